From an optimization exercise on the open Yosys and OpenROAD flow, aimed at small area; shortcuts taken in it are not production practice.
Only simulation tests tie the RTL to the original design; equivalence was not proved.
Order is by start time. A run may have started before the one above it ended, and the first run may already hold edits.
The series may have gaps, and a smaller design here may also do less where the tests do not look.
Power and IR drop assume default switching activity.

===== design/flow/config.mk =====
export PLATFORM = sky130hd
export DESIGN_NAME = top
export DESIGN_NICKNAME = top
export VERILOG_FILES = /design/flow/design.v
export SDC_FILE = /design/flow/constraint.sdc
export NUM_CORES = 4
export LEC_CHECK = 0
export CAP_MARGIN = 20
export CORE_MARGIN = 2
export CORE_UTILIZATION = 40
export SLEW_MARGIN = 20

===== design/flow/constraint.sdc =====
create_clock -name core_clock -period 16.0 [get_ports {clk}]
set_input_delay 3.2000 -clock core_clock [delete_from_list [all_inputs] [get_ports {clk}]]
set_output_delay 3.2000 -clock core_clock [all_outputs]
set_load 0.01 [all_outputs]

===== design/flow/design.v =====
`timescale 1ns / 1ps
module debounce(
    input clk,
    input rst,
    input btn_in,
    output reg btn_out
    );
    reg [11:0] count;
    reg btn_prev;
    reg btn_stable;
    always @(posedge clk) begin
        if (rst) begin
            count <= 0;
            btn_prev <= 0;
            btn_stable <= 0;
            btn_out <= 0;
        end else begin
            if (btn_in != btn_stable) begin
                count <= count + 1;
                if (count == 12'd2400) begin
                    btn_stable <= btn_in;
                    count <= 0;
                end
            end else begin
                count <= 0;
            end
            btn_prev <= btn_stable;
            btn_out <= (btn_stable == 1'b1 && btn_prev == 1'b0) ? 1'b1 : 1'b0;
        end
    end
endmodule
`timescale 1ns / 1ps
module vga_display(
    input clk,               
    input rst,
    output hsync,
    output vsync,
    output video_on,
    output [9:0] x,          
    output [9:0] y,          
    output p_tick            
    );
    parameter HD = 640, HF = 16, HB = 48, HR = 96;
    parameter VD = 480, VF = 10, VB = 33, VR = 2;
    reg [1:0] clk_div;
    always @(posedge clk) begin
        if (rst)
            clk_div <= 0;
        else
            clk_div <= clk_div + 1;
    end
    assign p_tick = (clk_div == 0);  
    reg [9:0] h_count_reg, h_count_next;
    reg [9:0] v_count_reg, v_count_next;
    always @(posedge clk) begin
        if (rst) begin
            h_count_reg <= 0;
            v_count_reg <= 0;
        end else if (p_tick) begin
            h_count_reg <= h_count_next;
            v_count_reg <= v_count_next;
        end
    end
    always @(*) begin
        h_count_next = h_count_reg;
        v_count_next = v_count_reg;
        if (h_count_reg == (HD+HF+HB+HR-1)) begin
            h_count_next = 0;
            if (v_count_reg == (VD+VF+VB+VR-1))
                v_count_next = 0;
            else
                v_count_next = v_count_reg + 1;
        end else begin
            h_count_next = h_count_reg + 1;
        end
    end
    assign hsync = ~(h_count_reg >= (HD+HF) && h_count_reg < (HD+HF+HR));
    assign vsync = ~(v_count_reg >= (VD+VF) && v_count_reg < (VD+VF+VR));
    assign video_on = (h_count_reg < HD) && (v_count_reg < VD);
    assign x = h_count_reg;
    assign y = v_count_reg;
endmodule
`timescale 1ns / 1ps
module game_engine(
    input clk,
    input rst,
    input jump_btn,
    input start_btn,
    input video_on,
    input [9:0] pixel_x,
    input [9:0] pixel_y,
    output reg [11:0] rgb,
    output reg [13:0] score
    );
    reg [13:0] current_score_reg;
    reg [13:0] high_score;
    reg [9:0] bird_y;
    reg signed [9:0] velocity;
    parameter BIRD_X = 100;
    parameter BIRD_SIZE = 20;
    parameter PIPE_WIDTH = 50;
    parameter PIPE_GAP_SIZE = 120;
    reg [11:0] pipe1_x;
    reg [9:0] pipe1_gap_y;
    reg [11:0] pipe2_x;
    reg [9:0] pipe2_gap_y;
    wire [10:0] real_pipe1_x = pipe1_x[11:2];
    wire [10:0] real_pipe2_x = pipe2_x[11:2];
    reg [4:0] current_speed;
    reg [3:0] pipes_passed;
    reg [1:0] state;
    reg [3:0] gravity_counter;
    reg first_play;
    reg [5:0] timer_frame_tick;
    reg [2:0] countdown_val;
    reg [15:0] random_lfsr;
    always @(posedge clk) begin
        if (rst) random_lfsr <= 16'hACE1;
        else random_lfsr <= {random_lfsr[14:0], random_lfsr[15] ^ random_lfsr[13] ^ random_lfsr[12] ^ random_lfsr[10]};
    end
    reg [10:0] frame_counter;
    wire frame_tick = (frame_counter == 1999);
    reg jump_latched;
    always @(posedge clk) begin
        if (rst) jump_latched <= 0;
        else begin
            if (jump_btn) jump_latched <= 1;
            else if (frame_tick) jump_latched <= 0;
        end
    end
    reg start_latched;
    always @(posedge clk) begin
        if (rst) start_latched <= 0;
        else begin
            if (start_btn) start_latched <= 0;
            if (start_btn) start_latched <= 1;
            else if (frame_tick) start_latched <= 0;
        end
    end
    always @(*) score = current_score_reg;
    always @(posedge clk) begin
        if(rst) begin
            state <= 0;
            bird_y <= 240;
            velocity <= 0;
            current_score_reg <= 0;
            high_score <= 0;
            pipe1_x <= 320 * 4;
            pipe1_gap_y <= 200;
            pipe2_x <= (320 + 340) * 4;
            pipe2_gap_y <= 300;
            frame_counter <= 0;
            gravity_counter <= 0;
            current_speed <= 4;
            pipes_passed <= 0;
            first_play <= 1;
            timer_frame_tick <= 0;
            countdown_val <= 3;
        end else begin
            frame_counter <= (frame_counter >= 1999) ? 0 : frame_counter + 1;
            if (frame_tick) begin
                case (state)
                    0: begin
                        if (first_play) begin
                            if (pipe1_x < current_speed) begin
                                pipe1_x <= 640 * 4;
                                pipe1_gap_y <= (random_lfsr % 280) + 100;
                            end else begin
                                pipe1_x <= pipe1_x - current_speed;
                            end
                            if (pipe2_x < current_speed) begin
                                pipe2_x <= 640 * 4;
                                pipe2_gap_y <= (random_lfsr % 280) + 100;
                            end else begin
                                pipe2_x <= pipe2_x - current_speed;
                            end
                        end
                        if (start_latched) begin
                            state <= 1;  
                            current_score_reg <= 0;
                            first_play <= 0;
                            bird_y <= 240;
                            velocity <= 0;
                            gravity_counter <= 0;
                            current_speed <= 4;
                            pipes_passed <= 0;
                            pipe1_x <= 320 * 4;
                            pipe2_x <= (320 + 340) * 4;
                            pipe1_gap_y <= (random_lfsr[15:0] % 280) + 100;
                            pipe2_gap_y <= (random_lfsr[7:0] % 280) + 100;
                            countdown_val <= 3;
                            timer_frame_tick <= 0;
                        end
                    end
                    1: begin
                        if (timer_frame_tick >= 60) begin
                            timer_frame_tick <= 0;
                            if (countdown_val == 0) begin
                                state <= 2;  
                            end else begin
                                countdown_val <= countdown_val - 1;
                            end
                        end else begin
                            timer_frame_tick <= timer_frame_tick + 1;
                        end
                    end
                    2: begin
                        if (jump_latched) begin
                            velocity <= -3;
                            gravity_counter <= 0;
                        end
                        else begin
                            gravity_counter <= gravity_counter + 1;
                            if (gravity_counter == 8) begin
                                if (velocity < 10) velocity <= velocity + 1;
                                gravity_counter <= 0;
                            end
                        end
                        bird_y <= bird_y + velocity;
                        if (pipe1_x < current_speed) begin
                            pipe1_x <= 640 * 4;
                            pipe1_gap_y <= (random_lfsr % 280) + 100;
                            current_score_reg <= current_score_reg + 1;
                            pipes_passed <= pipes_passed + 1;
                            if (pipes_passed >= 1) begin
                                pipes_passed <= 0;
                                if (current_speed < 24) current_speed <= current_speed + 1;
                            end
                        end else begin
                            pipe1_x <= pipe1_x - current_speed;
                        end
                        if (pipe2_x < current_speed) begin
                            pipe2_x <= 640 * 4;
                            pipe2_gap_y <= (random_lfsr % 280) + 100;
                            current_score_reg <= current_score_reg + 1;
                            pipes_passed <= pipes_passed + 1;
                            if (pipes_passed >= 1) begin
                                pipes_passed <= 0;
                                if (current_speed < 24) current_speed <= current_speed + 1;
                            end
                        end else begin
                            pipe2_x <= pipe2_x - current_speed;
                        end
                        if (bird_y < 0 || bird_y > 480 ||
                           ((BIRD_X + BIRD_SIZE > real_pipe1_x) && (BIRD_X < real_pipe1_x + PIPE_WIDTH) && ((bird_y < pipe1_gap_y) || (bird_y + BIRD_SIZE > pipe1_gap_y + PIPE_GAP_SIZE))) ||
                           ((BIRD_X + BIRD_SIZE > real_pipe2_x) && (BIRD_X < real_pipe2_x + PIPE_WIDTH) && ((bird_y < pipe2_gap_y) || (bird_y + BIRD_SIZE > pipe2_gap_y + PIPE_GAP_SIZE))))
                        begin
                            state <= 3;  
                        end
                    end
                    3: begin
                         if (current_score_reg > high_score) begin
                             high_score <= current_score_reg;
                         end
                         state <= 0;  
                    end
                endcase
            end
        end
    end
    function [6:0] get_digit_seg(input [3:0] num);
        case(num)
            0: get_digit_seg = 7'b1111110; 1: get_digit_seg = 7'b0110000;
            2: get_digit_seg = 7'b1101101; 3: get_digit_seg = 7'b1111001;
            4: get_digit_seg = 7'b0110011; 5: get_digit_seg = 7'b1011011;
            6: get_digit_seg = 7'b1011111; 7: get_digit_seg = 7'b1110000;
            8: get_digit_seg = 7'b1111111; 9: get_digit_seg = 7'b1111011;
            default: get_digit_seg = 7'b0000000;
        endcase
    endfunction
    wire [3:0] cur_tens = (current_score_reg / 10) % 10;
    wire [3:0] cur_ones = current_score_reg % 10;
    wire in_cur_tens = (pixel_x >= 280 && pixel_x < 320 && pixel_y >= 280 && pixel_y < 340);
    wire in_cur_ones = (pixel_x >= 330 && pixel_x < 370 && pixel_y >= 280 && pixel_y < 340);
    wire in_high_text_y = (pixel_y >= 20 && pixel_y < 34);
    reg is_highest_text;
    always @(*) begin
        is_highest_text = 0;
        if (in_high_text_y) begin
            if (pixel_x>=20 && pixel_x<=28) begin
                if (pixel_x==20 || pixel_x==28 || pixel_y==27) is_highest_text = 1;
            end
            else if (pixel_x>=32 && pixel_x<=34) begin
                if (pixel_x==33 || pixel_y==20 || pixel_y==33) is_highest_text = 1;
            end
            else if (pixel_x>=38 && pixel_x<=46) begin
                if (pixel_y==20 || pixel_y==33 || pixel_x==38 || (pixel_x==46 && pixel_y>=27) || (pixel_y==27 && pixel_x>=42)) is_highest_text = 1;
            end
            else if (pixel_x>=50 && pixel_x<=58) begin
                if (pixel_x==50 || pixel_x==58 || pixel_y==27) is_highest_text = 1;
            end
            else if (pixel_x>=62 && pixel_x<=70) begin
                if (pixel_x==62 || pixel_y==20 || pixel_y==27 || pixel_y==33) is_highest_text = 1;
            end
            else if (pixel_x>=74 && pixel_x<=82) begin
                if (pixel_y==20 || pixel_y==27 || pixel_y==33 || (pixel_x==74 && pixel_y<27) || (pixel_x==82 && pixel_y>27)) is_highest_text = 1;
            end
            else if (pixel_x>=86 && pixel_x<=94) begin
                if (pixel_y==20 || pixel_x==90) is_highest_text = 1;
            end
            else if (pixel_x>=98 && pixel_x<=100) begin
                if (pixel_y==24 || pixel_y==30) is_highest_text = 1;
            end
        end
    end
    wire [3:0] hi_tens = (high_score / 10) % 10;
    wire [3:0] hi_ones = high_score % 10;
    wire in_hi_tens = (pixel_x >= 110 && pixel_x < 120 && pixel_y >= 15 && pixel_y < 35);
    wire in_hi_ones = (pixel_x >= 125 && pixel_x < 135 && pixel_y >= 15 && pixel_y < 35);
    wire in_countdown = (state == 1) && (pixel_x >= 300 && pixel_x < 340 && pixel_y >= 210 && pixel_y < 270);
    reg pixel_is_big_score;
    reg pixel_is_small_score;
    reg [9:0] dx, dy;
    reg [6:0] current_segs;
    reg is_seg_draw;
    always @(*) begin
        pixel_is_big_score = 0;
        pixel_is_small_score = 0;
        dx = 0; dy = 0; current_segs = 0;
        is_seg_draw = 0;
        if (state == 1 && in_countdown) begin
             dx = pixel_x - 300; dy = pixel_y - 210;
             current_segs = get_digit_seg({1'b0, countdown_val});
        end
        else if (state != 1) begin
            if (in_cur_tens) begin
                 dx = pixel_x - 280; dy = pixel_y - 280; current_segs = get_digit_seg(cur_tens);
            end
            else if (in_cur_ones) begin
                 dx = pixel_x - 330; dy = pixel_y - 280; current_segs = get_digit_seg(cur_ones);
            end
            if (state == 0 && !first_play) begin
                if (in_hi_tens) begin
                    dx = (pixel_x - 110) * 4;
                    dy = (pixel_y - 15) * 3;
                    current_segs = get_digit_seg(hi_tens);
                end
                else if (in_hi_ones) begin
                    dx = (pixel_x - 125) * 4;
                    dy = (pixel_y - 15) * 3;
                    current_segs = get_digit_seg(hi_ones);
                end
            end
        end
        if (current_segs != 0) begin
            if (current_segs[6] && dy >= 0 && dy < 6 && dx >= 6 && dx <= 33) is_seg_draw = 1;
            if (current_segs[5] && dx >= 34 && dx <= 39 && dy >= 6 && dy <= 26) is_seg_draw = 1;
            if (current_segs[4] && dx >= 34 && dx <= 39 && dy >= 33 && dy <= 53) is_seg_draw = 1;
            if (current_segs[3] && dy >= 54 && dy <= 59 && dx >= 6 && dx <= 33) is_seg_draw = 1;
            if (current_segs[2] && dx >= 0 && dx <= 5 && dy >= 33 && dy <= 53) is_seg_draw = 1;
            if (current_segs[1] && dx >= 0 && dx <= 5 && dy >= 6 && dy <= 26) is_seg_draw = 1;
            if (current_segs[0] && dy >= 27 && dy <= 32 && dx >= 6 && dx <= 33) is_seg_draw = 1;
            if (is_seg_draw) begin
                if (in_hi_tens || in_hi_ones) pixel_is_small_score = 1;
                else pixel_is_big_score = 1;
            end
        end
    end
    wire in_text_y = (pixel_y >= 200 && pixel_y <= 260);
    wire draw_M = in_text_y && ((pixel_x>=220 && pixel_x<=225) || (pixel_x>=255 && pixel_x<=260) || (pixel_x>=235 && pixel_x<=245 && pixel_y<=220));
    wire draw_E_menu = in_text_y && ((pixel_x>=270 && pixel_x<=275) || (pixel_x>=270 && pixel_x<=310 && (pixel_y<=205 || (pixel_y>=227 && pixel_y<=232) || pixel_y>=255)));
    wire draw_N = in_text_y && ((pixel_x>=320 && pixel_x<=325) || (pixel_x>=355 && pixel_x<=360) || (pixel_x>=320 && pixel_x<=360 && pixel_y<=205));
    wire draw_U = in_text_y && ((pixel_x>=370 && pixel_x<=375) || (pixel_x>=405 && pixel_x<=410) || (pixel_x>=370 && pixel_x<=410 && pixel_y>=255));
    wire text_MENU = (draw_M || draw_E_menu || draw_N || draw_U);
    wire draw_R1 = in_text_y && (pixel_x>=190 && pixel_x<=220) && ((pixel_x<=195) || (pixel_y<=205) || (pixel_y>=225 && pixel_y<=230) || (pixel_x>=215 && pixel_y<=230) || (pixel_x>=195 && pixel_y>=230 && (pixel_y - pixel_x >= 32) && (pixel_y - pixel_x <= 38)));
    wire draw_E_res = in_text_y && (pixel_x>=230 && pixel_x<=260) && ((pixel_x<=235) || (pixel_y<=205) || (pixel_y>=225 && pixel_y<=230) || (pixel_y>=255));
    wire draw_S  = in_text_y && (pixel_x>=270 && pixel_x<=300) && ((pixel_y<=205) || (pixel_y>=225 && pixel_y<=230) || (pixel_y>=255) || (pixel_x<=275 && pixel_y<=230) || (pixel_x>=295 && pixel_y>=230));
    wire draw_T1 = in_text_y && (pixel_x>=310 && pixel_x<=340) && ((pixel_y<=205) || (pixel_x>=322 && pixel_x<=327));
    wire draw_A  = in_text_y && (pixel_x>=350 && pixel_x<=380) && ((pixel_y<=205) || (pixel_x<=355) || (pixel_x>=375) || (pixel_y>=225 && pixel_y<=230));
    wire draw_R2 = in_text_y && (pixel_x>=390 && pixel_x<=420) && ((pixel_x<=395) || (pixel_y<=205) || (pixel_y>=225 && pixel_y<=230) || (pixel_x>=415 && pixel_y<=230) || (pixel_x>=395 && pixel_y>=230 && (pixel_y - pixel_x >= -168) && (pixel_y - pixel_x <= -162)));
    wire draw_T2 = in_text_y && (pixel_x>=430 && pixel_x<=460) && ((pixel_y<=205) || (pixel_x>=442 && pixel_x<=447));
    wire text_RESTART = (draw_R1 || draw_E_res || draw_S || draw_T1 || draw_A || draw_R2 || draw_T2);
    wire cloud1 = (pixel_x >= 60 && pixel_x <= 110 && pixel_y >= 60 && pixel_y <= 85) || (pixel_x >= 75 && pixel_x <= 100 && pixel_y >= 50 && pixel_y <= 60);
    wire cloud2 = (pixel_x >= 400 && pixel_x <= 460 && pixel_y >= 150 && pixel_y <= 175) || (pixel_x >= 415 && pixel_x <= 445 && pixel_y >= 140 && pixel_y <= 150);
    wire cloud3 = (pixel_x >= 250 && pixel_x <= 310 && pixel_y >= 350 && pixel_y <= 375) || (pixel_x >= 265 && pixel_x <= 295 && pixel_y >= 340 && pixel_y <= 350);
    wire is_cloud = (cloud1 || cloud2 || cloud3);
    always @(*) begin
        if (!video_on) rgb = 12'h000;
        else begin
            if (state == 0) begin  
                if (first_play) begin
                    if (text_MENU) rgb = 12'hFF0;
                    else draw_background_with_pipes();
                end else begin
                    if (text_RESTART) rgb = 12'hF00;
                    else if (pixel_is_big_score) rgb = 12'hF00;
                    else if (is_highest_text || pixel_is_small_score) rgb = 12'hF00;
                    else draw_frozen_crash_with_filter();
                end
            end
            else if (state == 1) begin
                 if (pixel_is_big_score) rgb = 12'hFF0;
                 else draw_background_with_bird_pipes();
            end
            else begin  
                draw_background_with_bird_pipes();
            end
        end
    end
    task draw_background_with_pipes;
    begin
         if (pixel_x >= real_pipe1_x && pixel_x < real_pipe1_x+PIPE_WIDTH && (pixel_y < pipe1_gap_y || pixel_y > pipe1_gap_y+PIPE_GAP_SIZE)) rgb = 12'h444;
         else if (pixel_x >= real_pipe2_x && pixel_x < real_pipe2_x+PIPE_WIDTH && (pixel_y < pipe2_gap_y || pixel_y > pipe2_gap_y+PIPE_GAP_SIZE)) rgb = 12'h444;
         else begin
             if (is_cloud) rgb = 12'hFFF;
             else rgb = 12'h8CE;
         end
    end
    endtask
    task draw_background_with_bird_pipes;
    begin
        if (pixel_x >= BIRD_X && pixel_x < BIRD_X+BIRD_SIZE && pixel_y >= bird_y && pixel_y < bird_y+BIRD_SIZE) rgb = 12'hFF0;
        else if (pixel_x >= real_pipe1_x && pixel_x < real_pipe1_x+PIPE_WIDTH && (pixel_y < pipe1_gap_y || pixel_y > pipe1_gap_y+PIPE_GAP_SIZE)) rgb = 12'h444;
        else if (pixel_x >= real_pipe2_x && pixel_x < real_pipe2_x+PIPE_WIDTH && (pixel_y < pipe2_gap_y || pixel_y > pipe2_gap_y+PIPE_GAP_SIZE)) rgb = 12'h444;
        else begin
            if (is_cloud) rgb = 12'hFFF;
            else rgb = 12'h8CE;
        end
    end
    endtask
    task draw_frozen_crash_with_filter;
    begin
        if (pixel_x >= BIRD_X && pixel_x < BIRD_X+BIRD_SIZE && pixel_y >= bird_y && pixel_y < bird_y+BIRD_SIZE) rgb = 12'hF40;
        else if (pixel_x >= real_pipe1_x && pixel_x < real_pipe1_x+PIPE_WIDTH && (pixel_y < pipe1_gap_y || pixel_y > pipe1_gap_y+PIPE_GAP_SIZE)) rgb = 12'h622;
        else if (pixel_x >= real_pipe2_x && pixel_x < real_pipe2_x+PIPE_WIDTH && (pixel_y < pipe2_gap_y || pixel_y > pipe2_gap_y+PIPE_GAP_SIZE)) rgb = 12'h622;
        else begin
            if (is_cloud) rgb = 12'hFBB;
            else rgb = 12'hD66;
        end
    end
    endtask
endmodule
`timescale 1ns / 1ps
module seg7_control(
    input clk,
    input rst,
    input [13:0] number,
    output reg [3:0] an,  
    output reg [6:0] seg  
    );
    reg [3:0] digit_val;
    reg [19:0] refresh_counter;
    wire [1:0] digit_sel = refresh_counter[19:18];
    always @(posedge clk) begin
        if (rst) refresh_counter <= 0;
        else refresh_counter <= refresh_counter + 1;
    end
    integer val;
    always @(*) begin
        case(digit_sel)
            2'b00: begin an = 4'b1110; val = number % 10; end
            2'b01: begin an = 4'b1101; val = (number / 10) % 10; end
            default: begin an = 4'b1111; val = 0; end
        endcase
    end
    always @(*) begin
        case(val)
            0: seg = 7'b1000000;  
            1: seg = 7'b1111001;  
            2: seg = 7'b0100100;  
            3: seg = 7'b0110000;  
            4: seg = 7'b0011001;  
            5: seg = 7'b0010010;  
            6: seg = 7'b0000010;  
            7: seg = 7'b1111000;  
            8: seg = 7'b0000000;  
            9: seg = 7'b0010000;  
            default: seg = 7'b1111111;
        endcase
    end
endmodule
`timescale 1ns / 1ps
module top(
    input clk,           
    input btnC,          
    input btnL,          
    input sw0,           
    output [3:0] vgaRed,
    output [3:0] vgaGreen,
    output [3:0] vgaBlue,
    output Hsync,
    output Vsync,
    output [6:0] seg,    
    output [3:0] an      
    );
    wire clean_jump;     
    wire clean_start;    
    wire video_on;
    wire [9:0] x, y;
    wire [11:0] rgb_out;
    wire [13:0] score;
    wire p_tick;
    debounce db_jump (
        .clk(clk),
        .rst(sw0),
        .btn_in(btnC),
        .btn_out(clean_jump)
    );
    debounce db_start (
        .clk(clk),
        .rst(sw0),
        .btn_in(btnL),
        .btn_out(clean_start)
    );
    vga_display vga_inst (
        .clk(clk),
        .rst(sw0),
        .hsync(Hsync),
        .vsync(Vsync),
        .video_on(video_on),
        .x(x),
        .y(y),
        .p_tick(p_tick)
    );
    game_engine game_inst (
        .clk(clk),
        .rst(sw0),
        .jump_btn(clean_jump),
        .start_btn(clean_start),  
        .video_on(video_on),
        .pixel_x(x),
        .pixel_y(y),
        .rgb(rgb_out),
        .score(score)
    );
    seg7_control seg_inst (
        .clk(clk),
        .rst(sw0),
        .number(score),
        .an(an),
        .seg(seg)
    );
    assign vgaRed   = rgb_out[11:8];
    assign vgaGreen = rgb_out[7:4];
    assign vgaBlue  = rgb_out[3:0];
endmodule

===== design/flow/run.sh =====
#!/bin/bash
# synth_recipe.tcl (not shown) runs the flow's synth.tcl, then flattens the netlist and writes it again
# the make line also repeats each setting of config.mk as NAME=value (left out here)
make -C /OpenROAD-flow-scripts/flow DESIGN_CONFIG=/design/flow/config.mk WORK_HOME=/design/flow/orfs CLKGATE_MAP_FILE= SYNTH_SCRIPT=/design/flow/synth_recipe.tcl finish

==> summary.md, run 1 <==
| Metric | Value |
|---|---|
| Via-to-Cell Ratio | `between 6 and 7` |
| Largest net degree at the start of global routing | `73` |
| Slowest Stage Delay on Critical Path | `slightly above 0.6 ns` |
| Clock Pin Slew Worst Setup and Hold Paths | `around 0.060 ns` |
| Number of clock sinks | `approximately 230` |
| Vias | `about 35000` |
| Die height | `290 um` |
| WL/cell | `around 19 um` |
| Worst Path Required | `12.80 ns` |
| CTS Buffer Depth | `3` |
| CTS tree | `done` |
| IO Pins | `29` |
| CP Capture Type | `output pin` |
| Area Overhead vs Synth | `8.73%` |
| Final setup fails | `0` |
| Headroom to the max-slew limit | `between 20% and 30%` |
| Mapped cell area | `between 30000 and 40000 um^2` |
| Commonest non-fill, non-tap cell in the layout | `nor2_1` |
| Worst skew pair latency | `roughly 0.63 ns` |
| Startpoint Class | `flop` |
| Least-Margin Pin Slew | `1.10 ns` |
| # port buffers | `26` |
| Final Net Count | `4907` |
| Worst R2R Setup Slack | `~4.3 ns` |
| Max-cap viol count | `0` |
| Dpl hpwl | `~80000 um` |
| Antenna-violating nets left | `0` |
| Critical path peak fanout | `8` |
| Synth area leaders | `dfxtp_1 (14%), ha_1 (11%), nor2_1 (5.8%), a21oi_1 (5.6%), xnor2_1 (5.6%)` |
| Root buffer cell | `clkbuf_16` |
| Register area share after synthesis | `between 10% and 20%` |
| Tightest Hold Check Type | `flop to flop` |
| Die area | `84300 um^2` |
| P_leak | `approximately 14 nW` |
| DRC | `0` |
| Final wirelength | `108000 um` |
| Tcrit/Tclk final | `96.9%` |
| Largest regs | `seg_inst.refresh_counter: 20 flops, game_inst.random_lfsr: 16 flops` |
| Vias in the first global route | `32427` |
| Final hold vios | `0` |
| Layout Skew | `about 0.070 ns` |
| Max stage delay cell, worst path | `clkdlybuf4s50_1` |
| Achievable frequency | `roughly 65 MHz` |
| Area fraction of the dominant cell type after synthesis | `roughly 14%` |
| Drt pass-1 iters | `6` |
| Placer congestion estimate | `~0.98` |
| Max H-tree Level | `1` |
| Status | `timing/DRC/antenna clean` |
| Initial core utilization | `about 40%` |
| Initial antenna violation count | `0` |
| VDD IR-drop max | `about 0.095 mV` |
| Post-synth EDFFs | `0` |
| Slew Viols, Final | `0` |
| Iteration-0 DRC Markers | `3095` |
| Min Clock Period, post-route | `15.50 ns` |
| Critical setup path kind | `flop to output pin` |
| Share of cells above drive strength 1 | `~8.7%` |
| Most frequent cells in the layout | `nor2_1 (499), nand2_1 (423), a21oi_1 (364)` |
| Die W | `290 um` |
| Gate Count Post-Synth | `between 4000 and 5000` |
| Setup TNS | `0 ns` |
| Power per cell area | `a little under 50 nW/um^2` |
| #FFs+latches synth | `225` |
| Most flops, register | `seg_inst.refresh_counter` |
| Grt ovf | `0` |
| Post-synth top area cell | `dfxtp_1` |
| GRT Overall Usage | `between 20% and 30%` |
| First-pass GRT wire length | `174000 um` |
| # hold bufs at CTS | `0` |
| Pwr Total | `1.72 mW` |
| Core Region | `just over 80000 um^2` |
| Worst Path Arrival | `12.30 ns` |
| Yosys warnings | `4` |
| Max FFs per register | `20` |
| Mean post-synth cell area | `between 7 and 8 um^2` |
| Hold_ws | `approximately 0.38 ns` |
| Synth Flop Type | `dfxtp_1` |
| Synth cell types | `137` |
| Inserted Clock Buffers | `30` |
| FFs w/ async S/R, synth | `0%` |
| Row cnt | `~110` |
## worst max-delay path, delay by kind of cell (launching register included)
family / cells / cell delay, ns
fa+ha+maj: 2 / 0.53
mux: 2 / 0.70
buf+inv: 5 / 1.21
xor+xnor: 1 / 0.18
compound gates: 23 / 6.27
simple gates: 10 / 2.51
flops: 1 / 0.33
## through the flow
step,setup slack [ns],utilization (%),instance area (um^2),cells
3_3_place_gp,0.570,41.8,34100,5632
5_1_grt,-0.141,43.7,35700,5701
3_5_place_dp,0.330,41.8,34100,5632
4_1_cts,0.00547,43.1,35200,5686
6_report,0.502,43.7,35700,5702
2_1_floorplan,2.20,-,32800,4683
## per-layer routing
layer  GRT usage (%)  vias to the layer above  part of all wire (%)
met4            6.61                        0                   2.7
li1                -                    17143                     -
met2            39.5                     1346                    45
met5               0                        -                     0
met3            3.42                      216                   6.8
met1            33.5                    16356                    46
## final timing paths
kind	from	end	cells past startpoint
hold / removal	db_start.btn_prev$_SDFF_PP0_	db_start.btn_out$_SDFF_PP0_	1
setup reg to reg	game_inst.random_lfsr[11]$_SDFF_PP1_	game_inst.pipe2_gap_y[8]$_SDFFE_PP1P_	38
setup / recovery	game_inst.current_score_reg[11]$_SDFFE_PP0P_	vgaBlue[1]	43
hold reg to reg	db_start.btn_prev$_SDFF_PP0_	db_start.btn_out$_SDFF_PP0_	1
## kinds of logic after synthesis
| kind of cell | share of synthesized area (%) |
|---|---|
| AO/OA/AOI/OAI | 30.0 |
| XOR/XNOR | 7.64 |
| adder cells (fa/ha/maj) | 11.7 |
| buffers and inverters | 5.67 |
| flip-flops | 13.7 |
| multiplexers | 2.50 |
| other | 0.0114 |
| AND/OR/NAND/NOR | 28.8 |
## power by group
group | switching (mW) | total, mW | internal [mW]
clock | 0.283 | 0.706 | 0.423
combinational | 0.273 | 0.431 | 0.157
sequential | 0.0144 | 0.581 | 0.567
## layout make-up
| class | instances | area (um^2) |
|---|---|---|
| Antenna cell | 1 | 2.50 |
| Clock buffer | 35 | 800 |
| Clock inverter | 18 | 236 |
| Fill cell | 8431 | 45900 |
| Inverter | 220 | 828 |
| Multi-Input combinational cell | 3992 | 26800 |
| Sequential cell | 225 | 4500 |
| Tap cell | 1070 | 1340 |
| Timing Repair Buffer | 141 | 1130 |
## synthesized netlist by cell type, types with 50 or more instances
master,n
nor2_1,505
nand2_1,425
a21oi_1,369
ha_1,288
o21ai_0,276
dfxtp_1,225
xnor2_1,208
inv_1,200
nand3_1,183
clkbuf_1,178
nor3_1,148
nand4_1,91
nand2b_1,84
xor2_1,78
a31oi_1,76
nor2b_1,71
and3_1,62
mux2i_1,59
a211oi_1,56
and2_1,53
a21o_1,52
o211ai_1,50
## what timing repair did
item / 4_1_cts / 5_1_grt
setup buffers: 1 / 15
resized for setup: 3 / 78
setup endpoints to repair: 4 / 12
gates cloned: 0 / 0
pin swaps: 1 / 15
==> run 2: changes to the inputs <==
==> design/flow/design.v (replaced) <==
`timescale 1ns / 1ps
module debounce(
    input clk,
    input rst,
    input btn_in,
    output reg btn_out
    );
    reg [11:0] count;
    reg btn_prev;
    reg btn_stable;
    wire diff = btn_in ^ btn_stable;
    wire hit = (count == 12'b111110100101);
    always @(posedge clk) begin
        if (rst) begin
            count <= 0;
            btn_prev <= 0;
            btn_stable <= 0;
            btn_out <= 0;
        end else begin
            if (diff && !hit) count <= {count[10:0], ~(count[11] ^ count[0])};
            else count <= 0;
            if (diff && hit) btn_stable <= btn_in;
            btn_prev <= btn_stable;
            btn_out <= btn_stable & ~btn_prev;
        end
    end
endmodule
`timescale 1ns / 1ps
module vga_display(
    input clk,
    input rst,
    input [3:0] tb,
    output hsync,
    output vsync,
    output video_on,
    output [9:0] x,
    output [9:0] y
    );
    function [15:0] inc16(input [15:0] a);
        integer i;
        reg c;
        begin
            c = 1'b1;
            for (i = 0; i < 16; i = i + 1) begin
                inc16[i] = a[i] ^ c;
                c = c & a[i];
            end
        end
    endfunction
    reg [9:0] h, v;
    wire p_tick = (tb[1:0] == 2'd0);
    always @(posedge clk) begin
        if (rst) begin
            h <= 0;
            v <= 0;
        end else if (p_tick) begin
            if (h == 10'd799) begin
                h <= 0;
                v <= (v == 10'd524) ? 10'd0 : inc16({6'd0, v});
            end else begin
                h <= inc16({6'd0, h});
            end
        end
    end
    assign hsync = ~(h >= 656 && h < 752);
    assign vsync = ~(v >= 490 && v < 492);
    assign video_on = (h < 640) && (v < 480);
    assign x = h;
    assign y = v;
endmodule
`timescale 1ns / 1ps
module game_engine(
    input clk,
    input rst,
    input jump_btn,
    input start_btn,
    input video_on,
    input [9:0] pixel_x,
    input [9:0] pixel_y,
    output reg [11:0] rgb,
    output [3:0] ones,
    output [3:0] tens,
    output [3:0] tb
    );
    function lt12(input [11:0] a, input [11:0] b);
        integer i;
        reg l;
        begin
            l = 1'b0;
            for (i = 0; i < 12; i = i + 1)
                l = (~a[i] & b[i]) | ((~a[i] | b[i]) & l);
            lt12 = l;
        end
    endfunction
    function [12:0] sub12(input [11:0] a, input [11:0] b);
        integer i;
        reg c;
        reg [11:0] d;
        begin
            c = 1'b1;
            for (i = 0; i < 12; i = i + 1) begin
                d[i] = a[i] ^ ~b[i] ^ c;
                c = (a[i] & ~b[i]) | (c & (a[i] | ~b[i]));
            end
            sub12 = {~c, d};
        end
    endfunction
    function [12:0] add12(input [11:0] a, input [11:0] b, input cin);
        integer i;
        reg c;
        reg [11:0] d;
        begin
            c = cin;
            for (i = 0; i < 12; i = i + 1) begin
                d[i] = a[i] ^ b[i] ^ c;
                c = (a[i] & b[i]) | (c & (a[i] | b[i]));
            end
            add12 = {c, d};
        end
    endfunction
    function [11:0] inc12(input [11:0] a);
        integer i;
        reg c;
        begin
            c = 1'b1;
            for (i = 0; i < 12; i = i + 1) begin
                inc12[i] = a[i] ^ c;
                c = c & a[i];
            end
        end
    endfunction
    reg [3:0] fc_lo;
    reg [6:0] fc_hi;
    wire fc_hi_end = (fc_hi == 7'b1110000);
    wire frame_tick = fc_hi_end && (fc_lo == 4'd15);
    assign tb = fc_lo;
    always @(posedge clk) begin
        if (rst) begin
            fc_lo <= 0;
            fc_hi <= 0;
        end else begin
            fc_lo <= inc12({8'd0, fc_lo});
            if (fc_lo == 4'd15) fc_hi <= fc_hi_end ? 7'd0 : {fc_hi[5:0], ~(fc_hi[6] ^ fc_hi[0])};
        end
    end
    reg [15:0] lfsr;
    wire fb = lfsr[15] ^ lfsr[13] ^ lfsr[12] ^ lfsr[10];
    always @(posedge clk) begin
        if (rst) lfsr <= 16'hACE1;
        else lfsr <= {lfsr[14:0], fb};
    end
    reg [5:0] rq;
    wire rq_start = fc_hi_end && (fc_lo == 4'd2);
    wire [6:0] rq_t = {(rq_start ? 6'd0 : rq), lfsr[2]};
    always @(posedge clk)
        rq <= (rq_t >= 7'd35) ? rq_t - 7'd35 : rq_t[5:0];
    wire [8:0] rnd = {rq, lfsr[2:0]};
    reg jump_latched, start_latched;
    always @(posedge clk) begin
        if (rst) begin
            jump_latched <= 0;
            start_latched <= 0;
        end else begin
            if (jump_btn) jump_latched <= 1;
            else if (frame_tick) jump_latched <= 0;
            if (start_btn) start_latched <= 1;
            else if (frame_tick) start_latched <= 0;
        end
    end
    reg [1:0] state;
    reg first_play;
    reg [9:0] bird_y;
    reg signed [4:0] velocity;
    reg [3:0] gravity_counter;         
    reg [11:0] pipe1_x, pipe2_x;
    reg [8:0] gap1, gap2;              
    reg [4:0] speed;
    reg pipes_passed;
    reg [5:0] timer;                   
    reg [1:0] countdown;
    reg [7:0] cs_h, hs_h;
    reg [3:0] cs_t, cs_o, hs_t, hs_o;
    assign ones = cs_o;
    assign tens = cs_t;
    wire [9:0] rp1 = pipe1_x[11:2];
    wire [9:0] rp2 = pipe2_x[11:2];
    wire [12:0] p1_sub = sub12(pipe1_x, {7'd0, speed});
    wire [12:0] p2_sub = sub12(pipe2_x, {7'd0, speed});
    wire w1 = p1_sub[12];
    wire w2 = p2_sub[12];
    wire [11:0] p1_next = p1_sub[11:0];
    wire [11:0] p2_next = p2_sub[11:0];
    wire [12:0] bm100 = sub12({2'd0, bird_y}, 12'd100);
    wire [12:0] bm200 = sub12({2'd0, bird_y}, 12'd200);
    wire hit1 = (rp1 > 10'd50) && (rp1 < 10'd120) &&
                (bm100[12] || lt12(bm100[11:0], {3'd0, gap1}) ||
                 (!bm200[12] && lt12({3'd0, gap1}, bm200[11:0])));
    wire hit2 = (rp2 > 10'd50) && (rp2 < 10'd120) &&
                (bm100[12] || lt12(bm100[11:0], {3'd0, gap2}) ||
                 (!bm200[12] && lt12({3'd0, gap2}, bm200[11:0])));
    wire dead = (bird_y > 10'd480) || hit1 || hit2;
    wire cs_max = (cs_h == 8'd163) && (cs_t == 4'd8) && (cs_o == 4'd3);
    wire cs_gt = lt12({hs_h, hs_t}, {cs_h, cs_t}) || ({hs_h, hs_t} == {cs_h, cs_t} && lt12({8'd0, hs_o}, {8'd0, cs_o}));
    always @(posedge clk) begin
        if (rst) begin
            state <= 0;
            bird_y <= 240;
            velocity <= 0;
            cs_h <= 0; cs_t <= 0; cs_o <= 0;
            hs_h <= 0; hs_t <= 0; hs_o <= 0;
            pipe1_x <= 320 * 4;
            gap1 <= 100;
            pipe2_x <= (320 + 340) * 4;
            gap2 <= 200;
            gravity_counter <= 0;
            speed <= 4;
            pipes_passed <= 0;
            first_play <= 1;
            timer <= 0;
            countdown <= 3;
        end else if (frame_tick) begin
            case (state)
                2'd0: begin
                    if (start_latched) begin
                        state <= 1;
                        cs_h <= 0; cs_t <= 0; cs_o <= 0;
                        first_play <= 0;
                        bird_y <= 240;
                        velocity <= 0;
                        gravity_counter <= 0;
                        speed <= 4;
                        pipes_passed <= 0;
                        pipe1_x <= 320 * 4;
                        pipe2_x <= (320 + 340) * 4;
                        gap1 <= rnd;
                        gap2 <= {1'b0, lfsr[7:0]};
                        countdown <= 3;
                        timer <= 0;
                    end else if (first_play) begin
                        if (w1) begin pipe1_x <= 640 * 4; gap1 <= rnd; end
                        else pipe1_x <= p1_next;
                        if (w2) begin pipe2_x <= 640 * 4; gap2 <= rnd; end
                        else pipe2_x <= p2_next;
                    end
                end
                2'd1: begin
                    if (timer == 6'b111000) begin
                        timer <= 0;
                        if (countdown == 0) state <= 2;
                        else countdown <= countdown - 1'b1;
                    end else begin
                        timer <= {timer[4:0], ~(timer[5] ^ timer[0])};
                    end
                end
                2'd2: begin
                    if (jump_latched) begin
                        velocity <= -3;
                        gravity_counter <= 0;
                    end else if (gravity_counter == 4'b0110) begin
                        if (velocity < 10) velocity <= inc12({7'd0, velocity});
                        gravity_counter <= 0;
                    end else begin
                        gravity_counter <= {gravity_counter[2:0], ~(gravity_counter[3] ^ gravity_counter[0])};
                    end
                    bird_y <= add12({2'd0, bird_y}, {{7{velocity[4]}}, velocity}, 1'b0);
                    if (w1) begin pipe1_x <= 640 * 4; gap1 <= rnd; end
                    else pipe1_x <= p1_next;
                    if (w2) begin pipe2_x <= 640 * 4; gap2 <= rnd; end
                    else pipe2_x <= p2_next;
                    if (w1 || w2) begin
                        if (cs_max) begin
                            cs_h <= 0; cs_t <= 0; cs_o <= 0;
                        end else if (cs_o == 9) begin
                            cs_o <= 0;
                            if (cs_t == 9) begin
                                cs_t <= 0;
                                cs_h <= inc12({4'd0, cs_h});
                            end else cs_t <= inc12({8'd0, cs_t});
                        end else cs_o <= inc12({8'd0, cs_o});
                        pipes_passed <= ~pipes_passed;
                        if (pipes_passed && speed < 24) speed <= inc12({7'd0, speed});
                    end
                    if (dead) state <= 3;
                end
                2'd3: begin
                    if (cs_gt) begin
                        hs_h <= cs_h; hs_t <= cs_t; hs_o <= cs_o;
                    end
                    state <= 0;
                end
            endcase
        end
    end
    wire [9:0] x = pixel_x;
    wire [9:0] y = pixel_y;
    function [6:0] digit_seg(input [3:0] n);
        case (n)
            4'd0: digit_seg = 7'b1111110; 4'd1: digit_seg = 7'b0110000;
            4'd2: digit_seg = 7'b1101101; 4'd3: digit_seg = 7'b1111001;
            4'd4: digit_seg = 7'b0110011; 4'd5: digit_seg = 7'b1011011;
            4'd6: digit_seg = 7'b1011111; 4'd7: digit_seg = 7'b1110000;
            4'd8: digit_seg = 7'b1111111; 4'd9: digit_seg = 7'b1111011;
            default: digit_seg = 7'b0000000;
        endcase
    endfunction
    reg [3:0] dsel;
    reg in_digit, cL, cM, cR, rT, rU, rC, rW, rB;
    always @(*) begin
        dsel = 4'd0; in_digit = 0;
        cL = 0; cM = 0; cR = 0; rT = 0; rU = 0; rC = 0; rW = 0; rB = 0;
        if (state == 2'd1) begin
            if (x >= 300 && x < 340 && y >= 210 && y < 270) begin
                in_digit = 1;
                dsel = {2'b00, countdown};
                cL = x <= 305; cR = x >= 334; cM = !cL && !cR;
                rT = y <= 215; rU = y >= 216 && y <= 236; rC = y >= 237 && y <= 242;
                rW = y >= 243 && y <= 263; rB = y >= 264;
            end
        end else if (state == 2'd0) begin
            if (y >= 280 && y < 340) begin
                rT = y <= 285; rU = y >= 286 && y <= 306; rC = y >= 307 && y <= 312;
                rW = y >= 313 && y <= 333; rB = y >= 334;
                if (x >= 280 && x < 320) begin
                    in_digit = 1; dsel = cs_t;
                    cL = x <= 285; cR = x >= 314; cM = !cL && !cR;
                end else if (x >= 330 && x < 370) begin
                    in_digit = 1; dsel = cs_o;
                    cL = x <= 335; cR = x >= 364; cM = !cL && !cR;
                end
            end else if (y >= 15 && y < 35) begin
                rT = y <= 16; rU = y >= 17 && y <= 23; rC = y >= 24 && y <= 25;
                rW = y >= 26 && y <= 32; rB = y >= 33;
                if (x >= 110 && x < 120) begin
                    in_digit = 1; dsel = hs_t;
                    cL = x <= 111; cR = x == 119; cM = !cL && !cR;
                end else if (x >= 125 && x < 135) begin
                    in_digit = 1; dsel = hs_o;
                    cL = x <= 126; cR = x == 134; cM = !cL && !cR;
                end
            end
        end
    end
    wire [6:0] sg = digit_seg(dsel);
    wire digit_hit = in_digit && (
        (sg[6] && rT && cM) || (sg[5] && cR && rU) || (sg[4] && cR && rW) ||
        (sg[3] && rB && cM) || (sg[2] && cL && rW) || (sg[1] && cL && rU) ||
        (sg[0] && rC && cM));
    wire in_high_text_y = (y >= 20 && y < 34);
    reg is_highest_text;
    always @(*) begin
        is_highest_text = 0;
        if (in_high_text_y) begin
            if (x>=20 && x<=28) begin
                if (x==20 || x==28 || y==27) is_highest_text = 1;
            end else if (x>=32 && x<=34) begin
                if (x==33 || y==20 || y==33) is_highest_text = 1;
            end else if (x>=38 && x<=46) begin
                if (y==20 || y==33 || x==38 || (x==46 && y>=27) || (y==27 && x>=42)) is_highest_text = 1;
            end else if (x>=50 && x<=58) begin
                if (x==50 || x==58 || y==27) is_highest_text = 1;
            end else if (x>=62 && x<=70) begin
                if (x==62 || y==20 || y==27 || y==33) is_highest_text = 1;
            end else if (x>=74 && x<=82) begin
                if (y==20 || y==27 || y==33 || (x==74 && y<27) || (x==82 && y>27)) is_highest_text = 1;
            end else if (x>=86 && x<=94) begin
                if (y==20 || x==90) is_highest_text = 1;
            end else if (x>=98 && x<=100) begin
                if (y==24 || y==30) is_highest_text = 1;
            end
        end
    end
    wire in_text_y = (y >= 200 && y <= 260);
    wire draw_M = in_text_y && ((x>=220 && x<=225) || (x>=255 && x<=260) || (x>=235 && x<=245 && y<=220));
    wire draw_E_menu = in_text_y && ((x>=270 && x<=275) || (x>=270 && x<=310 && (y<=205 || (y>=227 && y<=232) || y>=255)));
    wire draw_N = in_text_y && ((x>=320 && x<=325) || (x>=355 && x<=360) || (x>=320 && x<=360 && y<=205));
    wire draw_U = in_text_y && ((x>=370 && x<=375) || (x>=405 && x<=410) || (x>=370 && x<=410 && y>=255));
    wire text_MENU = draw_M || draw_E_menu || draw_N || draw_U;
    wire [10:0] ymx = {1'b0, y} - {1'b0, x};
    wire draw_R1 = in_text_y && (x>=190 && x<=220) && ((x<=195) || (y<=205) || (y>=225 && y<=230) || (x>=215 && y<=230) || (x>=195 && y>=230 && ymx >= 11'd32 && ymx <= 11'd38));
    wire draw_E_res = in_text_y && (x>=230 && x<=260) && ((x<=235) || (y<=205) || (y>=225 && y<=230) || (y>=255));
    wire draw_S  = in_text_y && (x>=270 && x<=300) && ((y<=205) || (y>=225 && y<=230) || (y>=255) || (x<=275 && y<=230) || (x>=295 && y>=230));
    wire draw_T1 = in_text_y && (x>=310 && x<=340) && ((y<=205) || (x>=322 && x<=327));
    wire draw_A  = in_text_y && (x>=350 && x<=380) && ((y<=205) || (x<=355) || (x>=375) || (y>=225 && y<=230));
    wire draw_R2 = in_text_y && (x>=390 && x<=420) && ((x<=395) || (y<=205) || (y>=225 && y<=230) || (x>=415 && y<=230) || (x>=395 && y>=230 && ymx >= 11'd1880 && ymx <= 11'd1886));
    wire draw_T2 = in_text_y && (x>=430 && x<=460) && ((y<=205) || (x>=442 && x<=447));
    wire text_RESTART = draw_R1 || draw_E_res || draw_S || draw_T1 || draw_A || draw_R2 || draw_T2;
    wire cloud1 = (x >= 60 && x <= 110 && y >= 60 && y <= 85) || (x >= 75 && x <= 100 && y >= 50 && y <= 60);
    wire cloud2 = (x >= 400 && x <= 460 && y >= 150 && y <= 175) || (x >= 415 && x <= 445 && y >= 140 && y <= 150);
    wire cloud3 = (x >= 250 && x <= 310 && y >= 350 && y <= 375) || (x >= 265 && x <= 295 && y >= 340 && y <= 350);
    wire is_cloud = cloud1 || cloud2 || cloud3;
    wire [12:0] ym20 = sub12({2'd0, y}, 12'd20);
    wire bird_px = (x >= 100) && (x < 120) && !lt12({2'd0, y}, {2'd0, bird_y}) &&
                   (ym20[12] || lt12(ym20[11:0], {2'd0, bird_y}));
    wire [12:0] xm50 = sub12({2'd0, x}, 12'd50);
    wire [12:0] ym100 = sub12({2'd0, y}, 12'd100);
    wire [12:0] ym220 = sub12({2'd0, y}, 12'd220);
    wire pipe1_px = !lt12({2'd0, x}, {2'd0, rp1}) && (xm50[12] || lt12(xm50[11:0], {2'd0, rp1})) &&
                    (ym100[12] || lt12(ym100[11:0], {3'd0, gap1}) ||
                     (!ym220[12] && lt12({3'd0, gap1}, ym220[11:0])));
    wire pipe2_px = !lt12({2'd0, x}, {2'd0, rp2}) && (xm50[12] || lt12(xm50[11:0], {2'd0, rp2})) &&
                    (ym100[12] || lt12(ym100[11:0], {3'd0, gap2}) ||
                     (!ym220[12] && lt12({3'd0, gap2}, ym220[11:0])));
    wire pipe_px = pipe1_px || pipe2_px;
    always @(*) begin
        if (!video_on) rgb = 12'h000;
        else if (state == 2'd0 && first_play) begin
            if (text_MENU) rgb = 12'hFF0;
            else if (pipe_px) rgb = 12'h444;
            else if (is_cloud) rgb = 12'hFFF;
            else rgb = 12'h8CE;
        end else if (state == 2'd0) begin
            if (text_RESTART || digit_hit || is_highest_text) rgb = 12'hF00;
            else if (bird_px) rgb = 12'hF40;
            else if (pipe_px) rgb = 12'h622;
            else if (is_cloud) rgb = 12'hFBB;
            else rgb = 12'hD66;
        end else begin
            if (digit_hit || bird_px) rgb = 12'hFF0;
            else if (pipe_px) rgb = 12'h444;
            else if (is_cloud) rgb = 12'hFFF;
            else rgb = 12'h8CE;
        end
    end
endmodule
`timescale 1ns / 1ps
module seg7_control(
    input clk,
    input rst,
    input [3:0] tb,
    input [3:0] ones,
    input [3:0] tens,
    output reg [3:0] an,
    output reg [6:0] seg
    );
    function [15:0] inc16(input [15:0] a);
        integer i;
        reg c;
        begin
            c = 1'b1;
            for (i = 0; i < 16; i = i + 1) begin
                inc16[i] = a[i] ^ c;
                c = c & a[i];
            end
        end
    endfunction
    reg [15:0] rc;
    always @(posedge clk) begin
        if (rst) rc <= 0;
        else if (tb == 4'd15) rc <= inc16(rc);
    end
    reg [3:0] val;
    always @(*) begin
        case (rc[15:14])
            2'b00: begin an = 4'b1110; val = ones; end
            2'b01: begin an = 4'b1101; val = tens; end
            default: begin an = 4'b1111; val = 4'd0; end
        endcase
    end
    always @(*) begin
        case (val)
            4'd0: seg = 7'b1000000;
            4'd1: seg = 7'b1111001;
            4'd2: seg = 7'b0100100;
            4'd3: seg = 7'b0110000;
            4'd4: seg = 7'b0011001;
            4'd5: seg = 7'b0010010;
            4'd6: seg = 7'b0000010;
            4'd7: seg = 7'b1111000;
            4'd8: seg = 7'b0000000;
            4'd9: seg = 7'b0010000;
            default: seg = 7'b1111111;
        endcase
    end
endmodule
`timescale 1ns / 1ps
module top(
    input clk,
    input btnC,
    input btnL,
    input sw0,
    output [3:0] vgaRed,
    output [3:0] vgaGreen,
    output [3:0] vgaBlue,
    output Hsync,
    output Vsync,
    output [6:0] seg,
    output [3:0] an
    );
    wire clean_jump, clean_start;
    wire video_on;
    wire [9:0] x, y;
    wire [11:0] rgb_out;
    wire [3:0] ones, tens;
    wire [3:0] tb;       
    debounce db_jump  (.clk(clk), .rst(sw0), .btn_in(btnC), .btn_out(clean_jump));
    debounce db_start (.clk(clk), .rst(sw0), .btn_in(btnL), .btn_out(clean_start));
    vga_display vga_inst (
        .clk(clk), .rst(sw0), .tb(tb),
        .hsync(Hsync), .vsync(Vsync), .video_on(video_on), .x(x), .y(y));
    game_engine game_inst (
        .clk(clk), .rst(sw0),
        .jump_btn(clean_jump), .start_btn(clean_start),
        .video_on(video_on), .pixel_x(x), .pixel_y(y),
        .rgb(rgb_out), .ones(ones), .tens(tens), .tb(tb));
    seg7_control seg_inst (
        .clk(clk), .rst(sw0), .tb(tb), .ones(ones), .tens(tens), .an(an), .seg(seg));
    assign vgaRed   = rgb_out[11:8];
    assign vgaGreen = rgb_out[7:4];
    assign vgaBlue  = rgb_out[3:0];
endmodule
==> summary.md, run 2 <==
| Metric | Value |
|---|---|
| Worst Path Arrival | `6.55 ns (was 12.30 ns)` |
| Min Clock Period, post-route | `9.75 ns (was 15.50 ns)` |
| CTS Buffer Depth | `3 (unchanged)` |
| WHS Endpoint | `db_start.btn_out$_SDFF_PP0_ (unchanged)` |
| Drt pass-1 iters | `6 (unchanged)` |
| Startpoint Class | `flop (unchanged)` |
| Synth cell count leaders | `nand2_1 (219), dfxtp_1 (211), nor2_1 (179), a21oi_1 (170), ha_1 (165) (was nor2_1 (505), nand2_1 (425), a21oi_1 (369), ha_1 (288), o21ai_0 (276))` |
| Synth cell types | `104 (was 137)` |
| Achievable frequency | `103 MHz (was 64.5 MHz)` |
| Placer congestion estimate | `1.02 (was 0.977)` |
| Crit path buffers/inverters | `3 (was 5)` |
| Grt peak-use layer | `met2 (unchanged)` |
| Vias | `17529 (was 35061)` |
| Worst R2R Setup Slack | `10.40 ns (was 4.33 ns)` |
| Root buffer cell | `clkbuf_16 (unchanged)` |
| Dpl hpwl | `42700 um (was 81100 um)` |
| Hold path start | `db_start.btn_prev$_SDFF_PP0_ (unchanged)` |
| # port buffers | `26 (unchanged)` |
| #FFs+latches synth | `211 (was 225)` |
| Mapped cell area | `17500 um^2 (was 32800 um^2)` |
| Fill count | `4311 (was 8431)` |
| Top Family by Delay on Critical Path | `compound AO/OA/AOI/OAI gates (unchanged)` |
| FF-to-FF path depth | `21 (was 38)` |
| Worst Path Required | `12.80 ns (about the same)` |
| Area Overhead vs Synth | `8.89% (was 8.73%)` |
| Critical path peak fanout | `20 (was 8)` |
| Row cnt | `76 (was 105)` |
| Hold_ws | `0.380 ns (was 0.381 ns)` |
| DRC | `0 (unchanged)` |
| Most frequent cell after synthesis | `nand2_1 (was nor2_1)` |
| CP Capture Type | `output pin (unchanged)` |
| Slowest Stage Delay on Critical Path | `0.92 ns (was 0.62 ns)` |
| CTS tree | `done (unchanged)` |
| Non-filler instance count after layout | `2833 (was 5702)` |
| Iteration-0 DRC Markers | `2082 (was 3095)` |
| Max-cap viol count | `0 (unchanged)` |
| Post-synth EDFFs | `0 (unchanged)` |
| Yosys warnings | `4 (unchanged)` |
| Layout Skew | `0.0233 ns (was 0.0696 ns)` |
| WL/cell | `20.6 um (was 19.0 um)` |
| Tightest Hold Check Type | `flop to flop (unchanged)` |
| Post-synth top area cell | `dfxtp_1 (unchanged)` |
| Max H-tree Level | `1 (unchanged)` |
| Worst skew pair latency | `0.58 ns (was 0.63 ns)` |
| Tcrit/Tclk final | `60.9% (was 96.9%)` |
| Largest net degree at the start of global routing | `90 (was 73)` |
| Die height | `213 um (was 290 um)` |
| FFs w/ async S/R, synth | `0% (unchanged)` |
| Mean post-synth cell area | `7.66 um^2 (was 7.00 um^2)` |
| Global routing usage on met2 | `40.0% (was 39.5%)` |
| Synth Flop Type | `dfxtp_1 (unchanged)` |
| P_leak | `7.18 nW (was 14.1 nW)` |
| IO Pins | `29 (unchanged)` |
| Least-Margin Pin Slew | `1.16 ns (was 1.10 ns)` |
| VDD IR-drop max | `0.0946 mV (about the same)` |
| Slew Viols, Final | `0 (unchanged)` |
| GRT Overall Usage | `25.3% (was 24.3%)` |
| First-pass GRT wire length | `92400 um (was 174000 um)` |
| Die area | `45500 um^2 (was 84300 um^2)` |
| Final wirelength | `58200 um (was 108000 um)` |
| Number of clock sinks | `211 (was 225)` |
| Final setup fails | `0 (unchanged)` |
| Critical setup path kind | `flop to output pin (unchanged)` |
| Core Util, Final | `44.2% (was 43.7%)` |
| RSZ-0062 raised after global routing | `false` |
| Via-to-Cell Ratio | `6.19 (was 6.15)` |
| Grt ovf | `0 (unchanged)` |
| Global Route met1 Usage | `35.2% (was 33.5%)` |
| Worst reg2reg startpoint | `game_inst.speed[0]$_SDFFE_PP0P_ (was game_inst.random_lfsr[11]$_SDFF_PP1_)` |
| Gate Count Post-Synth | `2288 (was 4682)` |
| Met3 usage | `3.50% (was 3.42%)` |
| Share of cells above drive strength 1 | `5.79% (was 8.68%)` |
| Clock Pin Slew Worst Setup and Hold Paths | `0.06 ns (about the same)` |
| Die W | `213 um (was 290 um)` |
| Initial core utilization | `40.6% (was 40.2%)` |
| Core Region | `43200 um^2 (was 81600 um^2)` |
| Headroom to the max-slew limit | `21.4% (was 26.0%)` |
| Synth area leaders | `dfxtp_1 (24%), ha_1 (12%), a21oi_1 (4.9%), nand2_1 (4.7%), nor2_1 (3.8%) (was dfxtp_1 (14%), ha_1 (11%), nor2_1 (5.8%), a21oi_1 (5.6%), xnor2_1 (5.6%))` |
| Status | `timing/DRC/antenna clean (unchanged)` |
| Max stage delay cell, worst path | `a222oi_1 (was clkdlybuf4s50_1)` |
| Crit-path cells | `inv_1 > ha_1 > a21boi_1 > o211ai_1 > nand2_1 > nor2_1 > a222oi_1 > inv_1 > ha_1 > o211ai_1 > a211oi_1 > a2111oi_1 > or3_2 > nor3_2 > o31a_1 > a21oi_1 > clkdlybuf4s50_1` |
| Pwr Total | `1.26 mW (was 1.72 mW)` |
| Final Net Count | `2414 (was 4907)` |
| Setup TNS | `0 ns (unchanged)` |
| Area fraction of the dominant cell type after synthesis | `24.1% (was 13.7%)` |
| Initial antenna violation count | `1 (was 0)` |
| Most frequent cells in the layout | `nand2_1 (219), dfxtp_1 (211), nor2_1 (179) (was nor2_1 (499), nand2_1 (423), a21oi_1 (364))` |
| Inserted Clock Buffers | `27 (was 30)` |
| Commonest non-fill, non-tap cell in the layout | `nand2_1 (was nor2_1)` |
| Cells resized by post-CTS repair | `0 (was 3)` |
| Placed Cells | `2784 (was 5632)` |
| Largest regs | `game_inst.lfsr: 16 flops, seg_inst.rc: 16 flops (was seg_inst.refresh_counter: 20 flops, game_inst.random_lfsr: 16 flops)` |
| Power per cell area | `66.1 nW/um^2 (was 48.2 nW/um^2)` |
| Register area share after synthesis | `24.1% (was 13.7%)` |
| # hold bufs at CTS | `0 (unchanged)` |
| Vias in the first global route | `16360 (was 32427)` |
| Cells on Worst Hold Path | `1 (unchanged)` |
| Final hold vios | `0 (unchanged)` |
| Reg2reg end | `game_inst.cs_h[1]$_SDFFE_PP0P_ (was game_inst.pipe2_gap_y[8]$_SDFFE_PP1P_)` |
| Post CTS Setup Buffer Count | `0 (was 1)` |
| Antenna-violating nets left | `0 (unchanged)` |
==> run 2: per-stage QoR <==
| stage | instance area, um^2 | setup slack (ns) |
|---|---|---|
| 4_1_cts | 19100 | 6.27 |
| 2_1_floorplan | 17500 | 7.85 |
| 5_1_grt | 19100 | 5.92 |
| 3_5_place_dp | 18200 | 6.94 |
| 3_3_place_gp | 18200 | 7.08 |
| 6_report | 19100 | 6.25 |
==> run 2: final cells by class <==
| class | instances | area (um^2) | area share (%) |
|---|---|---|---|
| repair buffers | 58 | 498 | 2.61 |
| flip-flops and latches | 211 | 4220 | 22.1 |
| well taps | 585 | 732 | 3.84 |
| diodes | 1 | 2.50 | 0.0131 |
| clock inverters | 14 | 166 | 0.872 |
| inverters | 140 | 526 | 2.75 |
| clock buffers | 34 | 712 | 3.73 |
| multi-input cells | 1790 | 12200 | 64.1 |
==> run 2: per-layer routing <==
layer,vias to the layer above,part of all wire (%)
met5,-,0
met4,0,3.8
met3,163,8.5
met2,820,44
met1,8303,44
li1,8243,-
==> run 2: cells by family (layout without fill, tap and decap cells) <==
group                      after synthesis  count (layout)  synth area share (%)
and+or+nand+nor                        865             865                  25.2
AOI/OAI and AO/OA                      647             647                  25.5
buffers and inverters                  288             246                  6.29
DFF                                    211             211                  24.1
adders and majority gates              200             200                  14.7
muxes                                   48              48                  2.75
xor gates and xnor gates                28              28                  1.40
other                                    1               3                0.0214
==> run 2: report_power, final <==
group | internal (mW) | total [mW] | switching (mW)
Sequential | 0.539 | 0.555 | 0.0162
Clock | 0.352 | 0.606 | 0.254
Combinational | 0.0397 | 0.0995 | 0.0599
Total | 0.931 | 1.26 | 0.330
==> run 2: worst max path at each step <==
stage / cells past startpoint / start / endpoint / slack [ns]
3_3_place_gp: 20 / vga_inst.v[2]$_SDFFE_PP0P_ / vgaRed[3] / 7.08
4_1_cts: 17 / vga_inst.v[2]$_SDFFE_PP0P_ / vgaRed[3] / 6.27
3_5_place_dp: 17 / vga_inst.v[2]$_SDFFE_PP0P_ / vgaRed[3] / 6.94
2_1_floorplan: 24 / vga_inst.h[2]$_SDFFE_PP0N_ / vgaGreen[3] / 7.85
5_1_grt: 17 / vga_inst.v[2]$_SDFFE_PP0P_ / vgaRed[3] / 5.92
6_report: 17 / vga_inst.v[2]$_SDFFE_PP0P_ / vgaRed[3] / 6.25
==> run 2: worst reg2reg max path, cell delays in order, from the launching register on <==
cell	delay (ns)
dfxtp_1	0.43
ha_1	0.18
inv_1	0.05
fa_1	0.45
fa_1	0.46
fa_1	0.48
fa_1	0.44
inv_1	0.07
ha_1	0.15
ha_1	0.14
ha_1	0.15
ha_1	0.16
ha_1	0.17
nor2b_1	0.18
ha_1	0.30
nor2_1	0.07
a21oi_1	0.26
buf_4	0.27
o21a_1	0.25
nand2b_1	0.12
nor3_1	0.54
a22o_1	0.23
==> run 3: changes to the inputs <==
--- a/design/flow/design.v
+++ b/design/flow/design.v
@@ -36,31 +36,24 @@
     output [9:0] x,
     output [9:0] y
     );
-    function [15:0] inc16(input [15:0] a);
+    function [9:0] inc10(input [9:0] a, input cin);
         integer i;
         reg c;
         begin
-            c = 1'b1;
-            for (i = 0; i < 16; i = i + 1) begin
-                inc16[i] = a[i] ^ c;
+            c = cin;
+            for (i = 0; i < 10; i = i + 1) begin
+                inc10[i] = a[i] ^ c;
                 c = c & a[i];
             end
         end
     endfunction
     reg [9:0] h, v;
     wire p_tick = (tb[1:0] == 2'd0);
+    wire h_end = p_tick && (h == 10'd799);
+    wire v_end = (v == 10'd524);
     always @(posedge clk) begin
-        if (rst) begin
-            h <= 0;
-            v <= 0;
-        end else if (p_tick) begin
-            if (h == 10'd799) begin
-                h <= 0;
-                v <= (v == 10'd524) ? 10'd0 : inc16({6'd0, v});
-            end else begin
-                h <= inc16({6'd0, h});
-            end
-        end
+        h <= (rst || h_end) ? 10'd0 : inc10(h, p_tick);
+        v <= (rst || (h_end && v_end)) ? 10'd0 : inc10(v, h_end);
     end
     assign hsync = ~(h >= 656 && h < 752);
     assign vsync = ~(v >= 490 && v < 492);
@@ -105,24 +98,22 @@
             sub12 = {~c, d};
         end
     endfunction
-    function [12:0] add12(input [11:0] a, input [11:0] b, input cin);
+    function [11:0] add12(input [11:0] a, input [11:0] b, input cin);
         integer i;
         reg c;
-        reg [11:0] d;
         begin
             c = cin;
             for (i = 0; i < 12; i = i + 1) begin
-                d[i] = a[i] ^ b[i] ^ c;
+                add12[i] = a[i] ^ b[i] ^ c;
                 c = (a[i] & b[i]) | (c & (a[i] | b[i]));
             end
-            add12 = {c, d};
         end
     endfunction
-    function [11:0] inc12(input [11:0] a);
+    function [11:0] inc12(input [11:0] a, input cin);
         integer i;
         reg c;
         begin
-            c = 1'b1;
+            c = cin;
             for (i = 0; i < 12; i = i + 1) begin
                 inc12[i] = a[i] ^ c;
                 c = c & a[i];
@@ -130,68 +121,116 @@
         end
     endfunction
     reg [3:0] fc_lo;
-    reg [6:0] fc_hi;
+    reg [6:0] fc_hi;                          
+    wire lo_end = (fc_lo == 4'd15);
     wire fc_hi_end = (fc_hi == 7'b1110000);
-    wire frame_tick = fc_hi_end && (fc_lo == 4'd15);
+    wire tick = fc_hi_end && lo_end;          
     assign tb = fc_lo;
     always @(posedge clk) begin
-        if (rst) begin
-            fc_lo <= 0;
-            fc_hi <= 0;
-        end else begin
-            fc_lo <= inc12({8'd0, fc_lo});
-            if (fc_lo == 4'd15) fc_hi <= fc_hi_end ? 7'd0 : {fc_hi[5:0], ~(fc_hi[6] ^ fc_hi[0])};
-        end
+        fc_lo <= rst ? 4'd0 : inc12({8'd0, fc_lo}, 1'b1);
+        if (rst || (lo_end && fc_hi_end)) fc_hi <= 7'd0;
+        else if (lo_end) fc_hi <= {fc_hi[5:0], ~(fc_hi[6] ^ fc_hi[0])};
     end
     reg [15:0] lfsr;
-    wire fb = lfsr[15] ^ lfsr[13] ^ lfsr[12] ^ lfsr[10];
     always @(posedge clk) begin
         if (rst) lfsr <= 16'hACE1;
-        else lfsr <= {lfsr[14:0], fb};
+        else lfsr <= {lfsr[14:0], lfsr[15] ^ lfsr[13] ^ lfsr[12] ^ lfsr[10]};
     end
     reg [5:0] rq;
     wire rq_start = fc_hi_end && (fc_lo == 4'd2);
     wire [6:0] rq_t = {(rq_start ? 6'd0 : rq), lfsr[2]};
     always @(posedge clk)
         rq <= (rq_t >= 7'd35) ? rq_t - 7'd35 : rq_t[5:0];
-    wire [8:0] rnd = {rq, lfsr[2:0]};
+    wire [8:0] rnd = {rq, lfsr[2:0]};         
     reg jump_latched, start_latched;
     always @(posedge clk) begin
-        if (rst) begin
-            jump_latched <= 0;
-            start_latched <= 0;
-        end else begin
-            if (jump_btn) jump_latched <= 1;
-            else if (frame_tick) jump_latched <= 0;
-            if (start_btn) start_latched <= 1;
-            else if (frame_tick) start_latched <= 0;
-        end
+        jump_latched  <= !rst && (jump_btn  || (jump_latched  && !tick));
+        start_latched <= !rst && (start_btn || (start_latched && !tick));
     end
     reg [1:0] state;
     reg first_play;
     reg [9:0] bird_y;
-    reg signed [4:0] velocity;
-    reg [3:0] gravity_counter;         
+    reg [4:0] velocity;                       
+    reg [3:0] gcount;                         
     reg [11:0] pipe1_x, pipe2_x;
-    reg [8:0] gap1, gap2;              
+    reg [8:0] gap1, gap2;                     
     reg [4:0] speed;
-    reg pipes_passed;
-    reg [5:0] timer;                   
+    reg passed;
+    reg [5:0] timer;                          
     reg [1:0] countdown;
     reg [7:0] cs_h, hs_h;
     reg [3:0] cs_t, cs_o, hs_t, hs_o;
     assign ones = cs_o;
     assign tens = cs_t;
-    wire [9:0] rp1 = pipe1_x[11:2];
-    wire [9:0] rp2 = pipe2_x[11:2];
-    wire [12:0] p1_sub = sub12(pipe1_x, {7'd0, speed});
-    wire [12:0] p2_sub = sub12(pipe2_x, {7'd0, speed});
+    wire s0 = (state == 2'd0);
+    wire s1 = (state == 2'd1);
+    wire s2 = (state == 2'd2);
+    wire s3 = (state == 2'd3);
+    wire start = tick && s0 && start_latched;
+    wire init  = rst || start;
+    wire move  = tick && (s2 || (s0 && first_play && !start_latched));
+    wire play  = tick && s2;
+    wire [4:0] dspeed = move ? speed : 5'd0;
+    wire [12:0] p1_sub = sub12(pipe1_x, {7'd0, dspeed});
+    wire [12:0] p2_sub = sub12(pipe2_x, {7'd0, dspeed});
     wire w1 = p1_sub[12];
     wire w2 = p2_sub[12];
-    wire [11:0] p1_next = p1_sub[11:0];
-    wire [11:0] p2_next = p2_sub[11:0];
+    wire scored = play && (w1 || w2);
+    always @(posedge clk) begin
+        if (init) pipe1_x <= 12'd1280;
+        else if (w1) pipe1_x <= 12'd2560;
+        else pipe1_x <= p1_sub[11:0];
+        if (init) pipe2_x <= 12'd2640;
+        else if (w2) pipe2_x <= 12'd2560;
+        else pipe2_x <= p2_sub[11:0];
+        if (rst) gap1 <= 9'd100;
+        else if (start || w1) gap1 <= rnd;
+        if (rst) gap2 <= 9'd200;
+        else if (start) gap2 <= {1'b0, lfsr[7:0]};
+        else if (w2) gap2 <= rnd;
+    end
+    wire sp_inc = scored && passed && (speed != 5'd24);
+    always @(posedge clk) begin
+        speed  <= init ? 5'd4 : inc12({7'd0, speed}, sp_inc);
+        passed <= !init && (passed ^ scored);
+    end
+    wire [4:0] dvel = play ? velocity : 5'd0;
+    wire g_end = (gcount == 4'b0110);
+    always @(posedge clk) begin
+        bird_y <= init ? 10'd240 : add12({2'd0, bird_y}, {{7{dvel[4]}}, dvel}, 1'b0);
+        if (init) begin
+            velocity <= 5'd0;
+            gcount <= 4'd0;
+        end else if (play) begin
+            if (jump_latched) begin
+                velocity <= 5'b11101;
+                gcount <= 4'd0;
+            end else if (g_end) begin
+                if (velocity[4] || velocity < 5'd10) velocity <= velocity + 1'b1;
+                gcount <= 4'd0;
+            end else begin
+                gcount <= {gcount[2:0], ~(gcount[3] ^ gcount[0])};
+            end
+        end
+    end
+    wire t_end = (timer == 6'b111000);
+    always @(posedge clk) begin
+        if (init) begin
+            timer <= 6'd0;
+            countdown <= 2'd3;
+        end else if (tick && s1) begin
+            if (t_end) begin
+                timer <= 6'd0;
+                if (countdown != 2'd0) countdown <= countdown - 1'b1;
+            end else begin
+                timer <= {timer[4:0], ~(timer[5] ^ timer[0])};
+            end
+        end
+    end
     wire [12:0] bm100 = sub12({2'd0, bird_y}, 12'd100);
     wire [12:0] bm200 = sub12({2'd0, bird_y}, 12'd200);
+    wire [9:0] rp1 = pipe1_x[11:2];
+    wire [9:0] rp2 = pipe2_x[11:2];
     wire hit1 = (rp1 > 10'd50) && (rp1 < 10'd120) &&
                 (bm100[12] || lt12(bm100[11:0], {3'd0, gap1}) ||
                  (!bm200[12] && lt12({3'd0, gap1}, bm200[11:0])));
@@ -199,96 +238,37 @@
                 (bm100[12] || lt12(bm100[11:0], {3'd0, gap2}) ||
                  (!bm200[12] && lt12({3'd0, gap2}, bm200[11:0])));
     wire dead = (bird_y > 10'd480) || hit1 || hit2;
+    always @(posedge clk) begin
+        if (rst) begin
+            state <= 2'd0;
+            first_play <= 1'b1;
+        end else if (tick) begin
+            if (start) begin
+                state <= 2'd1;
+                first_play <= 1'b0;
+            end else if (s1 && t_end && countdown == 2'd0) state <= 2'd2;
+            else if (s2 && dead) state <= 2'd3;
+            else if (s3) state <= 2'd0;
+        end
+    end
     wire cs_max = (cs_h == 8'd163) && (cs_t == 4'd8) && (cs_o == 4'd3);
-    wire cs_gt = lt12({hs_h, hs_t}, {cs_h, cs_t}) || ({hs_h, hs_t} == {cs_h, cs_t} && lt12({8'd0, hs_o}, {8'd0, cs_o}));
+    wire o_nine = (cs_o == 4'd9);
+    wire t_nine = (cs_t == 4'd9);
+    wire c_o = scored && o_nine;
+    wire c_t = c_o && t_nine;
+    wire cs_clr = init || (scored && cs_max);
+    always @(posedge clk) begin
+        cs_o <= (cs_clr || c_o) ? 4'd0 : inc12({8'd0, cs_o}, scored);
+        cs_t <= (cs_clr || c_t) ? 4'd0 : inc12({8'd0, cs_t}, c_o);
+        cs_h <= cs_clr ? 8'd0 : inc12({4'd0, cs_h}, c_t);
+    end
+    wire cs_gt = lt12({hs_h, hs_t}, {cs_h, cs_t}) ||
+                 ({hs_h, hs_t} == {cs_h, cs_t} && lt12({8'd0, hs_o}, {8'd0, cs_o}));
     always @(posedge clk) begin
         if (rst) begin
-            state <= 0;
-            bird_y <= 240;
-            velocity <= 0;
-            cs_h <= 0; cs_t <= 0; cs_o <= 0;
             hs_h <= 0; hs_t <= 0; hs_o <= 0;
-            pipe1_x <= 320 * 4;
-            gap1 <= 100;
-            pipe2_x <= (320 + 340) * 4;
-            gap2 <= 200;
-            gravity_counter <= 0;
-            speed <= 4;
-            pipes_passed <= 0;
-            first_play <= 1;
-            timer <= 0;
-            countdown <= 3;
-        end else if (frame_tick) begin
-            case (state)
-                2'd0: begin
-                    if (start_latched) begin
-                        state <= 1;
-                        cs_h <= 0; cs_t <= 0; cs_o <= 0;
-                        first_play <= 0;
-                        bird_y <= 240;
-                        velocity <= 0;
-                        gravity_counter <= 0;
-                        speed <= 4;
-                        pipes_passed <= 0;
-                        pipe1_x <= 320 * 4;
-                        pipe2_x <= (320 + 340) * 4;
-                        gap1 <= rnd;
-                        gap2 <= {1'b0, lfsr[7:0]};
-                        countdown <= 3;
-                        timer <= 0;
-                    end else if (first_play) begin
-                        if (w1) begin pipe1_x <= 640 * 4; gap1 <= rnd; end
-                        else pipe1_x <= p1_next;
-                        if (w2) begin pipe2_x <= 640 * 4; gap2 <= rnd; end
-                        else pipe2_x <= p2_next;
-                    end
-                end
-                2'd1: begin
-                    if (timer == 6'b111000) begin
-                        timer <= 0;
-                        if (countdown == 0) state <= 2;
-                        else countdown <= countdown - 1'b1;
-                    end else begin
-                        timer <= {timer[4:0], ~(timer[5] ^ timer[0])};
-                    end
-                end
-                2'd2: begin
-                    if (jump_latched) begin
-                        velocity <= -3;
-                        gravity_counter <= 0;
-                    end else if (gravity_counter == 4'b0110) begin
-                        if (velocity < 10) velocity <= inc12({7'd0, velocity});
-                        gravity_counter <= 0;
-                    end else begin
-                        gravity_counter <= {gravity_counter[2:0], ~(gravity_counter[3] ^ gravity_counter[0])};
-                    end
-                    bird_y <= add12({2'd0, bird_y}, {{7{velocity[4]}}, velocity}, 1'b0);
-                    if (w1) begin pipe1_x <= 640 * 4; gap1 <= rnd; end
-                    else pipe1_x <= p1_next;
-                    if (w2) begin pipe2_x <= 640 * 4; gap2 <= rnd; end
-                    else pipe2_x <= p2_next;
-                    if (w1 || w2) begin
-                        if (cs_max) begin
-                            cs_h <= 0; cs_t <= 0; cs_o <= 0;
-                        end else if (cs_o == 9) begin
-                            cs_o <= 0;
-                            if (cs_t == 9) begin
-                                cs_t <= 0;
-                                cs_h <= inc12({4'd0, cs_h});
-                            end else cs_t <= inc12({8'd0, cs_t});
-                        end else cs_o <= inc12({8'd0, cs_o});
-                        pipes_passed <= ~pipes_passed;
-                        if (pipes_passed && speed < 24) speed <= inc12({7'd0, speed});
-                    end
-                    if (dead) state <= 3;
-                end
-                2'd3: begin
-                    if (cs_gt) begin
-                        hs_h <= cs_h; hs_t <= cs_t; hs_o <= cs_o;
-                    end
-                    state <= 0;
-                end
-            endcase
+        end else if (tick && s3 && cs_gt) begin
+            hs_h <= cs_h; hs_t <= cs_t; hs_o <= cs_o;
         end
     end
     wire [9:0] x = pixel_x;
@@ -308,7 +288,7 @@
     always @(*) begin
         dsel = 4'd0; in_digit = 0;
         cL = 0; cM = 0; cR = 0; rT = 0; rU = 0; rC = 0; rW = 0; rB = 0;
-        if (state == 2'd1) begin
+        if (s1) begin
             if (x >= 300 && x < 340 && y >= 210 && y < 270) begin
                 in_digit = 1;
                 dsel = {2'b00, countdown};
@@ -316,7 +296,7 @@
                 rT = y <= 215; rU = y >= 216 && y <= 236; rC = y >= 237 && y <= 242;
                 rW = y >= 243 && y <= 263; rB = y >= 264;
             end
-        end else if (state == 2'd0) begin
+        end else if (s0) begin
             if (y >= 280 && y < 340) begin
                 rT = y <= 285; rU = y >= 286 && y <= 306; rC = y >= 307 && y <= 312;
                 rW = y >= 313 && y <= 333; rB = y >= 334;
@@ -403,12 +383,12 @@
     wire pipe_px = pipe1_px || pipe2_px;
     always @(*) begin
         if (!video_on) rgb = 12'h000;
-        else if (state == 2'd0 && first_play) begin
+        else if (s0 && first_play) begin
             if (text_MENU) rgb = 12'hFF0;
             else if (pipe_px) rgb = 12'h444;
             else if (is_cloud) rgb = 12'hFFF;
             else rgb = 12'h8CE;
-        end else if (state == 2'd0) begin
+        end else if (s0) begin
             if (text_RESTART || digit_hit || is_highest_text) rgb = 12'hF00;
             else if (bird_px) rgb = 12'hF40;
             else if (pipe_px) rgb = 12'h622;
@@ -432,11 +412,11 @@
     output reg [3:0] an,
     output reg [6:0] seg
     );
-    function [15:0] inc16(input [15:0] a);
+    function [15:0] inc16(input [15:0] a, input cin);
         integer i;
         reg c;
         begin
-            c = 1'b1;
+            c = cin;
             for (i = 0; i < 16; i = i + 1) begin
                 inc16[i] = a[i] ^ c;
                 c = c & a[i];
@@ -444,10 +424,8 @@
         end
     endfunction
     reg [15:0] rc;
-    always @(posedge clk) begin
-        if (rst) rc <= 0;
-        else if (tb == 4'd15) rc <= inc16(rc);
-    end
+    always @(posedge clk)
+        rc <= rst ? 16'd0 : inc16(rc, tb == 4'd15);
     reg [3:0] val;
     always @(*) begin
         case (rc[15:14])
==> summary.md, run 3 <==
| Metric | Value |
|---|---|
| First-pass GRT wire length | `88300 um (was 92400 um)` |
| Clock Pin Slew Worst Setup and Hold Paths | `0.06 ns (about the same)` |
| Iteration-0 DRC Markers | `1692 (was 2082)` |
| # hold bufs at CTS | `0 (unchanged)` |
| Power per cell area | `62.4 nW/um^2 (was 66.1 nW/um^2)` |
| VDD IR-drop max | `0.0667 mV (was 0.0946 mV)` |
| Mean post-synth cell area | `7.83 um^2 (was 7.66 um^2)` |
| Cells resized by post-CTS repair | `0 (unchanged)` |
| Via-to-Cell Ratio | `6.21 (was 6.19)` |
| Setup TNS | `0 ns (unchanged)` |
| Row cnt | `74 (was 76)` |
| Slowest Stage Delay on Critical Path | `0.93 ns (was 0.92 ns)` |
| Yosys warnings | `4 (unchanged)` |
| Tightest Hold Check Type | `flop to flop (unchanged)` |
| Crit-path cells | `inv_1 > ha_1 > a21boi_0 > a2bb2oi_1 > nor3_1 > a211oi_2 > nor2_1 > a22oi_1 > ha_1 > inv_1 > a21oi_1 > o21ai_0 > o2111ai_1 > a221o_1 > or4_1 > a221oi_2 > clkdlybuf4s50_1 (was inv_1 > ha_1 > a21boi_1 > o211ai_1 > nand2_1 > nor2_1 > a222oi_1 > inv_1 > ha_1 > o211ai_1 > a211oi_1 > a2111oi_1 > or3_2 > nor3_2 > o31a_1 > a21oi_1 > clkdlybuf4s50_1)` |
| Critical setup path kind | `flop to output pin (unchanged)` |
| Final wirelength | `56800 um (was 58200 um)` |
| Critical path peak fanout | `24 (was 20)` |
| Largest regs | `game_inst.lfsr: 16 flops, seg_inst.rc: 16 flops (unchanged)` |
| Post CTS Setup Buffer Count | `0 (unchanged)` |
| #FFs+latches synth | `211 (unchanged)` |
| Area fraction of the dominant cell type after synthesis | `25.2% (was 24.1%)` |
| Gate Count Post-Synth | `2140 (was 2288)` |
| Final Net Count | `2281 (was 2414)` |
| Min Clock Period, post-route | `10.11 ns (was 9.75 ns)` |
| Layout Skew | `0.0320 ns (was 0.0233 ns)` |
| Die W | `209 um (was 213 um)` |
| Initial antenna violation count | `1 (unchanged)` |
| Max-cap viol count | `0 (unchanged)` |
| Core Region | `41100 um^2 (was 43200 um^2)` |
| Root buffer cell | `clkbuf_16 (unchanged)` |
| Placer congestion estimate | `1.02 (about the same)` |
| Area Overhead vs Synth | `8.03% (was 8.89%)` |
| Mapped cell area | `16800 um^2 (was 17500 um^2)` |
| Synth cell count leaders | `dfxtp_1 (211), nand2_1 (171), ha_1 (163), a21oi_1 (158), nor2_1 (156) (was nand2_1 (219), dfxtp_1 (211), nor2_1 (179), a21oi_1 (170), ha_1 (165))` |
| Status | `timing/DRC/antenna clean (unchanged)` |
| P_leak | `6.92 nW (was 7.18 nW)` |
| Die height | `209 um (was 213 um)` |
| Vias in the first global route | `15186 (was 16360)` |
| Grt ovf | `0 (unchanged)` |
| Max stage delay cell, worst path | `dfxtp_1 (was a222oi_1)` |
| Initial core utilization | `40.8% (was 40.6%)` |
| Headroom to the max-slew limit | `26.6% (was 21.4%)` |
| FFs w/ async S/R, synth | `0% (unchanged)` |
| Max H-tree Level | `1 (unchanged)` |
| Final setup fails | `0 (unchanged)` |
| RSZ-0062 raised after global routing | `false (unchanged)` |
| Antenna-violating nets left | `0 (unchanged)` |
| Tcrit/Tclk final | `63.2% (was 60.9%)` |
| Worst Path Required | `12.80 ns (about the same)` |
| Commonest non-fill, non-tap cell in the layout | `dfxtp_1 (was nand2_1)` |
| Share of cells above drive strength 1 | `6.25% (was 5.79%)` |
| Slew Viols, Final | `0 (unchanged)` |
| Final hold vios | `0 (unchanged)` |
| Pwr Total | `1.13 mW (was 1.26 mW)` |
| Vias | `16420 (was 17529)` |
| CP Capture Type | `output pin (unchanged)` |
| Worst skew pair latency | `0.53 ns (was 0.58 ns)` |
| Post-synth top area cell | `dfxtp_1 (unchanged)` |
| Fin area | `18100 um^2 (was 19100 um^2)` |
| WL/cell | `21.5 um (was 20.6 um)` |
| Area after DPL | `17400 um^2 (was 18200 um^2)` |
| Synth Flop Type | `dfxtp_1 (unchanged)` |
| IO Pins | `29 (unchanged)` |
| Fill count | `4183 (was 4311)` |
| GRT Overall Usage | `25.4% (was 25.3%)` |
| Least-Margin Pin Slew | `1.09 ns (was 1.16 ns)` |
| Worst Path Arrival | `6.91 ns (was 6.55 ns)` |
| Number of clock sinks | `211 (unchanged)` |
| Most frequent cell after synthesis | `dfxtp_1 (was nand2_1)` |
| Most frequent cells in the layout | `dfxtp_1 (211), nand2_1 (171), ha_1 (163) (was nand2_1 (219), dfxtp_1 (211), nor2_1 (179))` |
| Synth area leaders | `dfxtp_1 (25%), ha_1 (12%), a21oi_1 (4.7%), nand2_1 (3.8%), nor2_1 (3.5%) (was dfxtp_1 (24%), ha_1 (12%), a21oi_1 (4.9%), nand2_1 (4.7%), nor2_1 (3.8%))` |
| Synth cell types | `104 (unchanged)` |
| Largest net degree at the start of global routing | `47 (was 90)` |
| Startpoint Class | `flop (unchanged)` |
| Dpl hpwl | `42600 um (was 42700 um)` |
| Inserted Diodes | `0 (was 1)` |
| DRC | `0 (unchanged)` |
| Die area | `43600 um^2 (was 45500 um^2)` |
| Hold_ws | `0.380 ns (about the same)` |
| # port buffers | `26 (unchanged)` |
| Post-synth EDFFs | `0 (unchanged)` |
| Register area share after synthesis | `25.2% (was 24.1%)` |
| Drt pass-1 iters | `6 (unchanged)` |
| Inserted Clock Buffers | `23 (was 27)` |
| CTS Buffer Depth | `3 (unchanged)` |
| CTS tree | `done (unchanged)` |
| Achievable frequency | `98.9 MHz (was 103 MHz)` |
==> run 3: changes by cell type after synthesis, moves of 12 or more <==
cell      change
nand2b_1     -53
nand2_1      -48
and2_1       +43
clkbuf_1     -33
mux2i_1      -29
nor2_1       -23
nor2b_1      +19
nor3_1       -18
a22oi_1      -16
a21oi_1      -12
a221oi_1     +12
maj3_1       +12
==> run 3: layer usage <==
metal | up-vias | global-route usage (%) | wire, um
met5 | - | 0 | 0
met2 | 673 | 41.5 | 25800
met3 | 157 | 2.86 | 3670
met4 | 0 | 12.6 | 3170
met1 | 7841 | 33.2 | 24100
li1 | 7749 | - | -
==> run 3: power by group <==
group / internal, mW / leakage, nW / switching, mW
Combinational: 0.0332 / 4.87 / 0.0587
Clock: 0.282 / 0.337 / 0.202
Sequential: 0.539 / 1.71 / 0.0151
Total: 0.855 / 6.92 / 0.275
==> run 3: kinds of logic after synthesis <==
family / Yosys count / share of synthesized area [%]
flip-flops: 211 / 25.2
AO/OA/AOI/OAI: 601 / 24.3
XOR/XNOR: 25 / 1.31
AND/OR/NAND/NOR: 803 / 25.7
adder cells (fa/ha/maj): 210 / 16.0
other: 1 / 0.0224
buffers and inverters: 270 / 6.32
multiplexers: 19 / 1.14
==> run 3: area by class of cell <==
class / count / area [um^2] / share of cell area [%]
well taps: 532 / 666 / 3.68
inverters: 143 / 537 / 2.96
clock inverters: 5 / 31.3 / 0.173
flip-flops and latches: 211 / 4220 / 23.3
clock buffers: 34 / 657 / 3.63
repair buffers: 58 / 495 / 2.74
multi-input cells: 1660 / 11500 / 63.5
==> run 3: worst paths after layout <==
path                                                    start                            to  slack [ns]  cells past startpoint
worst max-delay path                 vga_inst.v[2]$_SDFF_PP0_                   vgaGreen[3]        5.89                     17
worst max register to register  game_inst.fc_lo[0]$_SDFF_PP0_  game_inst.cs_h[6]$_SDFF_PP0_        8.70                     31
worst min-delay path              db_jump.btn_prev$_SDFF_PP0_    db_jump.btn_out$_SDFF_PP0_        0.38                      1
worst min register to register    db_jump.btn_prev$_SDFF_PP0_    db_jump.btn_out$_SDFF_PP0_        0.38                      1
==> run 3: critical path, delay by kind of cell, from the launching register on <==
| kind | cells | cell delay, ns |
|---|---|---|
| AO/OA/AOI/OAI | 9 | 2.87 |
| adder cells (fa/ha/maj) | 2 | 0.74 |
| buffers and inverters | 3 | 0.90 |
| flip-flops | 1 | 0.93 |
| AND/OR/NAND/NOR | 3 | 0.92 |
==> run 3: through the flow <==
| step | util, % | worst slack (ns) | instances |
|---|---|---|---|
| 3_5_place_dp | 42.4 | 6.72 | 2604 |
| 3_3_place_gp | 42.4 | 6.81 | 2604 |
| 4_1_cts | 44.0 | 6.11 | 2643 |
| 5_1_grt | 44.0 | 5.64 | 2643 |
| 2_1_floorplan | - | 8.19 | 2141 |
| 6_report | 44.0 | 5.89 | 2643 |

## separate check: timing with driven ports
The flow's constraints put no driver on any port. The routed layouts listed below were extracted and timed again, unchanged, in two steps. Step 1 sets driving cells, clkbuf_16 on the clock port and buf_2 on the other inputs (assumed; they add their load-dependent delay and slew). Step 2 adds t to the input delays and takes it off the output delays; t is the mean of the earliest and latest rising clock arrival at the registers after step 1. Input paths then give back, and output paths get back, about the clock's delay inside the block. Three values: ideal, step 1, step 2; two values: the first two.
run | t (ns) | setup slack, ns | pins driven straight from the clock port
run 1 | 0.660 | 0.502 / 0.436 / 1.096 | 1
run 2 | 0.623 | 6.249 / 6.191 / 6.814 | 1
run 3 | 0.573 | 5.887 / 5.826 / 6.399 | 1
After both steps every run listed still meets setup and hold.
